Source: an optimization exercise on an open RTL-to-GDS flow (aim: small area). Production flows keep margins and buffers that such runs may drop.
Where RTL was checked, it was by simulation tests only, not by an equivalence proof against the original.
Runs are listed by start time; runs that overlapped did not see each other's results, and the first one shown may already differ from the original design.
The series may have gaps, and a smaller design here may also do less where the tests do not look.
No functional check of the RTL was part of runs 1, 3 to 5 and 7.
No activity file was given, so power comes from the tool's default toggle rates.

<file path="flow/config.mk">
export PLATFORM = sky130hd
export DESIGN_NAME = myModule
export DESIGN_NICKNAME = myModule
export VERILOG_FILES = /design/flow/design.v
export SDC_FILE = /design/flow/constraint.sdc
export NUM_CORES = 8
export LEC_CHECK = 0
export CAP_MARGIN = 20
export CORE_MARGIN = 2
export CORE_UTILIZATION = 55
export PLACE_DENSITY = 0.65
export SLEW_MARGIN = 20
export SYNTH_MEMORY_MAX_BITS = 16384
</file>
<file path="flow/design.v">
module myModule (clk, reset,
							red_input, green_input, blue_input, 
							x_pos, y_pos, 
							f_val, d_val,
							data_out1, data_out2, hist_out, cumhist_out,
							grey_check, grey_delayed, 
							yLine25, yLine50, yLine75);
	input clk, f_val, d_val, reset;
	input	[11:0] red_input, green_input, blue_input;
	input [15:0] x_pos;
	input [15:0] y_pos;
	output [15:0] data_out1, data_out2;
	output [19:0] hist_out, cumhist_out; 
	output reg [11:0] grey_check;
	output reg [11:0] grey_delayed;
	output reg [7:0] yLine25, yLine50, yLine75;
	reg [11:0] grey, dgrey;
	always @(posedge clk) begin
		grey <= (red_input + green_input + blue_input)/3;
		grey_check <= grey;
		dgrey <= grey;
		grey_delayed <= dgrey;
	end
	assign data_out1 = {grey[11:7],grey[11:2]};
	assign data_out2 = {grey[6:2],grey[11:2]}; 
	reg [2:0] state;
	wire [19:0] count_read1;
	reg [19:0] count_write1, count_write2, count_write3, count_write_reg;
	reg [10:0] iter;
	reg [7:0] write_add1, write_add2, read_add1, write_add_reg;
	reg [7:0] last_add1;
	reg hist1_write, hist2_write;
	reg grey_val, read_val, last_write;
	wire [7:0] calc_raddr = (state == 2) ? iter[7:0] : grey[11:4];
	wire [19:0] count_base = (hist1_write && write_add1 == read_add1) ? count_write1 :
	                         (last_write && last_add1 == read_add1) ? count_write_reg :
	                         count_read1;
	wire [19:0] cum_next = count_write3 + count_read1;
	ram_hist1 calc(.data(count_write1), .read_addr(calc_raddr), .write_addr(write_add1), .we(hist1_write), .clk(clk), .q(count_read1));
	ram_hist1 disp(.data(count_write2), .read_addr(y_pos[7:0]), .write_addr(write_add2), .we(hist2_write), .clk(clk), .q(hist_out));
	ram_hist1 cumu(.data(count_write3), .read_addr(y_pos[7:0]), .write_addr(write_add2), .we(hist2_write), .clk(clk), .q(cumhist_out));
	always@(posedge clk)
	begin
		if(!reset)begin
			hist1_write <= 0;
			hist2_write <= 0;
			count_write1 <= 0;
			count_write2 <= 0;
			count_write3 <= 0;
			write_add1 <= 0;
			write_add2 <= 0;
			read_add1 <= 0;
			iter <= 0;
			count_write_reg <= 0;
			write_add_reg <= 0;
			last_add1 <= 0;
			grey_val <= 0;
			read_val <= 0;
			last_write <= 0;
			yLine25 <= 0;
			yLine50 <= 0;
			yLine75 <= 0;
			state <= 0;
		end
		else begin
			grey_val <= (state == 1) && f_val && d_val;
			read_val <= grey_val;
			read_add1 <= calc_raddr;
			last_write <= hist1_write;
			last_add1 <= write_add1;
			count_write_reg <= count_write1;
			case(state)
				0: begin
						hist1_write <= 1;
						hist2_write <= 0;
						write_add1 <= iter[7:0];
						count_write1 <= 0;
						if(iter == 256) iter <= 0;
						else iter <= iter+1;
						if(f_val) begin
							state <= 1;
							iter <= 0;
						end
						else state <= 0;
					end
				1: begin
						hist1_write <= read_val;
						write_add1 <= read_add1;
						count_write1 <= count_base + 1;
						if(!f_val) state <= 2;
					end
				2: begin
						hist1_write <= read_val;
						write_add1 <= read_add1;
						count_write1 <= count_base + 1;
						if(iter < 256)
						begin
							hist2_write <= 1;
							write_add2 <= iter[7:0];
							count_write2 <= 0;
							count_write3 <= 0;
						end
						else if (iter == 256) begin
							hist2_write <= 0;
						end
						else if (iter <= 512) begin
							hist2_write <= 1;
							write_add2 <= read_add1;
							count_write2 <= count_read1;
							count_write3 <= cum_next;
							if (count_write3 <= 288000 && cum_next > 288000) yLine75 <= read_add1;
							if (count_write3 <= 192000 && cum_next > 192000) yLine50 <= read_add1;
							if (count_write3 <= 96000 && cum_next > 96000) yLine25 <= read_add1;
						end
						if(iter == 513) begin
							state <= 0;
							iter <= 0;
							hist2_write <= 0;
						end
						else iter <= iter+1;
					end
				default: state <= 0;
			endcase
		end
	end
endmodule
module ram_hist1
#(parameter DATA_WIDTH=20, parameter ADDR_WIDTH=8)
(
	input [(DATA_WIDTH-1):0] data,
	input [(ADDR_WIDTH-1):0] read_addr, write_addr,
	input we, clk,
	output reg [(DATA_WIDTH-1):0] q
);
	reg [DATA_WIDTH-1:0] ram[2**ADDR_WIDTH-1:0];
	always @ (posedge clk)
	begin
		if (we)
			ram[write_addr] <= data;
		q <= ram[read_addr];
	end
endmodule
</file>
<file path="flow/run.sh">
#!/bin/bash
# synth_recipe.tcl (not shown) runs the flow's synth.tcl, then flattens the netlist and writes it again
# the make line also repeats each setting of config.mk as NAME=value (left out here)
make -C /OpenROAD-flow-scripts/flow DESIGN_CONFIG=/design/flow/config.mk WORK_HOME=/design/flow/orfs CLKGATE_MAP_FILE= SYNTH_SCRIPT=/design/flow/synth_recipe.tcl finish
</file>
<file path="flow/constraint.sdc">
create_clock -name core_clock -period 10.0 [get_ports {clk}]
set_input_delay 2.0000 -clock core_clock [delete_from_list [all_inputs] [get_ports {clk}]]
set_output_delay 2.0000 -clock core_clock [all_outputs]
set_load 0.01 [all_outputs]
</file>
==> results.ini, run 1 <==
[finish]
nets=26700
multi_input_area_um2=128000
drive_gt1_share_pct=30.7
fin_util_pct=62.3
fillers=71800
regArea_um2=466000
reg_top3=calc.ram x5120, cumu.ram x5120, disp.ram x5120
area_growth_pct=12.9
finalInstanceArea_um2=675000

[critical_path]
critPathMaxFanout=13
worstSetupPathType=in2reg
start_kind=input port
critPathSlowestCell=a221oi_4
path_common_cell=inv_1
cp-end-kind=flip-flop
cpPeakStageDelay_ns=0.55
cp.arrival_ns=9.58
cp.required_ns=11.13

[clocking]
htreeDepth=7
clkLatencyLatePin_ns=1.30
clock-root-buffer=clkbuf_16
post_cts_resized=0
clock_sinks=15600
cts_tree=built
cts_hold_buf=0
clock_path_buffers=6
clkTransAtPathRegs_ns=0.06
cts_setup_buffers=0
cts_made_buffers=1609

[floorplanning]
die_w_um=1050
die_area_um2=1090000
core-area_um2=1080000
die_h_um=1050
io_pins=192
rows=382
start_util_pct=55.2

[detailed_routing]
postRouteAntennaNets=0
first_pass_iters=11
vias=284000
drc=0
wirelength_um=1600000
drt-initial-drc-count=41200
wl_per_cell_um=37.7
via_per_inst=6.71

[logic_synthesis]
synth.area.top_cells=edfxtp_1, mux4_2, dfxtp_1
syn_area_um2=597000
synth_top_area_cell=edfxtp_1
ys_seq_elements=15600
synthDominantCellAreaShare_pct=77.2
synth-main-ff-cell=edfxtp_1
synth_most_common_cell=edfxtp_1
yosys-top-cells-count=edfxtp_1, mux4_2, clkbuf_1, nand2_1, nor2_1
postSynthAreaPerCell_um2=23.6
ys_seq_area_share_pct=78.0
yosys_warnings=2
synth.distinct_cells=100
postSynthCellCount=25300
async_reset_ff_share_pct=0
synth_edf_count=15400

[sta]
holdWs_ns=0.338
finClkSkew_ns=0.0872
finalHoldViolCount=0
rsz0062_at_grt=no
tightest_slew_ns=1.30
period_share_pct=84.4
setup-tns-final_ns=0
slew_violations=0
relSlewSlack_pct=13.5
finalSetupViolations=0
max_freq_mhz=118
fin_crit_ns=8.44

[global_routing]
grt_pass1_vias=283000
grt_usage_pct=29.1
grt-ovfl-total=0
grt_max_degree=192
grt_pass1_wl_um=2220000
grt_antenna_before_repair=123

[power_and_ir_drop]
power_w=0.154
ir_drop_v=0.000294
p_per_area_nw_per_um2=228
total_leakage_power_nw=209

[min_path]
min-delay-path-class=reg2reg

[placement]
numPortBuffers=165
place_area_um2=623000
place_congestion=0.852
dp_hpwl_um=877000

[outcome]
status=timing/DRC/antenna clean

[run]
drv_cap=0

[cell type report]
type | instances | area share [%]
Tap cell | 14400 | 2.67
Timing Repair Buffer | 1175 | 1.62
Multi-Input combinational cell | 8143 | 19.0
Clock inverter | 902 | 1.26
Clock buffer | 1945 | 6.20
Inverter | 41 | 0.0228
Antenna cell | 154 | 0.0571
Sequential cell | 15600 | 69.1
[routing by layer]
| metal | vias to the layer above | global-route usage (%) | part of all wire (%) |
|---|---|---|---|
| met3 | 2655 | 5.06 | 9.8 |
| met5 | - | 0 | 0.011 |
| met4 | 26 | 11.9 | 4.7 |
| met2 | 15500 | 45.8 | 48 |
| met1 | 155000 | 41.2 | 37 |
| li1 | 111000 | - | - |
[critical path, delay by kind of cell]
family	cells	cell delay, ns
AO/OA/AOI/OAI	14	3.70
adder cells (fa/ha/maj)	5	1.62
buffers and inverters	6	0.95
AND/OR/NAND/NOR	8	1.27
[through the flow]
stage                     instances  setup WS, ns
after CTS                     42200          1.95
after floorplan               25300          2.00
final                         42400          1.56
after global placement        39400         0.412
after global routing          42300          1.34
after detailed placement      39400         0.561
[cells by family after synthesis]
group | synth area share (%)
XOR/XNOR | 0.125
multiplexers | 17.8
adder cells (fa/ha/maj) | 0.134
other | 0.000628
AND/OR/NAND/NOR | 1.52
flip-flops | 78.0
buffers and inverters | 0.989
AO/OA/AOI/OAI | 1.43
[cell usage in the layout, fill, tap and decap left out, drive strengths merged, types with 40 or more instances in the layout]
cell,count
clkdlybuf4s50,156
buf,1019
bufinv,153
mux2i,67
nand2,903
dfxtp,250
mux4,4680
a211oi,441
clkinvlp,44
nand3,67
nor2,588
xnor2,52
clkinv,674
inv,72
a21oi,187
o21ai,71
and2,367
a31oi,188
diode,154
clkbuf,1945
a311oi,161
ha,40
edfxtp,15400
[power breakdown]
part           leakage [nW]  switching (W)  internal [W]  total, W
Combinational          42.4         0.0144       0.00884    0.0232
Clock                  24.6         0.0244        0.0336    0.0580
Sequential              142       0.000510        0.0717    0.0722
Total                   209         0.0393         0.114     0.154
[worst paths after layout]
kind	startpoint	to	slack, ns	cells past startpoint
worst max register to register	state[0]	calc.q[0]	3.80	14
worst min-delay path	grey[0]	dgrey[0]	0.34	0
worst max-delay path	red_input[1]	grey[0]	1.56	33
worst min register to register	grey[0]	dgrey[0]	0.34	0
==> run 2: changes to the inputs <==
==> flow/design.v (replaced) <==
module myModule (clk, reset,
		red_input, green_input, blue_input,
		x_pos, y_pos,
		f_val, d_val,
		data_out1, data_out2, hist_out, cumhist_out,
		grey_check, grey_delayed,
		yLine25, yLine50, yLine75);
	input clk, f_val, d_val, reset;
	input [11:0] red_input, green_input, blue_input;
	input [15:0] x_pos;
	input [15:0] y_pos;
	output [15:0] data_out1, data_out2;
	output [19:0] hist_out, cumhist_out;
	output reg [11:0] grey_check;
	output reg [11:0] grey_delayed;
	output reg [7:0] yLine25, yLine50, yLine75;
	reg [11:0] grey;
	always @(posedge clk) begin
		grey <= (red_input + green_input + blue_input) / 3;
		grey_check <= grey;
		grey_delayed <= grey_check;
	end
	assign data_out1 = {1'b0, grey[11:7], grey[11:2]};
	assign data_out2 = {1'b0, grey[6:2], grey[11:2]};
	reg in_frame;      
	reg pix_val;       
	reg sweeping;      
	reg publishing;    
	reg [7:0] k;       
	wire frame_end = reset & in_frame & ~f_val;
	reg [19:0] build [0:255];
	wire [7:0] baddr = sweeping ? k : grey[11:4];
	wire [19:0] bcount = build[baddr];
	always @(posedge clk) begin
		if (pix_val | sweeping)
			build[baddr] <= sweeping ? 20'd0 : bcount + 20'd1;
	end
	reg [20*256-1:0] ring;
	wire [19:0] stage0 = ring[19:0];
	wire [19:0] prevc = (k == 8'd0) ? 20'd0 : stage0;
	wire [19:0] cnext = prevc + bcount;
	always @(posedge clk)
		ring <= {ring[20*255-1:0], (sweeping & publishing) ? cnext : ring[20*256-1 -: 20]};
	always @(posedge clk) begin
		if (!reset) begin
			in_frame <= 1'b0;
			pix_val <= 1'b0;
			sweeping <= 1'b1;
			publishing <= 1'b0;
			k <= 8'd0;
			yLine25 <= 8'd0;
			yLine50 <= 8'd0;
			yLine75 <= 8'd0;
		end else begin
			in_frame <= f_val;
			pix_val <= in_frame & f_val & d_val;
			if (frame_end) begin
				sweeping <= 1'b1;
				publishing <= 1'b1;
				k <= 8'd0;
			end else begin
				k <= k + 8'd1;
				if (k == 8'd255) begin
					sweeping <= 1'b0;
					publishing <= 1'b0;
				end
			end
			if (sweeping & publishing) begin
				if (prevc <= 20'd96000 && cnext > 20'd96000) yLine25 <= k;
				if (prevc <= 20'd192000 && cnext > 20'd192000) yLine50 <= k;
				if (prevc <= 20'd288000 && cnext > 20'd288000) yLine75 <= k;
			end
		end
	end
	reg [7:0] pos;      
	reg a_zero;
	always @(posedge clk) begin
		pos <= k - y_pos[7:0];
		a_zero <= (y_pos[7:0] == 8'd0);
	end
	wire [6:0] oidx = pos[7:1];
	wire [6:0] eidx = pos[7:1] + {6'd0, pos[0]};
	wire [19:0] ev = ring[{eidx, 1'b0}*20 +: 20];
	wire [19:0] od = ring[{oidx, 1'b1}*20 +: 20];
	wire [19:0] c_a  = pos[0] ? od : ev;
	wire [19:0] c_am = a_zero ? 20'd0 : (pos[0] ? ev : od);
	assign cumhist_out = c_a;
	assign hist_out = c_a - c_am;
endmodule
==> results.ini, run 2 <==
[sta]
slew_violations=0  ; unchanged
max_freq_mhz=103  ; was 118 MHz
finalHoldViolCount=0  ; unchanged
relSlewSlack_pct=15.4  ; was 13.5%
rsz0062_at_grt=no  ; unchanged
fin_crit_ns=9.70  ; was 8.44 ns
finalSetupViolations=0  ; unchanged
period_share_pct=97.0  ; was 84.4%
finClkSkew_ns=0.108  ; was 0.0872 ns
tightest_slew_ns=1.27  ; was 1.30 ns

[logic_synthesis]
yosys-top-cells-count=dfxtp_1, edfxtp_1, mux4_2, a22oi_1, a21oi_1  ; was edfxtp_1, mux4_2, clkbuf_1, nand2_1, nor2_1
synth_edf_count=5120  ; was 15,400
synth_top_area_cell=edfxtp_1  ; unchanged
async_reset_ff_share_pct=0  ; unchanged
synth_mux_area_share_pct=13.8  ; was 17.8%
postSynthCellCount=18700  ; was 25,300
synth.area.top_cells=edfxtp_1, dfxtp_1, mux4_2  ; was edfxtp_1, mux4_2, dfxtp_1
synth-xor-area-share_pct=0.180  ; was 0.125%
synth.distinct_cells=91  ; was 100
synthDominantCellAreaShare_pct=45.1  ; was 77.2%
syn_area_um2=341000  ; was 597,000 µm²
synth_compound_area_share_pct=7.03  ; was 1.43%
ys_seq_elements=10300  ; was 15,600
synth_top_family_by_area=multiplexers  ; unchanged
synthAdderAreaFrac_pct=0.325  ; was 0.134%
yosys.area_share.simple_pct=1.49  ; was 1.52%
yosys_warnings=1  ; was 2
ys_seq_area_share_pct=75.7  ; was 78.0%
postSynthAreaPerCell_um2=18.3  ; was 23.6 µm²
synth-main-ff-cell=dfxtp_1  ; was edfxtp_1
synth_most_common_cell=dfxtp_1  ; was edfxtp_1

[critical_path]
cp.required_ns=8.00  ; was 11.13 ns
critPathTopFamily=compound AO/OA/AOI/OAI gates  ; unchanged
crit_path_start=pos[1]  ; was red_input[1]
cp.arrival_ns=7.70  ; was 9.58 ns
ff2ff_setup_slack_ns=0.43  ; was 3.80 ns
worstSetupPathType=reg2out  ; was in2reg
crit_cells=26  ; was 33
reg2reg_depth=29  ; was 14
critPathMaxFanout=59  ; was 13
cpPeakStageDelay_ns=0.83  ; was 0.55 ns
r2r-start=k[0]  ; was state[0]
crit-reg2reg-capture=yLine25[6]  ; was calc.q[0]
crit_path_end=hist_out[18]  ; was grey[0]
critPathSlowestCell=a21oi_1  ; was a221oi_4
path_buf_inv=4  ; was 6
path_common_cell=a21oi_1  ; was inv_1
start_kind=flip-flop  ; was input port
cp-end-kind=primary output  ; was flip-flop

[finish]
final_common_cell=dfxtp_1  ; was edfxtp_1
mostFrequentLayoutCells=dfxtp_1, edfxtp_1, mux4_2  ; was edfxtp_1, mux4_2, clkbuf_16
nets=19600  ; was 26,700
reg_top3=build x5120, ring x5120  ; was calc.ram x5120, cumu.ram x5120, disp.ram x5120
fin_util_pct=63.0  ; was 62.3%
multi_input_area_um2=79600  ; was 128,000 µm²
fillers=42900  ; was 71,800
regArea_um2=258000  ; was 466,000 µm²
area_growth_pct=14.4  ; was 12.9%
drive_gt1_share_pct=22.9  ; was 30.7%

[floorplanning]
core-area_um2=618000  ; was 1,080,000 µm²
start_util_pct=55.1  ; was 55.2%
die_h_um=791  ; was 1050 µm
die_w_um=791  ; was 1050 µm
rows=289  ; was 382
die_area_um2=626000  ; was 1,090,000 µm²
io_pins=192  ; unchanged

[detailed_routing]
wirelength_um=900000  ; was 1,600,000 µm
met2_length_um=424000  ; was 768,000 µm
drc=0  ; unchanged
wl_per_cell_um=31.7  ; was 37.7 µm
via_per_inst=6.31  ; was 6.71
drt-initial-drc-count=19900  ; was 41,200
postRouteAntennaNets=0  ; unchanged
dr.max_layer_used=met5  ; unchanged
first_pass_iters=7  ; was 11
route.met3.wl_um=73200  ; was 156,000 µm
wl_met1_um=358000  ; was 598,000 µm
vias=179000  ; was 284,000

[run]
drv_cap=0  ; unchanged

[power_and_ir_drop]
power_w=0.0906  ; was 0.154 W
total_leakage_power_nw=126  ; was 209 nW
ir_drop_v=0.000225  ; was 0.000294 V
p_per_area_nw_per_um2=232  ; was 228 nW/µm²

[global_routing]
grt_antenna_before_repair=23  ; was 123
grt_max_degree=225  ; was 192
grt_usage_pct=28.3  ; was 29.1%
grt_pass1_vias=181000  ; was 283,000
grt_pass1_wl_um=1290000  ; was 2,220,000 µm
grt-ovfl-total=0  ; unchanged

[clocking]
cts_tree=built  ; unchanged
htreeDepth=6  ; was 7
clock_path_buffers=4  ; was 6
cts_hold_buf=0  ; unchanged
clock_sinks=10300  ; was 15,600
cts_made_buffers=957  ; was 1,609
clkTransAtPathRegs_ns=0.06  ; about the same
clock-root-buffer=clkbuf_16  ; unchanged
clkLatencyLatePin_ns=1.20  ; was 1.30 ns

[min_path]
min-delay-path-class=reg2reg  ; unchanged

[placement]
numPortBuffers=165  ; unchanged
dp_hpwl_um=525000  ; was 877,000 µm
place_congestion=0.874  ; was 0.852

[outcome]
status=timing/DRC/antenna clean  ; unchanged

## run 2: cell types whose count changed in the layout (fill, tap and decap cells not counted), moves of 367 or more
cell / delta
dfxtp_1: +5002
nand2_1: -705
mux4_2: -2755
edfxtp_1: -10200
a22oi_1: +1717
clkbuf_16: -637
a21oi_1: +846
a211oi_1: -367
## run 2: routing by layer
| layer | vias to the layer above | global-route usage [%] |
|---|---|---|
| li1 | 76000 | - |
| met1 | 93200 | 39.0 |
| met2 | 8234 | 45.2 |
| met3 | 1719 | 4.70 |
| met4 | 14 | 12.1 |
| met5 | - | 0 |
## run 2: per-stage QoR
stage / instance area [µm²] / instances / setup slack [ns] / hold WS, ns / setup TNS [ns]
2_1_floorplan: 341000 / 18700 / -1.07 / 0.310 / -3264.10
3_3_place_gp: 357000 / 26600 / 0.242 / 0.316 / 0
3_5_place_dp: 357000 / 26600 / 0.349 / 0.313 / 0
4_1_cts: 390000 / 28400 / 0.0511 / 0.322 / 0
5_1_grt: 390000 / 28400 / 0.00353 / 0.321 / 0
6_report: 390000 / 28400 / 0.300 / 0.317 / 0
## run 2: worst reg2reg max path: cells and delay by family, from the launching register on
family,cells,cell delay (ns)
AOI/OAI and AO/OA,16,4.40
adders and majority gates,1,0.45
buffers and inverters,5,1.50
DFF,1,0.61
muxes,1,0.26
and+or+nand+nor,6,2.26
## run 2: cell families after synthesis
group	Yosys count
flip-flops	10300
AO/OA/AOI/OAI	3574
multiplexers	2292
buffers and inverters	1256
AND/OR/NAND/NOR	1070
adder cells (fa/ha/maj)	79
XOR/XNOR	70
other	1
## run 2: worst min-delay path by stage
stage               depth (start not counted)  startpoint  slack [ns]       endpoint
floorplan                                   0     grey[0]        0.31  grey_check[0]
global placement                            0     grey[1]        0.32  grey_check[1]
detailed placement                          0     grey[1]        0.31  grey_check[1]
CTS                                         0  ring[2907]        0.32     ring[2927]
global route                                0  ring[4827]        0.32     ring[4847]
finish                                      0   ring[388]        0.32      ring[408]
## run 2: final cells by class
class | instances | area share [%]
flip-flops and latches | 10300 | 66.2
repair buffers | 994 | 2.57
inverters | 76 | 0.0751
multi-input cells | 7087 | 20.4
diodes | 13 | 0.00835
clock inverters | 477 | 1.25
well taps | 8148 | 2.62
clock buffers | 1290 | 6.89
## run 2: report_power, final
group	switching [W]	total [W]	internal (W)
logic	0.00561	0.00945	0.00384
clock network	0.0156	0.0366	0.0210
registers	0.000227	0.0445	0.0443
## run 2: timing repair
item	CTS	global route
resized for setup	58	18
endpoints found under the setup margin	9	10
buffers inserted	14	6
pin swaps	6	8
cloned	14	0
==> run 3: changes to the inputs <==
==> flow/design.v (replaced) <==
module myModule (clk, reset,
		red_input, green_input, blue_input,
		x_pos, y_pos,
		f_val, d_val,
		data_out1, data_out2, hist_out, cumhist_out,
		grey_check, grey_delayed,
		yLine25, yLine50, yLine75);
	input clk, f_val, d_val, reset;
	input [11:0] red_input, green_input, blue_input;
	input [15:0] x_pos;
	input [15:0] y_pos;
	output [15:0] data_out1, data_out2;
	output [19:0] hist_out, cumhist_out;
	output reg [11:0] grey_check;
	output reg [11:0] grey_delayed;
	output reg [7:0] yLine25, yLine50, yLine75;
	localparam K = 4;
	localparam L = 16;
	localparam R = 16;
	localparam HW = 13;
	localparam NS = 15;
	reg [11:0] grey;
	always @(posedge clk) begin
		grey <= (red_input + green_input + blue_input) / 3;
		grey_check <= grey;
		grey_delayed <= grey_check;
	end
	assign data_out1 = {1'b0, grey[11:7], grey[11:2]};
	assign data_out2 = {1'b0, grey[6:2], grey[11:2]};
	reg in_frame;      
	reg pix_val;       
	reg sweeping;      
	reg publishing;    
	reg req_pub;       
	reg [7:0] k;       
	wire frame_end = reset & in_frame & ~f_val;
	wire [3:0] ph = k[3:0];
	wire gclr = sweeping & (k == 8'd255);
	wire [7:0] pbin = grey[11:4];
	reg [3:0] lo [0:255];
	reg [255:0] pd;
	reg [HW*L-1:0] ring [0:R-1];
	wire [HW-1:0] hsum [0:R-1];
	wire [R-1:0] ovf_req;
	wire [R-1:0] ovf_gnt;
	reg [7:0] tag [0:NS-1];
	reg [3:0] nsl;     
	genvar gb, gr;
	generate
		for (gb = 0; gb < 256; gb = gb + 1) begin : g_bin
			wire inc = pix_val & (pbin == gb);
			wire [3:0] lov = lo[gb];
			wire carry = inc & (&lov);
			always @(posedge clk) begin
				if (gclr) lo[gb] <= 4'd0;
				else if (inc) lo[gb] <= lo[gb] + 1'b1;
				pd[gb] <= carry | (pd[gb] & (ph != (gb % L)));
			end
		end
		for (gr = 0; gr < R; gr = gr + 1) begin : g_ring
			wire [L-1:0] pdr = pd[gr*L +: L];
			assign hsum[gr] = ring[gr][HW*L-1 -: HW] + pdr[ph];
			assign ovf_req[gr] = hsum[gr][HW-1] & ~sweeping;
			wire clr = sweeping & (k[7:4] == gr);
			wire [HW-1:0] st = clr ? {HW{1'b0}} :
			                   {hsum[gr][HW-1] & ~ovf_gnt[gr], hsum[gr][HW-2:0]};
			always @(posedge clk)
				ring[gr] <= {ring[gr][HW*(L-1)-1:0], st};
		end
	endgenerate
	assign ovf_gnt = ovf_req & ~(ovf_req - 1'b1);
	reg [3:0] gnt_r;
	integer gi;
	always @* begin
		gnt_r = 4'd0;
		for (gi = 0; gi < R; gi = gi + 1)
			if (ovf_gnt[gi]) gnt_r = gnt_r | gi[3:0];
	end
	always @(posedge clk) begin
		if (gclr) nsl <= 4'd0;
		else if (|ovf_req) nsl <= nsl + 1'b1;
	end
	genvar gs;
	generate
		for (gs = 0; gs < NS; gs = gs + 1) begin : g_slot
			always @(posedge clk)
				if ((|ovf_req) && nsl == gs) tag[gs] <= {gnt_r, ph};
		end
	endgenerate
	wire [HW-1:0] hk = hsum[k[7:4]];
	reg [3:0] slots_k;
	integer si;
	always @* begin
		slots_k = {3'd0, hk[HW-1]};
		for (si = 0; si < NS; si = si + 1)
			if (si < nsl && tag[si] == k) slots_k = slots_k + 1'b1;
	end
	wire [19:0] bcount = {slots_k, hk[HW-2:0], lo[k]};
	reg [16*256-1:0] pring;
	reg [3:0] hacc;
	reg [8:0] mk [0:14];
	wire [19:0] prevc = (k == 8'd0) ? 20'd0 : {hacc, pring[15:0]};
	wire [19:0] cnext = prevc + bcount;
	always @(posedge clk)
		pring <= {pring[16*255-1:0], publishing ? cnext[15:0] : pring[16*256-1 -: 16]};
	genvar gv;
	generate
		for (gv = 1; gv <= 15; gv = gv + 1) begin : g_mk
			always @(posedge clk)
				if (publishing) begin
					if (cnext[19:16] < gv) mk[gv-1] <= {1'b0, k} + 9'd1;
					else if (k == 8'd0) mk[gv-1] <= 9'd0;
				end
		end
	endgenerate
	always @(posedge clk) begin
		if (publishing) hacc <= cnext[19:16];
		if (!reset) begin
			in_frame <= 1'b0;
			pix_val <= 1'b0;
			sweeping <= 1'b1;
			publishing <= 1'b0;
			req_pub <= 1'b0;
			k <= 8'd0;
			yLine25 <= 8'd0;
			yLine50 <= 8'd0;
			yLine75 <= 8'd0;
		end else begin
			in_frame <= f_val;
			pix_val <= in_frame & f_val & d_val;
			k <= k + 8'd1;
			if (k == 8'd255) begin
				sweeping <= req_pub | frame_end;
				publishing <= req_pub | frame_end;
				req_pub <= 1'b0;
			end else if (frame_end)
				req_pub <= 1'b1;
			if (publishing) begin
				if (prevc <= 20'd96000 && cnext > 20'd96000) yLine25 <= k;
				if (prevc <= 20'd192000 && cnext > 20'd192000) yLine50 <= k;
				if (prevc <= 20'd288000 && cnext > 20'd288000) yLine75 <= k;
			end
		end
	end
	reg [7:0] pos;      
	reg [7:0] ra;       
	always @(posedge clk) begin
		pos <= k - y_pos[7:0];
		ra <= y_pos[7:0];
	end
	wire [6:0] oidx = pos[7:1];
	wire [6:0] eidx = pos[7:1] + {6'd0, pos[0]};
	reg [15:0] ev, od;
	integer i;
	always @* begin
		ev = 16'd0;
		od = 16'd0;
		for (i = 0; i < 128; i = i + 1) begin
			ev = ev | (pring[(2*i)*16 +: 16] & {16{eidx == i}});
			od = od | (pring[(2*i+1)*16 +: 16] & {16{oidx == i}});
		end
	end
	reg [3:0] hi_a, hi_am;
	integer vi;
	always @* begin
		hi_a = 4'd0;
		hi_am = 4'd0;
		for (vi = 0; vi < 15; vi = vi + 1) begin
			if (mk[vi] <= {1'b0, ra}) hi_a = hi_a + 1'b1;
			if (mk[vi] < {1'b0, ra}) hi_am = hi_am + 1'b1;
		end
	end
	wire a_zero = (ra == 8'd0);
	wire [19:0] c_a  = {hi_a, pos[0] ? od : ev};
	wire [19:0] c_am = a_zero ? 20'd0 : {hi_am, pos[0] ? ev : od};
	assign cumhist_out = c_a;
	assign hist_out = c_a - c_am;
endmodule
--- a/flow/config.mk
+++ b/flow/config.mk
@@ -8,6 +8,9 @@
 export CAP_MARGIN = 20
 export CORE_MARGIN = 2
 export CORE_UTILIZATION = 55
+export CTS_CLUSTER_DIAMETER = 100
+export CTS_CLUSTER_SIZE = 40
+export GPL_TIMING_DRIVEN = 0
 export PLACE_DENSITY = 0.65
 export SLEW_MARGIN = 20
 export SYNTH_MEMORY_MAX_BITS = 16384
==> results.ini, run 3 <==
[outcome]
status=stopped before the end  ; was timing/DRC/antenna clean
stop_stage=global routing
error_line=[ERROR GRT-0116] Global routing finished with congestion. Check the congestion regions in the DRC Viewer.

[logic_synthesis]
syn_area_um2=261000  ; was 341,000 µm²
postSynthAreaPerCell_um2=12.5  ; was 18.3 µm²
ys_seq_area_share_pct=70.5  ; was 75.7%
synth-main-ff-cell=dfxtp_1  ; unchanged
yosys_warnings=5  ; was 1
synth.area.top_cells=dfxtp_1, edfxtp_1, nor2_1  ; was edfxtp_1, dfxtp_1, mux4_2
synthDominantCellAreaShare_pct=67.5  ; was 45.1%
ys_seq_elements=9056  ; was 10,300
synth_most_common_cell=dfxtp_1  ; unchanged
yosys-top-cells-count=dfxtp_1, nor2_1, nand2_1, a22oi_1, nand4_1  ; was dfxtp_1, edfxtp_1, mux4_2, a22oi_1, a21oi_1
async_reset_ff_share_pct=0  ; unchanged
synth_top_area_cell=dfxtp_1  ; was edfxtp_1
postSynthCellCount=20900  ; was 18,700
synth_edf_count=259  ; was 5,120
synth.distinct_cells=96  ; was 91

[clocking]
clock_path_buffers=4  ; unchanged
htreeDepth=5  ; was 6
cts_hold_buf=0  ; unchanged
cts_made_buffers=277  ; was 957
clock-root-buffer=clkbuf_16  ; unchanged
clock_sinks=9056  ; was 10,300

[floorplanning]
die_w_um=693  ; was 791 µm
start_util_pct=55.3  ; was 55.1%
io_pins=192  ; unchanged
rows=252  ; was 289
die_h_um=693  ; was 791 µm

[global_routing]
grt_max_degree=42
grt_pass1_vias=212000
grt_usage_pct=73.2
grt-ovfl-total=182
grt_pass1_wl_um=2280000

[placement]
place_area_um2=288000  ; was 357,000 µm²
numPlacedInstances=27800  ; was 26,600
place_congestion=1.29  ; was 0.874
numPortBuffers=165  ; unchanged
dp_hpwl_um=1270000  ; was 525,000 µm
dp_slack_ns=-7.58  ; was 0.349 ns

## run 3: power groups by stage
stage	registers, W	clock network [W]	logic, W
after floorplan	0.0373	0	0.00146
after global placement	0.0374	0	0.00323
after detailed placement	0.0374	0	0.00370
after CTS	0.0366	0.0164	0.00386
## run 3: kinds of logic after synthesis
logic type               after synthesis  share of synthesized area (%)
AO/OA/AOI/OAI                       3653                           10.6
buffers and inverters                994                           1.49
adder cells (fa/ha/maj)              534                           2.61
flip-flops                          9056                           70.5
AND/OR/NAND/NOR                     5125                           9.04
multiplexers                         274                           1.47
XOR/XNOR                            1245                           4.22
other                                  1                        0.00144
## run 3: worst max-delay path by stage
stage          start  slack (ns)          to
2_1_floorplan   k[0]       -2.97    mk[0][0]
3_3_place_gp    k[6]      -10.23  yLine75[5]
3_5_place_dp    k[2]       -7.58  yLine75[4]
4_1_cts         k[0]       -4.54    mk[0][5]
## run 3: stage by stage
step	hold WS (ns)	total power [W]
2_1_floorplan	0.310	0.0388
3_3_place_gp	0.309	0.0407
3_5_place_dp	0.312	0.0411
4_1_cts	0.276	0.0569
## run 3: metal layers
layer	GRT overflow	track usage [%]
met2	85	86.0
met3	13	60.4
met5	0	42.7
met4	76	65.7
met1	8	76.1
## run 3: repair_timing
item | in CTS
resized for setup | 325
setup endpoints to repair | 347
pin swaps | 75
cloned | 22
setup buffers | 140
hold endpoints to repair | 0
==> run 4: changes to the inputs <==
--- a/flow/config.mk
+++ b/flow/config.mk
@@ -7,10 +7,9 @@
 export LEC_CHECK = 0
 export CAP_MARGIN = 20
 export CORE_MARGIN = 2
-export CORE_UTILIZATION = 55
-export CTS_CLUSTER_DIAMETER = 100
-export CTS_CLUSTER_SIZE = 40
+export CORE_UTILIZATION = 65
+export CTS_CLUSTER_SIZE = 24
 export GPL_TIMING_DRIVEN = 0
-export PLACE_DENSITY = 0.65
+export PLACE_DENSITY = 0.75
 export SLEW_MARGIN = 20
 export SYNTH_MEMORY_MAX_BITS = 16384
==> results.ini, run 4 <==
[outcome]
status=stopped before the end  ; unchanged
stop_stage=global routing  ; unchanged
error_line=[ERROR GRT-0116] Global routing finished with congestion. Check the congestion regions in the DRC Viewer.  ; unchanged

[logic_synthesis]
synth_top_area_cell=dfxtp_1  ; unchanged
yosys-top-cells-count=dfxtp_1, nor2_1, nand2_1, a22oi_1, nand4_1  ; unchanged
synth_edf_count=259  ; unchanged
syn_area_um2=261000  ; unchanged
ys_seq_elements=9056  ; unchanged
async_reset_ff_share_pct=0  ; unchanged
synth_most_common_cell=dfxtp_1  ; unchanged
synth-main-ff-cell=dfxtp_1  ; unchanged
postSynthAreaPerCell_um2=12.5  ; unchanged
synthDominantCellAreaShare_pct=67.5  ; unchanged
synth.area.top_cells=dfxtp_1, edfxtp_1, nor2_1  ; unchanged
synth.distinct_cells=96  ; unchanged
ys_seq_area_share_pct=70.5  ; unchanged
postSynthCellCount=20900  ; unchanged
yosys_warnings=5  ; unchanged

[global_routing]
grt_pass1_vias=262000
grt_max_degree=20
grt_usage_pct=96.2
grt_pass1_wl_um=2670000
grt-ovfl-total=19800

[clocking]
clock_sinks=9056  ; unchanged
cts_hold_buf=0  ; unchanged
cts_made_buffers=781  ; was 277
clock_path_buffers=4  ; unchanged
htreeDepth=6  ; was 5
clock-root-buffer=clkbuf_16  ; unchanged

[placement]
dp_slack_ns=-7.85  ; was -7.58 ns
numPortBuffers=165  ; unchanged
dp_hpwl_um=1180000  ; was 1,270,000 µm
place_congestion=1.43  ; was 1.29

[floorplanning]
rows=232  ; was 252
die_w_um=637  ; was 693 µm
io_pins=192  ; unchanged
start_util_pct=65.3  ; was 55.3%
die_h_um=637  ; was 693 µm

==> run 4: cell counts after synthesis <==
No cell type changed its count.
==> run 4: power by group through the flow <==
stage | Sequential (W) | Clock, W | Combinational [W]
after floorplan | 0.0373 | 0 | 0.00146
after CTS | 0.0366 | 0.0327 | 0.00365
after global placement | 0.0374 | 0 | 0.00304
after detailed placement | 0.0374 | 0 | 0.00349
==> run 4: logic make-up after synthesis <==
logic type      after synthesis  synth area share (%)
flops                      9056                  70.5
simple gates               5125                  9.04
compound gates             3653                  10.6
xor+xnor                   1245                  4.22
buf+inv                     994                  1.49
fa+ha+maj                   534                  2.61
mux                         274                  1.47
other cells                   1               0.00144
==> run 4: stage by stage <==
step | hold slack [ns] | total power, W | area [µm²] | TNS [ns] | instances
after floorplan | 0.310 | 0.0388 | 262000 | -801.36 | 20900
after global placement | 0.309 | 0.0405 | 270000 | -2496.05 | 26300
after detailed placement | 0.312 | 0.0409 | 285000 | -2246.20 | 26800
after CTS | 0.281 | 0.0729 | 315000 | -1325.28 | 28400
==> run 4: repair_timing <==
| action | CTS |
|---|---|
| setup buffers | 128 |
| endpoints found under the setup margin | 350 |
| gates cloned | 24 |
| pin swaps | 75 |
| resized for setup | 356 |
==> run 4: how the worst min path moves through the flow <==
| stage | start | end | cells after the start | slack (ns) |
|---|---|---|---|---|
| 4_1_cts | ring[4][84] | ring[4][97] | 0 | 0.28 |
| 3_5_place_dp | ring[11][171] | ring[11][184] | 0 | 0.31 |
| 3_3_place_gp | ring[11][40] | ring[11][53] | 0 | 0.31 |
| 2_1_floorplan | grey[0] | grey_check[0] | 0 | 0.31 |
==> run 4: metal layers <==
layer / GRT usage, % / overflow
met5: 74.0 / 309
met4: 93.9 / 3173
met3: 87.9 / 2632
met2: 109 / 10300
met1: 93.7 / 3399
==> run 5: changes to the inputs <==
--- a/flow/design.v
+++ b/flow/design.v
@@ -19,6 +19,30 @@
 	localparam R = 16;
 	localparam HW = 13;
 	localparam NS = 15;
+	function [3:0] popc16(input [15:0] x);
+		reg [1:0] a0, a1, a2, a3, a4, a5, a6, a7;
+		reg [2:0] b0, b1, b2, b3;
+		reg [3:0] c0, c1;
+		begin
+			a0 = x[0] + x[1];   a1 = x[2] + x[3];
+			a2 = x[4] + x[5];   a3 = x[6] + x[7];
+			a4 = x[8] + x[9];   a5 = x[10] + x[11];
+			a6 = x[12] + x[13]; a7 = x[14] + x[15];
+			b0 = a0 + a1; b1 = a2 + a3; b2 = a4 + a5; b3 = a6 + a7;
+			c0 = b0 + b1; c1 = b2 + b3;
+			popc16 = c0 + c1;
+		end
+	endfunction
+	function [3:0] therm(input [15:0] t);
+		reg [3:0] n;
+		begin
+			n[3] = t[8];
+			n[2] = n[3] ? t[12] : t[4];
+			n[1] = t[{n[3:2], 2'b10}];
+			n[0] = t[{n[3:1], 1'b1}];
+			therm = n;
+		end
+	endfunction
 	reg [11:0] grey;
 	always @(posedge clk) begin
 		grey <= (red_input + green_input + blue_input) / 3;
@@ -88,13 +112,12 @@
 		end
 	endgenerate
 	wire [HW-1:0] hk = hsum[k[7:4]];
-	reg [3:0] slots_k;
+	reg [NS-1:0] hit;
 	integer si;
-	always @* begin
-		slots_k = {3'd0, hk[HW-1]};
+	always @*
 		for (si = 0; si < NS; si = si + 1)
-			if (si < nsl && tag[si] == k) slots_k = slots_k + 1'b1;
-	end
+			hit[si] = (si < nsl) && (tag[si] == k);
+	wire [3:0] slots_k = popc16({hit, hk[HW-1]});
 	wire [19:0] bcount = {slots_k, hk[HW-2:0], lo[k]};
 	reg [16*256-1:0] pring;
 	reg [3:0] hacc;
@@ -103,14 +126,18 @@
 	wire [19:0] cnext = prevc + bcount;
 	always @(posedge clk)
 		pring <= {pring[16*255-1:0], publishing ? cnext[15:0] : pring[16*256-1 -: 16]};
+	reg pub_d;
+	reg [2:0] done;
+	wire [8:0] kk = {pub_d & ~publishing, k};
+	wire [7:0] km1 = k - 8'd1;
+	wire pub_first = publishing & ~pub_d;
+	wire [19:0] cprev = {hacc, pring[15:0]};
 	genvar gv;
 	generate
 		for (gv = 1; gv <= 15; gv = gv + 1) begin : g_mk
 			always @(posedge clk)
-				if (publishing) begin
-					if (cnext[19:16] < gv) mk[gv-1] <= {1'b0, k} + 9'd1;
-					else if (k == 8'd0) mk[gv-1] <= 9'd0;
-				end
+				if (pub_first) mk[gv-1] <= 9'd0;
+				else if (pub_d && hacc < gv) mk[gv-1] <= kk;
 		end
 	endgenerate
 	always @(posedge clk) begin
@@ -120,6 +147,7 @@
 			pix_val <= 1'b0;
 			sweeping <= 1'b1;
 			publishing <= 1'b0;
+			pub_d <= 1'b0;
 			req_pub <= 1'b0;
 			k <= 8'd0;
 			yLine25 <= 8'd0;
@@ -128,6 +156,7 @@
 		end else begin
 			in_frame <= f_val;
 			pix_val <= in_frame & f_val & d_val;
+			pub_d <= publishing;
 			k <= k + 8'd1;
 			if (k == 8'd255) begin
 				sweeping <= req_pub | frame_end;
@@ -135,10 +164,11 @@
 				req_pub <= 1'b0;
 			end else if (frame_end)
 				req_pub <= 1'b1;
-			if (publishing) begin
-				if (prevc <= 20'd96000 && cnext > 20'd96000) yLine25 <= k;
-				if (prevc <= 20'd192000 && cnext > 20'd192000) yLine50 <= k;
-				if (prevc <= 20'd288000 && cnext > 20'd288000) yLine75 <= k;
+			if (pub_first) done <= 3'b000;
+			else if (pub_d) begin
+				if (!done[0] && cprev > 20'd96000) begin yLine25 <= km1; done[0] <= 1'b1; end
+				if (!done[1] && cprev > 20'd192000) begin yLine50 <= km1; done[1] <= 1'b1; end
+				if (!done[2] && cprev > 20'd288000) begin yLine75 <= km1; done[2] <= 1'b1; end
 			end
 		end
 	end
@@ -150,26 +180,20 @@
 	end
 	wire [6:0] oidx = pos[7:1];
 	wire [6:0] eidx = pos[7:1] + {6'd0, pos[0]};
-	reg [15:0] ev, od;
-	integer i;
-	always @* begin
-		ev = 16'd0;
-		od = 16'd0;
-		for (i = 0; i < 128; i = i + 1) begin
-			ev = ev | (pring[(2*i)*16 +: 16] & {16{eidx == i}});
-			od = od | (pring[(2*i+1)*16 +: 16] & {16{oidx == i}});
-		end
-	end
-	reg [3:0] hi_a, hi_am;
+	wire [15:0] ev = pring[{eidx, 1'b0}*16 +: 16];
+	wire [15:0] od = pring[{oidx, 1'b1}*16 +: 16];
+	reg [15:0] ta, tam;
 	integer vi;
 	always @* begin
-		hi_a = 4'd0;
-		hi_am = 4'd0;
+		ta[0] = 1'b1;
+		tam[0] = 1'b1;
 		for (vi = 0; vi < 15; vi = vi + 1) begin
-			if (mk[vi] <= {1'b0, ra}) hi_a = hi_a + 1'b1;
-			if (mk[vi] < {1'b0, ra}) hi_am = hi_am + 1'b1;
-		end
-	end
+			ta[vi+1] = (mk[vi] <= {1'b0, ra});
+			tam[vi+1] = (mk[vi] < {1'b0, ra});
+		end
+	end
+	wire [3:0] hi_a = therm(ta);
+	wire [3:0] hi_am = therm(tam);
 	wire a_zero = (ra == 8'd0);
 	wire [19:0] c_a  = {hi_a, pos[0] ? od : ev};
 	wire [19:0] c_am = a_zero ? 20'd0 : {hi_am, pos[0] ? ev : od};
--- a/flow/config.mk
+++ b/flow/config.mk
@@ -7,9 +7,9 @@
 export LEC_CHECK = 0
 export CAP_MARGIN = 20
 export CORE_MARGIN = 2
-export CORE_UTILIZATION = 65
-export CTS_CLUSTER_SIZE = 24
-export GPL_TIMING_DRIVEN = 0
-export PLACE_DENSITY = 0.75
+export CORE_UTILIZATION = 55
+export CTS_CLUSTER_DIAMETER = 70
+export CTS_CLUSTER_SIZE = 35
+export PLACE_DENSITY = 0.65
 export SLEW_MARGIN = 20
 export SYNTH_MEMORY_MAX_BITS = 16384
==> results.ini, run 5 <==
[finish]
mostFrequentLayoutCells=dfxtp_1, nor2_1, nand2_1
largest_reg_flops=4096
area_growth_pct=10.6
final_common_cell=dfxtp_1
drive_gt1_share_pct=12.6
stdcell_count=27100
nets=20800
regMostFlops=pring
fillers=38000
reg_top3=pring x4096, ring x3328, lo x1024

[logic_synthesis]
postSynthCellCount=20100  ; was 20,900
ys_seq_elements=9060  ; was 9,056
yosys-top-cells-count=dfxtp_1, nor2_1, nand2_1, mux4_2, clkbuf_1  ; was dfxtp_1, nor2_1, nand2_1, a22oi_1, nand4_1
synth_most_common_cell=dfxtp_1  ; unchanged
ys_seq_area_share_pct=68.1  ; was 70.5%
synth_top_area_cell=dfxtp_1  ; unchanged
synth.area.top_cells=dfxtp_1, mux4_2, mux2i_1  ; was dfxtp_1, edfxtp_1, nor2_1
yosys_warnings=5  ; unchanged
async_reset_ff_share_pct=0  ; unchanged
postSynthAreaPerCell_um2=13.4  ; was 12.5 µm²
synthDominantCellAreaShare_pct=66.7  ; was 67.5%
synth_edf_count=127  ; was 259
synth-main-ff-cell=dfxtp_1  ; unchanged
syn_area_um2=268000  ; was 261,000 µm²
synth.distinct_cells=90  ; was 96

[placement]
dp_hpwl_um=551000  ; was 1,180,000 µm
place_congestion=1.07  ; was 1.43
numPlacedInstances=26200  ; was 26,800
numPortBuffers=165  ; unchanged

[power_and_ir_drop]
p_int_w=0.0485
p_per_area_nw_per_um2=222
swShare_pct=26.3
comb_power_share_pct=10.3
switchingPower_w=0.0173
ir_drop_v=0.000201
clkPwrFrac_pct=34.2
p_seq_share_pct=55.5
total_leakage_power_nw=115

[critical_path]
start_kind=flip-flop
cp-end-kind=flip-flop
path_buf_inv=2
critPathMaxFanout=40
critPathTopFamily=simple AND/OR/NAND/NOR gates
r2r-start=k[1]
cp.required_ns=10.79
cp.arrival_ns=10.58
path_common_cell=a21oi_1
worstSetupPathType=reg2reg
cpPeakStageDelay_ns=0.99
crit-reg2reg-capture=hacc[3]
reg2reg_depth=30
critPathSlowestCell=dfxtp_4
ff2ff_setup_slack_ns=0.22
crit_cells=30

[floorplanning]
io_pins=192  ; unchanged
start_util_pct=55.2  ; was 65.3%
core-area_um2=486000
die_h_um=702  ; was 637 µm
die_w_um=702  ; was 637 µm
rows=256  ; was 232
die_area_um2=493000

[sta]
holdWs_ns=0.285
period_share_pct=97.8
tightest_slew_ns=1.36
finalHoldViolCount=0
finalSetupViolations=0
fin_crit_ns=9.78
relSlewSlack_pct=9.37
slew_violations=0
finClkSkew_ns=0.0980
max_freq_mhz=102

[global_routing]
grt_max_degree=183
grt-ovfl-total=0
grt_usage_pct=31.7
grt_pass1_wl_um=1120000
grt_antenna_before_repair=73
grt_pass1_vias=151000

[clocking]
clkLatencyLatePin_ns=1.09
clock_sinks=9060  ; was 9,056
cts_tree=built
cts_made_buffers=428  ; was 781
clkTransAtPathRegs_ns=0.12
htreeDepth=5  ; was 6
clock_path_buffers=4  ; unchanged
clock-root-buffer=clkbuf_16  ; unchanged

[outcome]
status=timing/DRC/antenna clean  ; was stopped before the end

[min_path]
min_to=ring[1][154]
holdPathStages=0
min-delay-path-class=reg2reg
hp-start=ring[1][141]

[detailed_routing]
first_pass_iters=9
drt-initial-drc-count=17400
wirelength_um=797000
via_per_inst=5.84
postRouteAntennaNets=0
wl_per_cell_um=29.4
vias=158000
drc=0

[run]
drv_cap=0

[run 5: cell types whose count changed after synthesis, sizes merged, moves of 273 or more]
cell,change
a22o,-654
mux4,+992
a221oi,-659
a22oi,-697
mux2i,+474
nor2,-273
[run 5: worst max path at each step]
stage           start           end  slack [ns]
2_1_floorplan  pos[0]  hist_out[18]        0.96
3_3_place_gp   pos[1]  hist_out[19]       -0.25
3_5_place_dp   pos[1]  hist_out[19]       -0.10
4_1_cts        pos[1]  hist_out[19]       -0.13
5_1_grt        pos[1]  hist_out[17]       -0.04
6_report         k[1]       hacc[3]        0.22
[run 5: kinds of logic (layout without fill, tap and decap cells)]
family                     count (synthesis)  count (layout)  synth area share (%)
and+or+nand+nor                         4405            4405                  7.25
AOI/OAI and AO/OA                       2163            2163                  5.41
other                                      1              38               0.00140
muxes                                   1721            1721                  11.5
buffers and inverters                   1078            1611                  1.57
xor gates and xnor gates                1139            1139                  3.72
adders and majority gates                507             507                  2.44
DFF                                     9060            9060                  68.1
[run 5: cell type report]
type,count,area [µm²],share of cell area (%)
Antenna cell,36,90.1,0.0304
Timing Repair Buffer,718,7020,2.37
Multi-Input combinational cell,9937,81800,27.6
Sequential cell,9060,183000,61.7
Clock buffer,459,11100,3.74
Inverter,112,428,0.144
Clock inverter,322,5160,1.74
Tap cell,6450,8070,2.72
[run 5: layer usage]
metal	vias to the layer above	share of wire, %	track usage (%)
li1	71000	-	-
met1	79200	44	45.8
met2	6389	41	45.3
met3	1665	8.6	6.75
met4	40	5.9	15.4
met5	-	0.035	0
[run 5: power by group through the flow]
stage,Clock [W],Combinational [W],Sequential (W)
2_1_floorplan,0,0.00399,0.0372
6_report,0.0225,0.00675,0.0365
5_1_grt,0.0242,0.00710,0.0366
4_1_cts,0.0229,0.00664,0.0365
3_5_place_dp,0,0.00642,0.0373
3_3_place_gp,0,0.00640,0.0373
[run 5: through the flow]
stage | util [%] | setup TNS, ns | worst slack [ns] | total power [W] | area, µm²
floorplan | - | 0 | 0.963 | 0.0412 | 268000
global placement | 57.5 | -0.420 | -0.255 | 0.0437 | 279000
detailed placement | 57.5 | -0.171 | -0.102 | 0.0438 | 279000
CTS | 60.9 | -0.215 | -0.130 | 0.0660 | 296000
global route | 61.0 | -0.0671 | -0.0390 | 0.0678 | 296000
finish | 61.0 | 0 | 0.215 | 0.0658 | 296000
[run 5: repair_timing]
item                                    4_1_cts  5_1_grt
hold buffers                                  0        0
hold endpoints to repair                      0        0
resized for setup                            54       52
cloned                                        8        7
endpoints found under the setup margin        9        8
pin swaps                                    12       17
setup buffers                                20        7
==> run 6: changes to the inputs <==
--- a/flow/design.v
+++ b/flow/design.v
@@ -122,15 +122,18 @@
 	reg [16*256-1:0] pring;
 	reg [3:0] hacc;
 	reg [8:0] mk [0:14];
-	wire [19:0] prevc = (k == 8'd0) ? 20'd0 : {hacc, pring[15:0]};
-	wire [19:0] cnext = prevc + bcount;
+	reg [19:0] bq;
+	reg pub1;
+	always @(posedge clk) bq <= bcount;
+	wire [19:0] prevc = (k == 8'd1) ? 20'd0 : {hacc, pring[15:0]};
+	wire [19:0] cnext = prevc + bq;
 	always @(posedge clk)
-		pring <= {pring[16*255-1:0], publishing ? cnext[15:0] : pring[16*256-1 -: 16]};
+		pring <= {pring[16*255-1:0], pub1 ? cnext[15:0] : pring[16*256-1 -: 16]};
 	reg pub_d;
 	reg [2:0] done;
-	wire [8:0] kk = {pub_d & ~publishing, k};
-	wire [7:0] km1 = k - 8'd1;
-	wire pub_first = publishing & ~pub_d;
+	wire [8:0] kk = {pub_d & ~pub1, k - 8'd1};
+	wire [7:0] km2 = k - 8'd2;
+	wire pub_first = pub1 & ~pub_d;
 	wire [19:0] cprev = {hacc, pring[15:0]};
 	genvar gv;
 	generate
@@ -141,13 +144,14 @@
 		end
 	endgenerate
 	always @(posedge clk) begin
-		if (publishing) hacc <= cnext[19:16];
+		if (pub1) hacc <= cnext[19:16];
 		if (!reset) begin
 			in_frame <= 1'b0;
 			pix_val <= 1'b0;
 			sweeping <= 1'b1;
 			publishing <= 1'b0;
 			pub_d <= 1'b0;
+			pub1 <= 1'b0;
 			req_pub <= 1'b0;
 			k <= 8'd0;
 			yLine25 <= 8'd0;
@@ -156,7 +160,8 @@
 		end else begin
 			in_frame <= f_val;
 			pix_val <= in_frame & f_val & d_val;
-			pub_d <= publishing;
+			pub1 <= publishing;
+			pub_d <= pub1;
 			k <= k + 8'd1;
 			if (k == 8'd255) begin
 				sweeping <= req_pub | frame_end;
@@ -166,22 +171,35 @@
 				req_pub <= 1'b1;
 			if (pub_first) done <= 3'b000;
 			else if (pub_d) begin
-				if (!done[0] && cprev > 20'd96000) begin yLine25 <= km1; done[0] <= 1'b1; end
-				if (!done[1] && cprev > 20'd192000) begin yLine50 <= km1; done[1] <= 1'b1; end
-				if (!done[2] && cprev > 20'd288000) begin yLine75 <= km1; done[2] <= 1'b1; end
+				if (!done[0] && cprev > 20'd96000) begin yLine25 <= km2; done[0] <= 1'b1; end
+				if (!done[1] && cprev > 20'd192000) begin yLine50 <= km2; done[1] <= 1'b1; end
+				if (!done[2] && cprev > 20'd288000) begin yLine75 <= km2; done[2] <= 1'b1; end
 			end
 		end
 	end
 	reg [7:0] pos;      
 	reg [7:0] ra;       
 	always @(posedge clk) begin
-		pos <= k - y_pos[7:0];
+		pos <= k - y_pos[7:0] - 8'd1;
 		ra <= y_pos[7:0];
 	end
 	wire [6:0] oidx = pos[7:1];
 	wire [6:0] eidx = pos[7:1] + {6'd0, pos[0]};
-	wire [15:0] ev = pring[{eidx, 1'b0}*16 +: 16];
-	wire [15:0] od = pring[{oidx, 1'b1}*16 +: 16];
+	wire [7:0] esel = 8'd1 << eidx[2:0];
+	wire [7:0] osel = 8'd1 << oidx[2:0];
+	reg [16*16-1:0] egrp, ogrp;
+	integer gi2, gj;
+	always @* begin
+		egrp = {16*16{1'b0}};
+		ogrp = {16*16{1'b0}};
+		for (gi2 = 0; gi2 < 16; gi2 = gi2 + 1)
+			for (gj = 0; gj < 8; gj = gj + 1) begin
+				egrp[gi2*16 +: 16] = egrp[gi2*16 +: 16] | (pring[(2*(8*gi2+gj))*16 +: 16] & {16{esel[gj]}});
+				ogrp[gi2*16 +: 16] = ogrp[gi2*16 +: 16] | (pring[(2*(8*gi2+gj)+1)*16 +: 16] & {16{osel[gj]}});
+			end
+	end
+	wire [15:0] ev = egrp[eidx[6:3]*16 +: 16];
+	wire [15:0] od = ogrp[oidx[6:3]*16 +: 16];
 	reg [15:0] ta, tam;
 	integer vi;
 	always @* begin
==> flow/flow/run.sh (new file) <==
#!/bin/bash
cp standard.sh standard_sh_copy.log
cp config.mk config_copy.log
export CTS_ARGS="-sink_clustering_enable -repair_clock_nets -dont_use_dummy_load -sink_clustering_size 30 -sink_clustering_max_diameter 80"
bash standard.sh > standard.log 2>&1
==> flow/standard.sh (new file) <==
#!/bin/bash
# synth_recipe.tcl (not shown) runs the flow's synth.tcl, then flattens the netlist and writes it again
# the make line also repeats each setting of config.mk as NAME=value (left out here)
make -C /OpenROAD-flow-scripts/flow DESIGN_CONFIG=/design/flow/config.mk WORK_HOME=/design/flow/orfs CLKGATE_MAP_FILE= SYNTH_SCRIPT=/design/flow/synth_recipe.tcl "${@:-finish}"
--- a/flow/config.mk
+++ b/flow/config.mk
@@ -8,8 +8,6 @@
 export CAP_MARGIN = 20
 export CORE_MARGIN = 2
 export CORE_UTILIZATION = 55
-export CTS_CLUSTER_DIAMETER = 70
-export CTS_CLUSTER_SIZE = 35
 export PLACE_DENSITY = 0.65
 export SLEW_MARGIN = 20
 export SYNTH_MEMORY_MAX_BITS = 16384
removed: flow/run.sh
==> results.ini, run 6 <==
[finish]
regArea_um2=183000  ; about the same
mostFrequentLayoutCells=dfxtp_1, nor2_1, nand2_1  ; unchanged
largest_reg_flops=4096  ; unchanged
fillers=38800  ; was 38,000
drive_gt1_share_pct=6.52  ; was 12.6%
reg_top3=pring x4096, ring x3328, lo x1024  ; unchanged
fin_util_pct=59.5  ; was 61.0%
final_common_cell=dfxtp_1  ; unchanged
stdcell_count=28200  ; was 27,100
area_growth_pct=7.99  ; was 10.6%
regMostFlops=pring  ; unchanged
multi_input_area_um2=76300  ; was 81,800 µm²
nets=22300  ; was 20,800

[detailed_routing]
drc=0  ; unchanged
postRouteAntennaNets=0  ; unchanged
via_per_inst=6.07  ; was 5.84
first_pass_iters=11  ; was 9
wl_per_cell_um=29.0  ; was 29.4 µm
drt-initial-drc-count=21700  ; was 17,400
wirelength_um=818000  ; was 797,000 µm
vias=171000  ; was 158,000

[logic_synthesis]
async_reset_ff_share_pct=0  ; unchanged
synth_most_common_cell=dfxtp_1  ; unchanged
synth-main-ff-cell=dfxtp_1  ; unchanged
synthDominantCellAreaShare_pct=68.1  ; was 66.7%
syn_area_um2=263000  ; was 268,000 µm²
synth_edf_count=127  ; unchanged
yosys_warnings=5  ; unchanged
synth_top_area_cell=dfxtp_1  ; unchanged
yosys-top-cells-count=dfxtp_1, nor2_1, nand2_1, a22oi_1, nand4_1  ; was dfxtp_1, nor2_1, nand2_1, mux4_2, clkbuf_1
postSynthCellCount=21800  ; was 20,100
postSynthAreaPerCell_um2=12.1  ; was 13.4 µm²
ys_seq_elements=9081  ; was 9,060
synth.area.top_cells=dfxtp_1, a22oi_1, nor2_1  ; was dfxtp_1, mux4_2, mux2i_1
synth.distinct_cells=99  ; was 90
ys_seq_area_share_pct=69.5  ; was 68.1%

[floorplanning]
core-area_um2=478000  ; was 486,000 µm²
rows=254  ; was 256
die_area_um2=484000  ; was 493,000 µm²
start_util_pct=55.1  ; was 55.2%
die_h_um=696  ; was 702 µm
die_w_um=696  ; was 702 µm
io_pins=192  ; unchanged

[critical_path]
critPathSlowestCell=dfxtp_4  ; unchanged
worstSetupPathType=reg2out  ; was reg2reg
cp.required_ns=8.00  ; was 10.79 ns
cp-end-kind=primary output  ; was flip-flop
cp.arrival_ns=7.78  ; was 10.58 ns
path_common_cell=buf_4  ; was a21oi_1
cpPeakStageDelay_ns=0.38  ; was 0.99 ns
start_kind=flip-flop  ; unchanged
critPathMaxFanout=22  ; was 40

[outcome]
status=timing/DRC/antenna clean  ; unchanged

[clocking]
cts_hold_buf=0  ; unchanged
cts_made_buffers=364  ; was 428
clkLatencyLatePin_ns=1.15  ; was 1.09 ns
cts_tree=built  ; unchanged
clkTransAtPathRegs_ns=0.11  ; was 0.12 ns
clock_sinks=9081  ; was 9,060
clock-root-buffer=clkbuf_16  ; unchanged
htreeDepth=5  ; unchanged
clock_path_buffers=4  ; unchanged

[global_routing]
grt_max_degree=204  ; was 183
grt-ovfl-total=0  ; unchanged
grt_usage_pct=32.6  ; was 31.7%
grt_pass1_wl_um=1150000  ; was 1,120,000 µm
grt_pass1_vias=160000  ; was 151,000
grt_antenna_before_repair=75  ; was 73

[power_and_ir_drop]
power_w=0.0602  ; was 0.0658 W
ir_drop_v=0.000180  ; was 0.000201 V
p_per_area_nw_per_um2=212  ; was 222 nW/µm²
total_leakage_power_nw=108  ; was 115 nW

[sta]
slew_violations=0  ; unchanged
fin_crit_ns=9.78  ; about the same
max_freq_mhz=102  ; about the same
finalHoldViolCount=0  ; unchanged
rsz0062_at_grt=yes
period_share_pct=97.8  ; about the same
finClkSkew_ns=0.187  ; was 0.0980 ns
tightest_slew_ns=1.27  ; was 1.36 ns
finalSetupViolations=0  ; unchanged
relSlewSlack_pct=14.3  ; was 9.37%

[placement]
numPlacedInstances=27700  ; was 26,200
place_congestion=1.09  ; was 1.07
numPortBuffers=165  ; unchanged
dp_hpwl_um=531000  ; was 551,000 µm

[run]
drv_cap=0  ; unchanged

[min_path]
min-delay-path-class=reg2reg  ; unchanged

-- run 6: report_power, final --
group	total (W)	internal [W]	leakage [nW]	switching [W]
clock network	0.0171	0.00656	4.49	0.0106
logic	0.00646	0.00194	30.8	0.00452
registers	0.0366	0.0364	73.1	0.000246
total	0.0602	0.0449	108	0.0153
-- run 6: metal layers --
| metal | GRT usage (%) | vias to the layer above | part of all wire, % |
|---|---|---|---|
| li1 | - | 76200 | - |
| met1 | 46.4 | 83900 | 43 |
| met2 | 46.9 | 8828 | 41 |
| met3 | 7.60 | 1874 | 11 |
| met4 | 15.4 | 28 | 5.8 |
| met5 | 0 | - | 0.029 |
-- run 6: cell type report --
class	count	area share, %
flip-flops and latches	9081	64.4
multi-input cells	11400	26.8
clock buffers	364	3.20
well taps	6400	2.82
repair buffers	744	2.58
inverters	120	0.158
diodes	33	0.0290
-- run 6: cell families (layout without fill, tap and decap cells) --
logic type               after synthesis  after routing  share of synthesized area [%]
flip-flops                          9081           9081                           69.5
XOR/XNOR                            1144           1144                           3.81
AO/OA/AOI/OAI                       4068           4068                           10.8
buffers and inverters               1293           1228                           1.90
AND/OR/NAND/NOR                     5163           5165                           8.90
adder cells (fa/ha/maj)              510            510                           2.50
multiplexers                         523            523                           2.60
other                                  1             35                        0.00142
-- run 6: final timing paths --
path                 from            to  slack [ns]  cells after the start
max                pos[1]  hist_out[18]        0.22                     40
min          ring[13][77]  ring[13][90]        0.28                      0
max reg2reg          k[0]        bq[18]        1.26                     23
min reg2reg  ring[13][77]  ring[13][90]        0.28                      0
-- run 6: through the flow --
stage	setup slack [ns]	setup TNS, ns	instance area (µm²)	hold WS (ns)
after detailed placement	-0.443	-0.692	274000	0.312
after floorplan	1.47	0	263000	0.310
after global routing	-0.116	-0.185	284000	0.260
final	0.215	0	284000	0.276
after global placement	-0.465	-0.712	274000	0.309
after CTS	0.0180	0	284000	0.207
-- run 6: what timing repair did --
action	4_1_cts	5_1_grt
setup buffers	21	30
gates cloned	4	6
gates resized for setup	94	96
pin swaps	21	52
setup endpoints to repair	9	7
-- run 6: critical path: cells and delay by family (launching register included) --
family | cells | cell delay [ns]
XOR/XNOR | 1 | 0.14
AO/OA/AOI/OAI | 18 | 2.64
buffers and inverters | 9 | 1.68
flip-flops | 1 | 0.38
AND/OR/NAND/NOR | 8 | 0.90
adder cells (fa/ha/maj) | 3 | 0.82
multiplexers | 1 | 0.15
==> run 7: changes to the inputs <==
--- a/flow/design.v
+++ b/flow/design.v
@@ -43,9 +43,26 @@
 			therm = n;
 		end
 	endfunction
+	function [11:0] div3(input [13:0] x);
+		reg [1:0] r;
+		reg [2:0] t;
+		integer i;
+		begin
+			r = 2'd0;
+			div3 = 12'd0;
+			for (i = 13; i >= 0; i = i - 1) begin
+				t = {r, x[i]};
+				if (t >= 3'd3) begin
+					if (i < 12) div3[i] = 1'b1;
+					r = t - 3'd3;
+				end else
+					r = t[1:0];
+			end
+		end
+	endfunction
 	reg [11:0] grey;
 	always @(posedge clk) begin
-		grey <= (red_input + green_input + blue_input) / 3;
+		grey <= div3(red_input + green_input + blue_input);
 		grey_check <= grey;
 		grey_delayed <= grey_check;
 	end
@@ -118,7 +135,17 @@
 		for (si = 0; si < NS; si = si + 1)
 			hit[si] = (si < nsl) && (tag[si] == k);
 	wire [3:0] slots_k = popc16({hit, hk[HW-1]});
-	wire [19:0] bcount = {slots_k, hk[HW-2:0], lo[k]};
+	wire [7:0] lsel = 8'd1 << k[2:0];
+	reg [4*32-1:0] lgrp;
+	integer li, lj;
+	always @* begin
+		lgrp = {4*32{1'b0}};
+		for (li = 0; li < 32; li = li + 1)
+			for (lj = 0; lj < 8; lj = lj + 1)
+				lgrp[li*4 +: 4] = lgrp[li*4 +: 4] | (lo[8*li+lj] & {4{lsel[lj]}});
+	end
+	wire [3:0] lo_k = lgrp[k[7:3]*4 +: 4];
+	wire [19:0] bcount = {slots_k, hk[HW-2:0], lo_k};
 	reg [16*256-1:0] pring;
 	reg [3:0] hacc;
 	reg [8:0] mk [0:14];
==> flow/flow/run.sh (replaced) <==
#!/bin/bash
export CTS_ARGS="-sink_clustering_enable -repair_clock_nets -dont_use_dummy_load -sink_clustering_size 30 -sink_clustering_max_diameter 60"
bash standard.sh > standard.log 2>&1
--- a/flow/config.mk
+++ b/flow/config.mk
@@ -7,7 +7,7 @@
 export LEC_CHECK = 0
 export CAP_MARGIN = 20
 export CORE_MARGIN = 2
-export CORE_UTILIZATION = 55
-export PLACE_DENSITY = 0.65
+export CORE_UTILIZATION = 68
+export PLACE_DENSITY = 0.75
 export SLEW_MARGIN = 20
 export SYNTH_MEMORY_MAX_BITS = 16384
==> results.ini, run 7 <==
[outcome]
status=failed layout checks  ; was timing/DRC/antenna clean
failed_checks=negative setup slack

[critical_path]
crit_cells=73  ; was 40
cp-end-kind=flip-flop  ; was primary output
cp.required_ns=10.96  ; was 8.00 ns
worstSetupPathType=in2reg  ; was reg2out
critPathSlowestCell=fa_1  ; was dfxtp_4
ff2ff_setup_slack_ns=1.42  ; was 1.26 ns
cp.arrival_ns=12.00  ; was 7.78 ns
path_buf_inv=56  ; was 9
reg2reg_depth=21  ; was 23
start_kind=input port  ; was flip-flop
cpPeakStageDelay_ns=0.54  ; was 0.38 ns
path_common_cell=buf_4  ; unchanged
critPathTopFamily=buffers and inverters  ; was compound AO/OA/AOI/OAI gates
critPathMaxFanout=3  ; was 22

[global_routing]
grt-ovfl-total=0  ; unchanged
grt_antenna_before_repair=29  ; was 75
grt_pass1_vias=161000  ; was 160,000
grt_max_degree=222  ; was 204
grt_pass1_wl_um=1010000  ; was 1,150,000 µm
grt_usage_pct=34.3  ; was 32.6%

[floorplanning]
die_area_um2=390000  ; was 484,000 µm²
io_pins=192  ; unchanged
rows=227  ; was 254
die_w_um=624  ; was 696 µm
die_h_um=624  ; was 696 µm
start_util_pct=68.4  ; was 55.1%
core-area_um2=383000  ; was 478,000 µm²

[detailed_routing]
drt-initial-drc-count=17300  ; was 21,700
vias=165000  ; was 171,000
wl_per_cell_um=25.9  ; was 29.0 µm
first_pass_iters=14  ; was 11
postRouteAntennaNets=0  ; unchanged
via_per_inst=6.19  ; was 6.07
drc=0  ; unchanged
wirelength_um=692000  ; was 818,000 µm

[logic_synthesis]
synth-main-ff-cell=dfxtp_1  ; unchanged
synth_top_family_by_area=compound AO/OA/AOI/OAI gates  ; unchanged
synth-xor-area-share_pct=3.80  ; was 3.81%
syn_area_um2=262000  ; was 263,000 µm²
synth_mux_area_share_pct=2.78  ; was 2.60%
synthDominantCellAreaShare_pct=68.5  ; was 68.1%
synth.distinct_cells=86  ; was 99
yosys_warnings=5  ; unchanged
synth_edf_count=127  ; unchanged
yosys.area_share.simple_pct=8.59  ; was 8.90%
synth_compound_area_share_pct=10.4  ; was 10.8%
postSynthCellCount=21400  ; was 21,800
synthAdderAreaFrac_pct=2.57  ; was 2.50%
postSynthAreaPerCell_um2=12.2  ; was 12.1 µm²
ys_seq_area_share_pct=70.0  ; was 69.5%
synth_most_common_cell=dfxtp_1  ; unchanged
synth_top_area_cell=dfxtp_1  ; unchanged
synth.area.top_cells=dfxtp_1, a22oi_1, nor2_1  ; unchanged
yosys-top-cells-count=dfxtp_1, nor2_1, nand2_1, a22oi_1, clkbuf_1  ; was dfxtp_1, nor2_1, nand2_1, a22oi_1, nand4_1
ys_seq_elements=9081  ; unchanged
async_reset_ff_share_pct=0  ; unchanged

[sta]
finalHoldViolCount=0  ; unchanged
fin_ws_ns=-1.03  ; was 0.215 ns
tightest_slew_ns=1.21  ; was 1.27 ns
rsz0062_at_grt=yes  ; unchanged
finalSetupViolations=3  ; was 0
holdWs_ns=0.263  ; was 0.276 ns
max_freq_mhz=90.6  ; was 102 MHz
setup-tns-final_ns=-2.40  ; was 0 ns
slew_violations=0  ; unchanged
relSlewSlack_pct=19.1  ; was 14.3%
fin_crit_ns=11.03  ; was 9.78 ns
period_share_pct=110  ; was 97.8%
finClkSkew_ns=0.103  ; was 0.187 ns

[finish]
mostFrequentLayoutCells=dfxtp_1, nor2_1, nand2_1  ; unchanged
finalInstanceArea_um2=285000  ; was 284,000 µm²
fillers=25200  ; was 38,800
nets=22300  ; about the same
largest_reg_flops=4096  ; unchanged
drive_gt1_share_pct=7.70  ; was 6.52%
regMostFlops=pring  ; unchanged
area_growth_pct=8.90  ; was 7.99%
final_common_cell=dfxtp_1  ; unchanged
reg_top3=pring x4096, ring x3328, lo x1024  ; unchanged
fin_util_pct=74.5  ; was 59.5%

[clocking]
cts_made_buffers=474  ; was 364
cts_hold_buf=0  ; unchanged
clkTransAtPathRegs_ns=0.10  ; was 0.11 ns
cts_tree=built  ; unchanged
clkLatencyLatePin_ns=1.04  ; was 1.15 ns
clock-root-buffer=clkbuf_16  ; unchanged
htreeDepth=5  ; unchanged
clock_sinks=9081  ; unchanged
clock_path_buffers=4  ; unchanged

[power_and_ir_drop]
comb_power_share_pct=16.3  ; was 10.7%
p_per_area_nw_per_um2=234  ; was 212 nW/µm²
swShare_pct=25.7  ; was 25.5%
switchingPower_w=0.0171  ; was 0.0153 W
ir_drop_v=0.00146  ; was 0.000180 V
p_seq_share_pct=54.9  ; was 60.8%
p_int_w=0.0495  ; was 0.0449 W
clkPwrFrac_pct=28.8  ; was 28.4%
total_leakage_power_nw=110  ; was 108 nW

[placement]
numPortBuffers=165  ; unchanged
dp_hpwl_um=424000  ; was 531,000 µm
place_area_um2=271000  ; was 274,000 µm²
place_congestion=0.883  ; was 1.09

[min_path]
holdPathStages=0  ; unchanged
min-delay-path-class=reg2reg  ; unchanged

[run]
drv_cap=0  ; unchanged

-- run 7: cell types whose count changed in the layout (fill, tap and decap cells not counted), moves of 78 or more --
cell	change
buf_4	+106
a22oi_1	-78
a32oi_1	-107
a222oi_1	+93
nand2_1	+109
clkbuf_16	+111
o22ai_1	-100
-- run 7: repair_timing --
action,in CTS,in global routing
gates cloned,2,7
pin swaps,46,61
gates resized for setup,122,117
setup endpoints to repair,13,12
setup buffers,89,52
-- run 7: routing by layer --
layer / wire length, µm / vias up / track usage (%) / share of wire [%]
met4: 41800 / 12 / 18.4 / 6.0
li1: - / 75200 / - / -
met5: 361 / - / 0 / 0.052
met2: 315000 / 7555 / 55.3 / 46
met3: 54100 / 1761 / 4.64 / 7.8
met1: 280000 / 80700 / 45.3 / 40
-- run 7: layout make-up --
class / count / area, µm² / share of cell area [%]
tap: 5038 / 6300 / 2.21
antenna: 12 / 30.0 / 0.0105
multi-input combinational: 11100 / 74900 / 26.3
clock buffer: 474 / 11900 / 4.16
inverter: 131 / 503 / 0.177
timing repair buffer: 852 / 8160 / 2.86
sequential: 9081 / 183000 / 64.3
-- run 7: per-stage QoR --
step / total power, W / cells / setup slack (ns)
2_1_floorplan: 0.0421 / 21400 / -1.62
3_3_place_gp: 0.0461 / 26100 / -2.29
3_5_place_dp: 0.0461 / 26100 / -2.30
4_1_cts: 0.0657 / 26600 / -0.710
5_1_grt: 0.0684 / 26700 / -1.22
6_report: 0.0666 / 26700 / -1.03
-- run 7: final timing paths --
path                                     from          end
worst max-delay path            blue_input[1]      grey[9]
worst min-delay path              ring[5][46]  ring[5][59]
worst min register to register    ring[5][46]  ring[5][59]
worst max register to register           k[1]       bq[17]
-- run 7: power groups by stage --
stage	Sequential, W	Clock, W	Combinational, W
after floorplan	0.0374	0	0.00471
after global placement	0.0374	0	0.00868
after global routing	0.0366	0.0205	0.0113
after CTS	0.0366	0.0193	0.00987
after detailed placement	0.0374	0	0.00871
final	0.0366	0.0192	0.0108
-- run 7: cells by family after synthesis --
logic type / count (synthesis)
fa+ha+maj: 522
buf+inv: 1249
mux: 529
flops: 9081
xor+xnor: 1135
compound gates: 3896
other cells: 1
simple gates: 5034
==> run 8: changes to the inputs <==
--- a/flow/design.v
+++ b/flow/design.v
@@ -43,26 +43,9 @@
 			therm = n;
 		end
 	endfunction
-	function [11:0] div3(input [13:0] x);
-		reg [1:0] r;
-		reg [2:0] t;
-		integer i;
-		begin
-			r = 2'd0;
-			div3 = 12'd0;
-			for (i = 13; i >= 0; i = i - 1) begin
-				t = {r, x[i]};
-				if (t >= 3'd3) begin
-					if (i < 12) div3[i] = 1'b1;
-					r = t - 3'd3;
-				end else
-					r = t[1:0];
-			end
-		end
-	endfunction
 	reg [11:0] grey;
 	always @(posedge clk) begin
-		grey <= div3(red_input + green_input + blue_input);
+		grey <= (red_input + green_input + blue_input) / 3;
 		grey_check <= grey;
 		grey_delayed <= grey_check;
 	end
--- a/flow/config.mk
+++ b/flow/config.mk
@@ -7,7 +7,7 @@
 export LEC_CHECK = 0
 export CAP_MARGIN = 20
 export CORE_MARGIN = 2
-export CORE_UTILIZATION = 68
-export PLACE_DENSITY = 0.75
+export CORE_UTILIZATION = 55
+export PLACE_DENSITY = 0.65
 export SLEW_MARGIN = 20
 export SYNTH_MEMORY_MAX_BITS = 16384
==> results.ini, run 8 <==
[outcome]
status=timing/DRC/antenna clean  ; was failed layout checks

[critical_path]
critPathSlowestCell=mux4_2  ; was fa_1
reg2reg_depth=23  ; was 21
cp-end-kind=primary output  ; was flip-flop
cp.arrival_ns=7.75  ; was 12.00 ns
worstSetupPathType=reg2out  ; was in2reg
start_kind=flip-flop  ; was input port
cpPeakStageDelay_ns=0.54  ; about the same
cp.required_ns=8.00  ; was 10.96 ns
critPathMaxFanout=17  ; was 3

[detailed_routing]
drc=0  ; unchanged
vias=162000  ; was 165,000
wirelength_um=685000  ; was 692,000 µm
first_pass_iters=9  ; was 14
wl_per_cell_um=24.6  ; was 25.9 µm
drt-initial-drc-count=16100  ; was 17,300
postRouteAntennaNets=0  ; unchanged
via_per_inst=5.82  ; was 6.19

[finish]
reg_top3=pring x4096, ring x3328, lo x1024  ; unchanged
mostFrequentLayoutCells=dfxtp_1, nor2_1, nand2_1  ; unchanged
regMostFlops=pring  ; unchanged
nets=22200  ; was 22,300
fin_util_pct=60.4  ; was 74.5%
area_growth_pct=9.39  ; was 8.90%
stdcell_count=27900  ; was 26,700
fillers=37800  ; was 25,200
final_common_cell=dfxtp_1  ; unchanged
largest_reg_flops=4096  ; unchanged
drive_gt1_share_pct=7.10  ; was 7.70%

[clocking]
clock_path_buffers=4  ; unchanged
clkTransAtPathRegs_ns=0.09  ; was 0.10 ns
clock_sinks=9081  ; unchanged
cts_tree=built  ; unchanged
htreeDepth=6  ; was 5
clock-root-buffer=clkbuf_16  ; unchanged
cts_made_buffers=528  ; was 474
clkLatencyLatePin_ns=1.07  ; was 1.04 ns

[logic_synthesis]
synth.distinct_cells=102  ; was 86
synth_most_common_cell=dfxtp_1  ; unchanged
synth_edf_count=127  ; unchanged
synth_top_area_cell=dfxtp_1  ; unchanged
postSynthAreaPerCell_um2=12.2  ; about the same
ys_seq_area_share_pct=69.9  ; was 70.0%
postSynthCellCount=21500  ; was 21,400
yosys_warnings=5  ; unchanged
yosys-top-cells-count=dfxtp_1, nor2_1, nand2_1, a22oi_1, clkbuf_1  ; unchanged
syn_area_um2=262000  ; about the same
synth.area.top_cells=dfxtp_1, a22oi_1, nor2_1  ; unchanged
synthDominantCellAreaShare_pct=68.5  ; about the same
synth-main-ff-cell=dfxtp_1  ; unchanged
async_reset_ff_share_pct=0  ; unchanged
ys_seq_elements=9081  ; unchanged

[sta]
fin_crit_ns=9.75  ; was 11.03 ns
tightest_slew_ns=1.21  ; about the same
finClkSkew_ns=0.0871  ; was 0.103 ns
relSlewSlack_pct=19.3  ; was 19.1%
finalSetupViolations=0  ; was 3
slew_violations=0  ; unchanged
finalHoldViolCount=0  ; unchanged
period_share_pct=97.5  ; was 110%
rsz0062_at_grt=yes  ; unchanged
max_freq_mhz=103  ; was 90.6 MHz

[floorplanning]
start_util_pct=55.2  ; was 68.4%
io_pins=192  ; unchanged
rows=253  ; was 227
core-area_um2=475000  ; was 383,000 µm²
die_area_um2=482000  ; was 390,000 µm²
die_h_um=694  ; was 624 µm
die_w_um=694  ; was 624 µm

[global_routing]
grt-busiest-layer=met2  ; unchanged
grt_antenna_before_repair=36  ; was 29
grtUsageMet3_pct=4.14  ; was 4.64%
grt_max_degree=210  ; was 222
grt_util_met1_pct=40.1  ; was 45.3%
met2_usage_pct=42.1  ; was 55.3%
grt_pass1_wl_um=1010000  ; about the same
grt-ovfl-total=0  ; unchanged
grt_usage_pct=27.5  ; was 34.3%
grt_pass1_vias=157000  ; was 161,000

[run]
drv_cap=0  ; unchanged

[power_and_ir_drop]
power_w=0.0635  ; was 0.0666 W
ir_drop_v=0.000196  ; was 0.00146 V
total_leakage_power_nw=110  ; about the same
p_per_area_nw_per_um2=222  ; was 234 nW/µm²

[placement]
dp_hpwl_um=423000  ; was 424,000 µm
place_congestion=0.864  ; was 0.883
numPortBuffers=165  ; unchanged
numPlacedInstances=27300  ; was 26,100

[min_path]
min-delay-path-class=reg2reg  ; unchanged
holdPathStages=0  ; unchanged

==> run 8: metal layers <==
layer | routed length [µm] | up-vias
li1 | - | 75300
met1 | 311000 | 79700
met2 | 298000 | 6042
met3 | 53200 | 1144
met4 | 23600 | 8
met5 | 55 | -
==> run 8: cell type report <==
type | instances | area (µm²) | area share (%)
Inverter | 117 | 442 | 0.154
Clock buffer | 528 | 13200 | 4.61
Tap cell | 6247 | 7820 | 2.73
Timing Repair Buffer | 724 | 7140 | 2.49
Multi-Input combinational cell | 11100 | 74700 | 26.1
Sequential cell | 9081 | 183000 | 63.9
Antenna cell | 12 | 30.0 | 0.0105
==> run 8: per-stage QoR <==
stage / cell area [µm²] / hold slack [ns] / worst slack, ns / TNS [ns]
after floorplan: 262000 / 0.310 / 1.10 / 0
after global placement: 272000 / 0.310 / -0.488 / -0.935
after detailed placement: 272000 / 0.312 / -0.420 / -0.429
after CTS: 286000 / 0.270 / -0.0119 / -0.0119
after global routing: 286000 / 0.274 / -0.104 / -0.104
final: 286000 / 0.270 / 0.250 / 0
==> run 8: logic make-up (layout without fill, tap and decap cells) <==
logic type                 count (synthesis)  count (layout)  share of synthesized area, %
AOI/OAI and AO/OA                       3930            3930                          10.5
buffers and inverters                   1244            1369                          1.83
and+or+nand+nor                         5026            5027                          8.59
adders and majority gates                513             513                          2.53
DFF                                     9081            9081                          69.9
other                                      1              14                       0.00143
muxes                                    534             534                          2.79
xor gates and xnor gates                1138            1138                          3.81
==> run 8: worst max-delay path: cells and delay by family (launching register included) <==
kind,cells,cell delay [ns]
buffers and inverters,7,1.15
DFF,1,0.41
AOI/OAI and AO/OA,19,3.21
adders and majority gates,2,0.53
xor gates and xnor gates,1,0.10
and+or+nand+nor,3,0.44
muxes,2,0.83
==> run 8: repair_timing <==
item / CTS / global route
setup buffers: 37 / 2
gates cloned: 5 / 0
pin swaps: 23 / 10
setup endpoints to repair: 10 / 7
hold buffers: 0 / 0
resized for setup: 79 / 25
==> run 8: path summary, 6_finish.rpt <==
kind / to / start / slack [ns]
max: hist_out[18] / pos[2] / 0.25
max reg2reg: bq[18] / k[0] / 1.73
min: ring[8][104] / ring[8][91] / 0.27
min reg2reg: ring[8][104] / ring[8][91] / 0.27
==> run 8: report_power, final <==
part	internal, W	leakage [nW]	switching, W
Sequential	0.0364	73.2	0.000226
Clock	0.00939	6.51	0.0110
Combinational	0.00199	30.2	0.00449
==> run 9: changes to the inputs <==
==> flow/flow/run.sh (replaced) <==
#!/bin/bash
export CTS_ARGS="-sink_clustering_enable -repair_clock_nets -dont_use_dummy_load -sink_clustering_size 40 -sink_clustering_max_diameter 50"
bash standard.sh > standard.log 2>&1
==> results.ini, run 9 <==
[outcome]
status=timing/DRC/antenna clean  ; unchanged

[clocking]
cts_made_buffers=589  ; was 528
clock_sinks=9081  ; unchanged
clkLatencyLatePin_ns=1.08  ; was 1.07 ns
clock_path_buffers=4  ; unchanged
cts_tree=built  ; unchanged
clock-root-buffer=clkbuf_16  ; unchanged
clkTransAtPathRegs_ns=0.10  ; was 0.09 ns
htreeDepth=6  ; unchanged

[run]
drv_cap=0  ; unchanged

[power_and_ir_drop]
p_per_area_nw_per_um2=225  ; was 222 nW/µm²
clkPwrFrac_pct=33.5  ; was 32.2%
switchingPower_w=0.0160  ; was 0.0157 W
total_leakage_power_nw=111  ; was 110 nW
ir_drop_v=0.000201  ; was 0.000196 V
p_int_w=0.0488  ; was 0.0477 W
comb_power_share_pct=10.0  ; was 10.2%
p_seq_share_pct=56.5  ; was 57.6%
swShare_pct=24.7  ; was 24.8%

[sta]
tightest_slew_ns=1.22  ; was 1.21 ns
period_share_pct=98.4  ; was 97.5%
slew_violations=0  ; unchanged
setup-tns-final_ns=0  ; unchanged
rsz0062_at_grt=yes  ; unchanged
relSlewSlack_pct=18.8  ; was 19.3%
max_freq_mhz=102  ; was 103 MHz
finClkSkew_ns=0.111  ; was 0.0871 ns
finalHoldViolCount=0  ; unchanged
finalSetupViolations=0  ; unchanged
fin_crit_ns=9.84  ; was 9.75 ns

[logic_synthesis]
yosys_warnings=5  ; unchanged
synth_most_common_cell=dfxtp_1  ; unchanged
synthDominantCellAreaShare_pct=68.5  ; unchanged
synth-xor-area-share_pct=3.81  ; unchanged
postSynthCellCount=21500  ; unchanged
synth-main-ff-cell=dfxtp_1  ; unchanged
ys_seq_area_share_pct=69.9  ; unchanged
synth_top_family_by_area=compound AO/OA/AOI/OAI gates  ; unchanged
synth_mux_area_share_pct=2.79  ; unchanged
async_reset_ff_share_pct=0  ; unchanged
yosys-top-cells-count=dfxtp_1, nor2_1, nand2_1, a22oi_1, clkbuf_1  ; unchanged
synth.distinct_cells=102  ; unchanged
synth.area.top_cells=dfxtp_1, a22oi_1, nor2_1  ; unchanged
synth_top_area_cell=dfxtp_1  ; unchanged
yosys.area_share.simple_pct=8.59  ; unchanged
synth_edf_count=127  ; unchanged
synth_compound_area_share_pct=10.5  ; unchanged
syn_area_um2=262000  ; unchanged
postSynthAreaPerCell_um2=12.2  ; unchanged
synthAdderAreaFrac_pct=2.53  ; unchanged
ys_seq_elements=9081  ; unchanged

[floorplanning]
die_h_um=694  ; unchanged
core-area_um2=475000  ; unchanged
start_util_pct=55.2  ; unchanged
rows=253  ; unchanged
io_pins=192  ; unchanged
die_area_um2=482000  ; unchanged
die_w_um=694  ; unchanged

[placement]
numPlacedInstances=27300  ; unchanged
place_congestion=0.864  ; unchanged
dp_hpwl_um=423000  ; unchanged
numPortBuffers=165  ; unchanged

[detailed_routing]
postRouteAntennaNets=0  ; unchanged
first_pass_iters=11  ; was 9
via_per_inst=5.83  ; was 5.82
drc=0  ; unchanged
drt-initial-drc-count=15600  ; was 16,100
wl_per_cell_um=24.6  ; about the same
vias=163000  ; was 162,000
wirelength_um=688000  ; was 685,000 µm

[critical_path]
worstSetupPathType=reg2out  ; unchanged
cp.arrival_ns=7.84  ; was 7.75 ns
start_kind=flip-flop  ; unchanged
path_common_cell=o21ai_2
critPathSlowestCell=mux4_2  ; unchanged
cp-end-kind=primary output  ; unchanged
critPathMaxFanout=11  ; was 17
cpPeakStageDelay_ns=0.63  ; was 0.54 ns
cp.required_ns=8.00  ; about the same

[global_routing]
grt_util_met1_pct=40.0  ; was 40.1%
grt_antenna_before_repair=35  ; was 36
met2_usage_pct=42.2  ; was 42.1%
grt_usage_pct=27.6  ; was 27.5%
grt_max_degree=210  ; unchanged
grtUsageMet3_pct=4.41  ; was 4.14%
grt-busiest-layer=met2  ; unchanged
grt-ovfl-total=0  ; unchanged
grt_pass1_vias=157000  ; about the same
grt_pass1_wl_um=1010000  ; about the same

[min_path]
min-delay-path-class=reg2reg  ; unchanged

[finish]
largest_reg_flops=4096  ; unchanged
drive_gt1_share_pct=7.35  ; was 7.10%
reg_top3=pring x4096, ring x3328, lo x1024  ; unchanged
final_common_cell=dfxtp_1  ; unchanged
regMostFlops=pring  ; unchanged
area_growth_pct=10.0  ; was 9.39%
stdcell_count=27900  ; about the same
nets=22200  ; about the same
mostFrequentLayoutCells=dfxtp_1, nor2_1, nand2_1  ; unchanged

## run 9: worst max-delay path, delay by kind of cell, from the launching register on
kind,cells,cell delay (ns)
multiplexers,1,0.63
XOR/XNOR,2,0.54
AO/OA/AOI/OAI,18,2.77
AND/OR/NAND/NOR,3,0.65
flip-flops,1,0.38
adder cells (fa/ha/maj),3,0.71
buffers and inverters,6,1.07
## run 9: cells by family (layout without fill, tap and decap cells)
logic type / after synthesis / count (layout)
simple gates: 5026 / 5027
mux: 534 / 534
fa+ha+maj: 513 / 513
xor+xnor: 1138 / 1138
other cells: 1 / 20
flops: 9081 / 9081
buf+inv: 1244 / 1424
compound gates: 3930 / 3930
## run 9: final timing paths
kind / from / endpoint / slack, ns / cells after the start
hold / removal: ring[11][34] / ring[11][47] / 0.27 / 0
hold reg to reg: ring[11][34] / ring[11][47] / 0.27 / 0
setup reg to reg: k[0] / bq[18] / 1.74 / 23
setup / recovery: pos[1] / hist_out[19] / 0.16 / 33
## run 9: cell type report
cell class	count	area, µm²
diodes	18	45.0
clock buffers	589	14700
fillers	37600	186000
inverters	117	442
multi-input cells	11100	74700
flip-flops and latches	9081	183000
well taps	6247	7820
repair buffers	718	7160
## run 9: metal layers
layer | vias to the layer above | part of all wire (%)
met5 | - | 0.0055
met4 | 6 | 3.5
met3 | 1214 | 7.8
met2 | 6123 | 43
met1 | 80100 | 45
li1 | 75400 | -
## run 9: per-stage QoR
step,cell area (µm²),total power (W),hold slack (ns),worst slack [ns],util (%)
after floorplan,262000,0.0404,0.310,1.10,-
after global placement,272000,0.0436,0.310,-0.488,57.4
after detailed placement,272000,0.0436,0.312,-0.420,57.4
after CTS,288000,0.0649,0.267,0.000644,60.6
after global routing,288000,0.0666,0.261,-0.163,60.7
final,288000,0.0648,0.274,0.163,60.7
## run 9: power groups by stage
stage	combinational (W)	sequential, W	clock (W)
floorplan	0.00302	0.0373	0
CTS	0.00633	0.0366	0.0220
detailed placement	0.00617	0.0374	0
finish	0.00650	0.0366	0.0217
global placement	0.00616	0.0374	0
global route	0.00673	0.0366	0.0233
## run 9: what timing repair did
action                                 4_1_cts  5_1_grt
buffers inserted                            27        4
cloned                                       4        4
hold buffers                                 0        0
resized for setup                           65       47
endpoints found under the hold margin        0        0
pin swaps                                   21       14
setup endpoints to repair                   10        7
==> run 10: changes to the inputs <==
==> flow/flow/run.sh (replaced) <==
#!/bin/bash
export CTS_ARGS="-sink_clustering_enable -repair_clock_nets -dont_use_dummy_load -sink_clustering_size 30 -sink_clustering_max_diameter 70"
bash standard.sh > standard.log 2>&1
==> results.ini, run 10 <==
[finish]
finalInstanceArea_um2=284000  ; was 288,000 µm²
reg_top3=pring x4096, ring x3328, lo x1024  ; unchanged
regMostFlops=pring  ; unchanged
nets=22100  ; was 22,200
drive_gt1_share_pct=6.70  ; was 7.35%
largest_reg_flops=4096  ; unchanged
mostFrequentLayoutCells=dfxtp_1, nor2_1, nand2_1  ; unchanged
final_common_cell=dfxtp_1  ; unchanged
area_growth_pct=8.49  ; was 10.0%

[sta]
finalSetupViolations=0  ; unchanged
tightest_slew_ns=1.17  ; was 1.22 ns
period_share_pct=97.9  ; was 98.4%
max_freq_mhz=102  ; about the same
relSlewSlack_pct=21.3  ; was 18.8%
setup-tns-final_ns=0  ; unchanged
holdWs_ns=0.265  ; was 0.274 ns
finClkSkew_ns=0.108  ; was 0.111 ns
finalHoldViolCount=0  ; unchanged
slew_violations=0  ; unchanged
fin_ws_ns=0.205  ; was 0.163 ns
rsz0062_at_grt=yes  ; unchanged
fin_crit_ns=9.79  ; was 9.84 ns

[power_and_ir_drop]
comb_power_share_pct=10.6  ; was 10.0%
ir_drop_v=0.000179  ; was 0.000201 V
p_per_area_nw_per_um2=216  ; was 225 nW/µm²
swShare_pct=25.1  ; was 24.7%
clkPwrFrac_pct=29.8  ; was 33.5%
switchingPower_w=0.0154  ; was 0.0160 W
total_leakage_power_nw=109  ; was 111 nW
p_seq_share_pct=59.6  ; was 56.5%
power_w=0.0614  ; was 0.0648 W
p_int_w=0.0460  ; was 0.0488 W

[logic_synthesis]
yosys_warnings=5  ; unchanged
synth.area.top_cells=dfxtp_1, a22oi_1, nor2_1  ; unchanged
ys_seq_elements=9081  ; unchanged
async_reset_ff_share_pct=0  ; unchanged
synth_top_area_cell=dfxtp_1  ; unchanged
postSynthCellCount=21500  ; unchanged
syn_area_um2=262000  ; unchanged
synth.distinct_cells=102  ; unchanged
ys_seq_area_share_pct=69.9  ; unchanged
synth_edf_count=127  ; unchanged
synth_most_common_cell=dfxtp_1  ; unchanged
yosys-top-cells-count=dfxtp_1, nor2_1, nand2_1, a22oi_1, clkbuf_1  ; unchanged
postSynthAreaPerCell_um2=12.2  ; unchanged
synth-main-ff-cell=dfxtp_1  ; unchanged
synthDominantCellAreaShare_pct=68.5  ; unchanged

[clocking]
htreeDepth=5  ; was 6
clkTransAtPathRegs_ns=0.10  ; about the same
cts_tree=built  ; unchanged
clock-root-buffer=clkbuf_16  ; unchanged
clock_sinks=9081  ; unchanged
clock_path_buffers=4  ; unchanged
cts_made_buffers=428  ; was 589
clkLatencyLatePin_ns=1.06  ; was 1.08 ns
cts_hold_buf=0  ; unchanged

[global_routing]
grt_antenna_before_repair=31  ; was 35
grt-ovfl-total=0  ; unchanged
grt_pass1_vias=156000  ; was 157,000
grt_pass1_wl_um=1000000  ; was 1,010,000 µm
grt_usage_pct=27.4  ; was 27.6%
grt_max_degree=210  ; unchanged

[placement]
place_area_um2=272000  ; unchanged
dp_slack_ns=-0.420  ; unchanged
place_congestion=0.864  ; unchanged
numPortBuffers=165  ; unchanged
dp_hpwl_um=423000  ; unchanged

[detailed_routing]
vias=162000  ; was 163,000
route.met3.wl_um=51300  ; was 53,500 µm
drt-initial-drc-count=16300  ; was 15,600
first_pass_iters=9  ; was 11
via_per_inst=5.82  ; was 5.83
wl_met1_um=312000  ; about the same
postRouteAntennaNets=0  ; unchanged
wl_per_cell_um=24.7  ; was 24.6 µm
wirelength_um=685000  ; was 688,000 µm
dr.max_layer_used=met5  ; unchanged
met2_length_um=297000  ; was 299,000 µm
drc=0  ; unchanged

[critical_path]
cp.required_ns=8.00  ; about the same
start_kind=flip-flop  ; unchanged
cp-end-kind=primary output  ; unchanged
critPathMaxFanout=83  ; was 11
worstSetupPathType=reg2out  ; unchanged
cp.arrival_ns=7.79  ; was 7.84 ns

[floorplanning]
start_util_pct=55.2  ; unchanged
die_h_um=694  ; unchanged
core-area_um2=475000  ; unchanged
die_area_um2=482000  ; unchanged
rows=253  ; unchanged
die_w_um=694  ; unchanged
io_pins=192  ; unchanged

[min_path]
min-delay-path-class=reg2reg  ; unchanged

[outcome]
status=timing/DRC/antenna clean  ; unchanged

[run]
drv_cap=0  ; unchanged

==> run 10: cell counts after synthesis <==
Identical to the previous run, type by type.
==> run 10: path summary, 6_finish.rpt <==
check                    start           end  slack (ns)  cells past startpoint
hold reg to reg   ring[8][151]  ring[8][164]        0.26                      0
setup reg to reg          k[0]        bq[18]        1.77                     23
hold / removal    ring[8][151]  ring[8][164]        0.26                      0
setup / recovery        pos[1]  hist_out[19]        0.21                     27
==> run 10: kinds of logic after synthesis <==
| kind of cell | after synthesis | share of synthesized area [%] |
|---|---|---|
| DFF | 9081 | 69.9 |
| and+or+nand+nor | 5026 | 8.59 |
| AOI/OAI and AO/OA | 3930 | 10.5 |
| buffers and inverters | 1244 | 1.83 |
| xor gates and xnor gates | 1138 | 3.81 |
| muxes | 534 | 2.79 |
| adders and majority gates | 513 | 2.53 |
| other | 1 | 0.00143 |
==> run 10: stage by stage <==
step | instances | util (%)
floorplan | 21500 | -
global placement | 27300 | 57.4
detailed placement | 27300 | 57.4
CTS | 27700 | 59.8
global route | 27700 | 59.9
finish | 27800 | 59.9
==> run 10: routing by layer <==
metal  up-vias  global-route usage, %
li1      75000                      -
met1     79700                   40.1
met2      5862                   42.1
met3      1113                   3.93
met4         4                   8.77
met5         -                      0
==> run 10: power groups by stage <==
stage | Combinational [W] | Sequential, W | Clock, W
finish | 0.00652 | 0.0366 | 0.0183
CTS | 0.00636 | 0.0366 | 0.0186
global placement | 0.00616 | 0.0374 | 0
global route | 0.00675 | 0.0366 | 0.0198
detailed placement | 0.00617 | 0.0374 | 0
floorplan | 0.00302 | 0.0373 | 0
==> run 10: worst max-delay path: stages, from the launching register on <==
cell and delay (ns):
dfxtp_4 0.37, ha_4 0.17, ha_4 0.19, xnor2_4 0.14
nor3_2 0.16, buf_4 0.16, buf_12 0.19, buf_12 0.41
buf_8 0.47, buf_4 0.55, a22oi_1 0.19, nand4_1 0.16
o21ai_0 0.10, o21ai_0 0.35, mux4_2 0.31, or2_2 0.11
o211ai_1 0.09, ha_1 0.48, nand3_1 0.15, nand2_1 0.06
a41o_1 0.24, buf_12 0.16, o41ai_4 0.23, o21bai_1 0.10
a21oi_1 0.15, xor2_1 0.31, buf_4 0.17, clkdlybuf4s15_1 0.23
==> run 10: repair_timing <==
item / 4_1_cts / 5_1_grt
pin swaps: 21 / 16
setup buffers: 36 / 3
endpoints found under the setup margin: 9 / 7
resized for setup: 75 / 38
cloned: 6 / 3
==> run 10: cell type report <==
cell class,instances,area [µm²]
fill,38000,190000
sequential,9081,183000
multi-input combinational,11100,74700
clock buffer,428,10700
tap,6247,7820
timing repair buffer,727,7250
inverter,117,442
antenna,8,20.0

-- afterwards: timing with drivers on the ports --
In the flow no input, the clock included, has a driving cell. The finished layouts below were timed again as built, in two steps.
Step 1 assumes that a clkbuf_16 drives the clock port and a buf_2 every other input.
Step 2 times the ports against the registers' clock, not the clock port: input delays grow and output delays shrink by t, the midpoint of the rising clock arrivals with the driver on.
Three values: no drivers, after step 1, after step 2; two values: the first two.
run	t (ns)	setup WS [ns]	worst setup path at the end	worst register clock-pin slew, ns	pins driven straight from the clock port
run 1	1.432	1.559 / 1.691 / 0.260	input to register	0.07 / 0.07	1
run 2	1.285	0.300 / 0.164 / 0.429	register to register	0.07 / 0.07	1
run 5	1.167	0.215 / 0.114 / 0.215	register to register	0.12 / 0.12	1
run 6	1.195	0.215 / 0.079 / 0.189	input to register	0.12 / 0.12	1
run 7	1.109	-1.034 / -0.976 / -2.085	input to register	0.11 / 0.11	1
run 8	1.151	0.250 / 0.131 / 0.677	input to register	0.11 / 0.11	1
run 9	1.155	0.163 / 0.046 / 0.652	input to register	0.12 / 0.12	1
run 10	1.126	0.205 / 0.085 / 0.671	input to register	0.11 / 0.11	1
The setup slack of run 1, which loses most, moves by +0.132 ns with the drivers and by -1.299 ns with both steps.
